This design comes from an exercise in tuning for a short achievable clock period and few clock cycles per item on the open sky130 flow, not from production work.
In this exercise RTL edits were held to simulation tests only and were not proved equivalent to the original.
Runs are listed by start time; runs that overlapped did not see each other's results, and the first one shown may already differ from the original design.
Not every run is shown, and edits may drop behaviour that the tests do not exercise.
In runs 6 to 9 the design's own scripts or RTL, not TritonCTS, make the clock network.
The clock port is modelled as an ideal driver, which makes a skipped or thinned clock tree look cheaper than it is; a real chip needs a root buffer or a tree.

`flow/design.v`:
```
`timescale 1ns/10ps
module  SOBEL(clk,reset,busy,ready,iaddr,idata,cdata_rd,cdata_wr,caddr_rd,caddr_wr,cwr,crd,csel	);
	input clk,reset;
	input ready;
	input [7:0] idata;
	input [7:0] cdata_rd;
	output reg busy;
	output reg [16:0] iaddr;
	output reg [7:0] cdata_wr;
	output [15:0] caddr_rd;
	output reg [15:0] caddr_wr;
	output reg cwr;
	output crd;
	output reg [1:0] csel;
	assign caddr_rd = 16'd0;
	assign crd = 1'b0;
	localparam IDLE = 2'd0, READ = 2'd1, WRITE = 2'd2, DONE = 2'd3;
	reg [1:0] state;
	reg [3:0] count;
	reg [16:0] count_iaddr;    
	reg [16:0] w_count;        
	reg [71:0] pixel_value;    
	reg [7:0] sobel_x;
	wire [71:0] win = {idata, pixel_value[63:0]};
	wire [7:0] p0 = win[7:0],   p1 = win[15:8],  p2 = win[23:16];
	wire [7:0] p3 = win[31:24], p5 = win[47:40];
	wire [7:0] p6 = win[55:48], p7 = win[63:56], p8 = win[71:64];
	wire signed [11:0] gx = $signed({4'b0, p0}) + $signed({3'b0, p3, 1'b0}) + $signed({4'b0, p6})
	                      - $signed({3'b0, p5, 1'b0}) - $signed({4'b0, p2}) - $signed({4'b0, p8});
	wire signed [11:0] gy_r = $signed({4'b0, pixel_value[7:0]}) + $signed({3'b0, pixel_value[15:8], 1'b0}) + $signed({4'b0, pixel_value[23:16]})
	                        - $signed({3'b0, pixel_value[63:56], 1'b0}) - $signed({4'b0, pixel_value[55:48]}) - $signed({4'b0, pixel_value[71:64]});
	function [7:0] clamp(input signed [11:0] v);
		if (v > 255) clamp = 8'd255;
		else if (v < 0) clamp = 8'd0;
		else clamp = v[7:0];
	endfunction
	wire [8:0] temp_combine = sobel_x + cdata_wr + 9'd1;
	always @(posedge clk)
	begin
		if (reset) begin
			state <= IDLE;
			busy <= 1'b0;
			cwr <= 1'b0;
			csel <= 2'b00;
			count <= 4'd0;
			iaddr <= 17'd0;
			count_iaddr <= 17'd0;
			w_count <= 17'd0;
			caddr_wr <= 16'd0;
			cdata_wr <= 8'd0;
		end
		else begin
			case (state)
			IDLE: begin
				if (ready) begin
					busy <= 1'b1;
					state <= READ;
					count <= 4'd0;
					count_iaddr <= 17'd0;
					iaddr <= 17'd0;
					w_count <= 17'd0;
				end
			end
			READ: begin
				pixel_value[count*8 +: 8] <= idata;
				if (count == 4'd8) begin
					cwr <= 1'b1;
					csel <= 2'b01;
					cdata_wr <= clamp(gx);
					sobel_x <= clamp(gx);
					caddr_wr <= w_count[15:0];
					state <= WRITE;
				end
				else begin
					if (count == 4'd2 || count == 4'd5)
						iaddr <= iaddr + 17'd256;
					else
						iaddr <= iaddr + 17'd1;
					count <= count + 4'd1;
				end
			end
			WRITE: begin
				if (csel == 2'b01) begin
					csel <= 2'b10;
					cdata_wr <= clamp(gy_r);
				end
				else if (csel == 2'b10) begin
					csel <= 2'b11;
					cdata_wr <= temp_combine[8:1];
				end
				else begin
					cwr <= 1'b0;
					csel <= 2'b00;
					count <= 4'd0;
					w_count <= w_count + 17'd1;
					if (w_count == 17'd65535) begin
						busy <= 1'b0;
						state <= DONE;
					end
					else begin
						state <= READ;
						if (count_iaddr % 258 == 255) begin
							count_iaddr <= count_iaddr + 17'd3;
							iaddr <= count_iaddr + 17'd3;
						end
						else begin
							count_iaddr <= count_iaddr + 17'd1;
							iaddr <= count_iaddr + 17'd1;
						end
					end
				end
			end
			default: ;
			endcase
		end
	end
endmodule
```
`flow/config.mk`:
```
export PLATFORM = sky130hd
export DESIGN_NAME = SOBEL
export DESIGN_NICKNAME = SOBEL
export VERILOG_FILES = /design/flow/design.v
export SDC_FILE = /design/flow/constraint.sdc
export NUM_CORES = 4
export LEC_CHECK = 0
export CAP_MARGIN = 20
export CORE_MARGIN = 2
export CORE_UTILIZATION = 40
export SLEW_MARGIN = 20
```
`flow/constraint.sdc`:
```
create_clock -name core_clock -period 9.6 [get_ports {clk}]
set_input_delay 1.9200 -clock core_clock [delete_from_list [all_inputs] [get_ports {clk}]]
set_output_delay 1.9200 -clock core_clock [all_outputs]
set_load 0.01 [all_outputs]
```
`flow/run.sh`:
```
#!/bin/bash
# synth_recipe.tcl (not shown) runs the flow's synth.tcl, then flattens the netlist and writes it again
# the make line also repeats each setting of config.mk as NAME=value (left out here)
make -C /OpenROAD-flow-scripts/flow DESIGN_CONFIG=/design/flow/config.mk WORK_HOME=/design/flow/orfs CLKGATE_MAP_FILE= SYNTH_SCRIPT=/design/flow/synth_recipe.tcl finish
```
==> results.cfg, run 1 <==
[run_status]
status = finished clean

[setup_path]
crit_type = reg -> reg
start_kind = flop
end_kind = flop
crit_top_cell = buf_4
path_buf_inv = 5
slowest_delay_ns = 0.58
cp_slowest_cell = or4_1
required_ns = 9.89
cp.arrival_ns = 9.19
critPathTopFamily = simple AND/OR/NAND/NOR gates
cp_max_fo = 19

[logic_synthesis]
synth_edf_count = 72
yosysTopAreaCell = edfxtp_1
yosysMostFrequentCell = nand2_1
synth.distinct_cells = 101
syn-cell-area_um2 = 12400
yosys_warnings = 1
synthArstFlopShare_pct = 0
synth_cells = 1411
ys_top_cells_by_area = edfxtp_1 (17%), dfxtp_1 (14%), fa_1 (10%)
syn_avg_cell_area_um2 = 8.81
synth_top_area_share_pct = 17.4
ys_ff_latch = 157
yosys-top-cells-count = nand2_1 (163), nor2_1 (144), inv_1 (109)
ys.flop_type = dfxtp_1
synth-seq-area-share_pct = 31.1

[layout]
drive_gt1_share_pct = 9.71
n_antenna_cell = 0
design_area_um2 = 14100
syn2layout_area_growth_pct = 13.6
fin_nets = 1593
multi_input_area_um2 = 7950
fin_cells = 1869
fin_util_pct = 46.2
fillers = 2990
regArea_um2 = 3870

[clock_tree]
cts_tree = yes
cts_max_level = 4
cts-root-buf = clkbuf_16
cts-buffers-inserted = 17
cts_hold_buf = 0
insertion_delay_ns = 0.43
clk_pin_slew_worst_paths_ns = 0.07
cts.sinks = 157
cts_buffer_depth = 2

[placed_design]
hpwl_mm = 23.3
io_buffer_count = 55
place_area_um2 = 13300
dp_cells = 1823
finalWeightedCongestion = 0.878

[drt]
drc = 0
drtIter0Drc = 774
wl_per_cell_um = 16.8
via_count = 10263
wl_mm = 31.4
drt_first_pass_iters = 5
drtAntennaViolNets = 0
viasPerCell = 5.49

[die]
num_rows = 64
initial_core_util_pct = 40.6
ios = 81
die_x_um = 180
dieHeight_um = 180
die_area_um2 = 32500
core_area_um2 = 30600

[timing]
final_max_slew_viol_count = 0
finalCritPeriodShare_pct = 92.7
max_slew_margin_pct = 27.3
setup_viol = 0
finClkSkew_ns = 0.00819
fin_crit_ns = 8.90
tightest_slew_ns = 1.08
hold_viol_final = 0
rsz0062_at_grt = false
setup-tns-final_ns = 0
clock.fmax_mhz = 112

[hold_path]
hp-class = reg -> reg

[global_routing]
grt_overflow = 0
antenna_found_initial = 0
grt_start_max_net_pins = 75
grt_pass1_vias = 9783
grt_pass1_wl_mm = 51.4
grt_use_total_pct = 19.3

[job]
cap_violations = 0
-- layout make-up --
class | count | share of cell area (%)
Multi-Input combinational cell | 1083 | 56.3
Sequential cell | 157 | 27.4
Timing Repair Buffer | 91 | 5.78
Tap cell | 396 | 3.51
Clock buffer | 21 | 3.48
Inverter | 110 | 2.92
Clock inverter | 11 | 0.558
-- kinds of logic (layout without fill, tap and decap cells) --
family,Yosys count,in the layout,synth area share [%]
AOI/OAI and AO/OA,374,374,21.3
xor gates and xnor gates,69,69,4.98
adders and majority gates,114,114,15.3
buffers and inverters,187,233,6.68
DFF,157,157,31.1
muxes,15,15,1.26
other,1,17,0.0302
and+or+nand+nor,494,494,19.3
-- per-stage QoR --
step / worst slack [ns] / hold slack (ns)
floorplan: 1.19 / 0.446
global placement: 0.477 / 0.444
detailed placement: 0.323 / 0.452
CTS: 0.238 / 0.468
global route: 0.0122 / 0.483
finish: 0.697 / 0.464
-- layer usage --
layer	routed length [um]	share of wire, %	GRT usage (%)
met5	0	0	0
met4	372	1.2	5.29
met3	1340	4.3	3.44
met2	14200	45	29.9
met1	15500	49	27.7
-- flip-flops by register name, indices dropped and copies added, names as in the netlist --
signal and cells:
iaddr 17, state 2, csel 2, count 4
caddr_wr 16, w_count 17, busy 1, sobel_x 8
cwr 1, count_iaddr 17, cdata_wr 8, pixel_value 64
-- worst min-delay path: cells and delay by family (launching register included) --
family	cells	cell delay, ns
compound gates	1	0.05
flops	1	0.31
simple gates	1	0.05
-- cell usage in the layout, fill, tap and decap left out, drive strengths merged, types with 9 or more instances in the layout --
cell type      instances
mux2i                 10
o21ai                 68
nor2                 144
o221ai                10
nor3                  32
inv                  113
o21bai                13
o211ai                16
clkbuf                21
nand3                 38
and3                  19
ha                    50
edfxtp                72
nand4                 14
a211oi                 9
xnor2                 48
buf                   37
and2                  10
nand2b                12
o31ai                 13
nor2b                  9
nor4                  10
a22o                  29
or3                   10
conb                  17
nand2                164
fa                    64
a21o                  15
a21oi                108
xor2                  21
a21boi                11
clkdlybuf4s50         54
dfxtp                 85
or4                    9
-- final timing paths --
check	startpoint	to	slack (ns)	cells after the start
worst max register to register	count_iaddr[12]$_SDFFE_PP0P_	iaddr[16]$_SDFFE_PP0P_	0.70	38
worst min-delay path	caddr_wr[0]$_SDFFE_PP0P_	caddr_wr[0]$_SDFFE_PP0P_	0.46	2
worst max-delay path	count_iaddr[12]$_SDFFE_PP0P_	iaddr[16]$_SDFFE_PP0P_	0.70	38
worst min register to register	caddr_wr[0]$_SDFFE_PP0P_	caddr_wr[0]$_SDFFE_PP0P_	0.46	2
-- timing repair --
action,in CTS,in global routing
buffers inserted,0,13
endpoints found under the setup margin,0,21
gates resized for setup,0,32
Testbench counts, summed over its fixed seeds: cycles 3,145,736, pixels 262,144.
Power of run 1 is not shown: the default activity estimate is doubtful for this run.
==> run 2, diff against run 1 <==
==> flow/design.v (replaced) <==
`timescale 1ns/10ps
module  SOBEL(clk,reset,busy,ready,iaddr,idata,cdata_rd,cdata_wr,caddr_rd,caddr_wr,cwr,crd,csel	);
	input clk,reset;
	input ready;
	input [7:0] idata;
	input [7:0] cdata_rd;
	output reg busy;
	output reg [16:0] iaddr;
	output reg [7:0] cdata_wr;
	output [15:0] caddr_rd;
	output reg [15:0] caddr_wr;
	output reg cwr;
	output crd;
	output reg [1:0] csel;
	assign caddr_rd = 16'd0;
	assign crd = 1'b0;
	reg st_idle, st_pre, st_run;
	reg wact;                  
	reg [2:0] pk;              
	reg [5:0] ph;              
	reg [7:0] ry;              
	reg [7:0] rs;              
	reg [16:0] cb, cb2, nb;    
	reg [7:0] pb;              
	reg [9:0] pa;              
	reg d_pre;                 
	reg [2:0] d_pk;
	reg pl_d;                  
	reg [1:0] plk_d;
	reg [7:0] wr_r;
	reg [6:0] wr_s;
	reg [7:0] ireg;
	reg [7:0] r0, r1, r2;
	reg [7:0] p0, p1, p2, p3, p4, p5, p6, p7;
	reg [7:0] w00, w01, w02, w03, w10, w11, w12, w13, w20, w21, w22, w23;
	wire pl_now = (ry[7:2] == 6'b111111);    
	always @(posedge clk) begin
		if (reset) begin
			st_idle <= 1'b1;
			st_pre <= 1'b0;
			st_run <= 1'b0;
			busy <= 1'b0;
			wact <= 1'b0;
			cwr <= 1'b0;
			csel <= 2'b00;
		end
		else begin
			if (st_idle && ready) begin
				st_idle <= 1'b0;
				st_pre <= 1'b1;
				busy <= 1'b1;
			end
			if (st_pre && pk == 3'd7) begin
				st_pre <= 1'b0;
				st_run <= 1'b1;
			end
			if (st_run && ph[0] && ry == 8'd1 && rs == 8'd0)
				wact <= 1'b1;
			if (wact && ph[0] && wr_r == 8'd255 && wr_s == 7'd127)
				wact <= 1'b0;
			cwr <= wact;
			if (cwr && !wact) begin
				busy <= 1'b0;
				st_run <= 1'b0;
			end
			if (wact)
				csel <= (ph[1] | ph[4]) ? 2'd1 : (ph[2] | ph[5]) ? 2'd2 : 2'd3;
			else
				csel <= 2'd0;
		end
	end
	always @(posedge clk) begin
		d_pre <= st_pre;
		d_pk <= pk;
		if (!st_run) begin
			ph <= 6'b000001;
			ry <= 8'd0;
			rs <= 8'd0;
			pl_d <= 1'b0;
			pb <= 8'd0;
			cb <= 17'd516;
			if (!st_pre) begin
				pk <= 3'd0;
				iaddr <= 17'd0;
			end
			else begin
				pk <= pk + 3'd1;
				case (pk)
					3'd0: iaddr <= 17'd1;
					3'd1: iaddr <= 17'd2;
					3'd2: iaddr <= 17'd3;
					3'd3: iaddr <= 17'd258;
					3'd4: iaddr <= 17'd259;
					3'd5: iaddr <= 17'd260;
					3'd6: iaddr <= 17'd261;
					default: iaddr <= 17'd516;
				endcase
			end
		end
		else begin
			ph <= {ph[4:0], ph[5]};
			if (ph[5]) begin
				cb <= nb;
				if (ry == 8'd255) begin
					rs <= rs + 8'd1;
					pb <= pb + 8'd2;
				end
				ry <= ry + 8'd1;
			end
			case (1'b1)
				ph[0]: iaddr <= cb | 17'd1;
				ph[1]: iaddr <= cb2;
				ph[2]: iaddr <= cb2 | 17'd1;
				ph[3]: iaddr <= {7'd0, pa};
				ph[4]: iaddr <= {7'd0, pa} | 17'd1;
				default: iaddr <= nb;
			endcase
			pl_d <= ph[5] & pl_now;
			plk_d <= ry[1:0];
		end
		cb2 <= cb + 17'd2;
		nb <= (ry == 8'd255) ? {9'd0, pb} + 17'd518 : cb + 17'd258;
		pa <= {1'b0, ry[1], 8'd0} + {8'd0, ry[1], 1'b0} + {2'd0, pb} + {8'd0, ry[0], 1'b0} + 10'd2;
	end
	always @(posedge clk) begin
		ireg <= idata;
		if (ph[1] && st_run) r0 <= ireg;
		if (ph[2]) r1 <= ireg;
		if (ph[3]) r2 <= ireg;
		if (ph[4] && st_run) begin
			w20 <= r0; w21 <= r1; w22 <= r2; w23 <= ireg;
			if (ry == 8'd0) begin
				w00 <= p0; w01 <= p1; w02 <= p2; w03 <= p3;
				w10 <= p4; w11 <= p5; w12 <= p6; w13 <= p7;
			end
			else begin
				w00 <= w10; w01 <= w11; w02 <= w12; w03 <= w13;
				w10 <= w20; w11 <= w21; w12 <= w22; w13 <= w23;
			end
		end
		if (d_pre) begin
			case (d_pk)
				3'd0: p0 <= ireg;
				3'd1: p1 <= ireg;
				3'd2: p2 <= ireg;
				3'd3: p3 <= ireg;
				3'd4: p4 <= ireg;
				3'd5: p5 <= ireg;
				3'd6: p6 <= ireg;
				default: p7 <= ireg;
			endcase
		end
		if (ph[5] && st_run && pl_now) begin
			case (ry[1:0])
				2'd0: p0 <= ireg;
				2'd1: p2 <= ireg;
				2'd2: p4 <= ireg;
				default: p6 <= ireg;
			endcase
		end
		if (pl_d) begin
			case (plk_d)
				2'd0: p1 <= ireg;
				2'd1: p3 <= ireg;
				2'd2: p5 <= ireg;
				default: p7 <= ireg;
			endcase
		end
	end
	reg [9:0] sa0, sa1, sa2, sa3, t00, t01, t20, t21;
	reg [7:0] x0, y0, x1, y1;
	reg [7:0] c0, c1;
	function [7:0] clamp(input [10:0] v);    
		if (v[10]) clamp = 8'd0;
		else if (v[9] | v[8]) clamp = 8'd255;
		else clamp = v[7:0];
	endfunction
	wire [10:0] gx0 = {1'b0, sa0} - {1'b0, sa2};
	wire [10:0] gx1 = {1'b0, sa1} - {1'b0, sa3};
	wire [10:0] gy0 = {1'b0, t00} - {1'b0, t20};
	wire [10:0] gy1 = {1'b0, t01} - {1'b0, t21};
	wire [8:0] cs0 = {1'b0, x0} + {1'b0, y0} + 9'd1;
	wire [8:0] cs1 = {1'b0, x1} + {1'b0, y1} + 9'd1;
	always @(posedge clk) begin
		sa0 <= {2'd0, w00} + {1'b0, w10, 1'b0} + {2'd0, w20};
		sa1 <= {2'd0, w01} + {1'b0, w11, 1'b0} + {2'd0, w21};
		sa2 <= {2'd0, w02} + {1'b0, w12, 1'b0} + {2'd0, w22};
		sa3 <= {2'd0, w03} + {1'b0, w13, 1'b0} + {2'd0, w23};
		t00 <= {2'd0, w00} + {1'b0, w01, 1'b0} + {2'd0, w02};
		t01 <= {2'd0, w01} + {1'b0, w02, 1'b0} + {2'd0, w03};
		t20 <= {2'd0, w20} + {1'b0, w21, 1'b0} + {2'd0, w22};
		t21 <= {2'd0, w21} + {1'b0, w22, 1'b0} + {2'd0, w23};
		x0 <= clamp(gx0);
		x1 <= clamp(gx1);
		y0 <= clamp(gy0);
		y1 <= clamp(gy1);
		c0 <= cs0[8:1];
		c1 <= cs1[8:1];
	end
	always @(posedge clk) begin
		if (!wact) begin
			wr_r <= 8'd0;
			wr_s <= 7'd0;
		end
		else begin
			case (1'b1)
				ph[1]: cdata_wr <= x0;
				ph[2]: cdata_wr <= y0;
				ph[3]: cdata_wr <= c0;
				ph[4]: cdata_wr <= x1;
				ph[5]: cdata_wr <= y1;
				default: cdata_wr <= c1;
			endcase
			if (ph[1]) caddr_wr <= {wr_r, wr_s, 1'b0};
			if (ph[4]) caddr_wr[0] <= 1'b1;
			if (ph[0]) {wr_s, wr_r} <= {wr_s, wr_r} + 15'd1;
		end
	end
endmodule
==> run 2 against run 1 <==
Core utilization down 0.33 points. Highest routed layer unchanged. Clock skew up 0.021 ns. Clock-buffer cell count up 46. Via count up 36%. Cell count up 49%. Register-to-register slack better by 6.1 ns. Non-clock buffer count down 25. Synthesized cell count up 37%. Sequential cell count up 326. Critical path depth down 37. First-iteration DRC count up 0.39%. Largest cell class is now flip-flops and latches. Worst setup slack better by 5.5 ns.
==> results.cfg, run 2 <==
[logic_synthesis]
yosysTopAreaCell = dfxtp_1
yosys_warnings = 1
yosys.area_share.adder_pct = 14.3
synth_top_area_share_pct = 30.0
yosys-top-cells-count = dfxtp_1 (334), nor2_1 (153), edfxtp_1 (149)
synth.distinct_cells = 71
syn_avg_cell_area_um2 = 11.5
ys.flop_type = dfxtp_1
synth-compound-area-share_pct = 9.68
synthXorXnorAreaFrac_pct = 5.23
yosysMostFrequentCell = dfxtp_1
synth_cells = 1937
ys_ff_latch = 483
syn-cell-area_um2 = 22300
synth_top_family_by_area = adder cells
synthSimpleGateAreaFrac_pct = 8.68
synth_edf_count = 149
synthMuxAreaShare_pct = 8.40
synthArstFlopShare_pct = 0
ys_top_cells_by_area = dfxtp_1 (30%), edfxtp_1 (20%), ha_1 (8.0%)
synth-seq-area-share_pct = 50.1

[hold_path]
hold_start = cb[0]$_SDFFE_PN0P_
hp-class = reg -> reg

[timing]
fin_crit_ns = 3.39
setup-tns-final_ns = 0
finalCritPeriodShare_pct = 35.3
clock.fmax_mhz = 295
finClkSkew_ns = 0.0296
max_slew_margin_pct = 29.9
setup_viol = 0
final_max_slew_viol_count = 0
rsz0062_at_grt = false
hold_viol_final = 0
tightest_slew_ns = 1.05
hold_slack_ns = 0.362

[clock_tree]
cts_setup_buffers = 0
cts_max_level = 2
cts_hold_buf = 0
insertion_delay_ns = 0.60
cts-buffers-inserted = 50
cts.sinks = 483
cts_resized = 0
clk_pin_slew_worst_paths_ns = 0.06
cts-root-buf = clkbuf_16
cts_buffer_depth = 3
cts_tree = yes

[die]
dieHeight_um = 240
die_x_um = 240
ios = 81
core_area_um2 = 55100
initial_core_util_pct = 40.4
die_area_um2 = 57600
num_rows = 86

[drt]
drtIter0Drc = 777
via_count = 13973
wl_mm = 47.3
wl_per_cell_um = 16.9
drt_first_pass_iters = 4
viasPerCell = 5.00
drc = 0
drtAntennaViolNets = 0

[layout]
n_antenna_cell = 0
drive_gt1_share_pct = 11.7
final_common_cell = dfxtp_1
design_area_um2 = 25200
syn2layout_area_growth_pct = 13.4
fin_nets = 2237
final_cell_mix = dfxtp_1 (333), nor2_1 (153), edfxtp_1 (149)

[setup_path]
cp.arrival_ns = 1.47
r2r-start = sa0[0]$_DFF_P_
end_kind = output port
path_buf_inv = 1
cp_slowest_cell = clkdlybuf4s50_1
start_kind = flop
crit_type = reg -> out
required_ns = 7.68
path_cells = clkdlybuf4s50_1
cp_max_fo = 2
critical_path.startpoint = cwr$_SDFF_PP0_
slowest_delay_ns = 0.54
r2r_setup_slack_ns = 6.75
critPathTopFamily = buffers and inverters

[global_routing]
grt_use_total_pct = 16.6
grt_pass1_vias = 13898
antenna_found_initial = 0
grt_start_max_net_pins = 66
grt_overflow = 0
grt_pass1_wl_mm = 75.4

[job]
cap_violations = 0

[placed_design]
finalWeightedCongestion = 0.878
io_buffer_count = 55
place_area_um2 = 23500
hpwl_mm = 34.2

[run_status]
status = finished clean
==> run 2: path summary, 6_finish.rpt <==
path	depth (start not counted)	end
max reg2reg	10	x0[6]$_SDFF_PN0_
min reg2reg	0	cb2[0]$_DFF_P_
max	1	cwr
min	0	cb2[0]$_DFF_P_
==> run 2: kinds of logic (layout without fill, tap and decap cells) <==
logic type	count (synthesis)	in the layout
AOI/OAI and AO/OA	355	355
muxes	168	168
other	1	17
adders and majority gates	213	213
and+or+nand+nor	406	406
xor gates and xnor gates	133	133
buffers and inverters	178	271
DFF	483	483
==> run 2: area by class of cell <==
class / count / area [um2]
clock buffers: 67 / 1370
clock inverters: 26 / 350
fillers: 5032 / 29800
inverters: 112 / 420
multi-input cells: 1292 / 10400
flip-flops and latches: 483 / 11200
well taps: 748 / 936
repair buffers: 66 / 633
==> run 2: metal layers <==
metal | vias up | GRT usage, % | wire, um
li1 | 6903 | - | -
met1 | 6749 | 22.6 | 22500
met2 | 246 | 27.4 | 22000
met3 | 75 | 2.57 | 1640
met4 | 0 | 4.86 | 1190
met5 | - | 0 | 0
==> run 2: per-stage QoR <==
stage	setup WS (ns)	cells	utilization [%]
2_1_floorplan	6.04	1953	-
6_report	6.21	2794	45.8
5_1_grt	6.15	2794	45.8
4_1_cts	6.16	2794	45.8
3_3_place_gp	6.10	2701	42.7
3_5_place_dp	6.13	2701	42.7
Testbench counts for the RTL of run 2, summed over its fixed seeds: cycles 786,504, pixels 262,144.
Power of run 2 is not shown: the default activity estimate is doubtful for this run.
==> run 3, diff against run 2 <==
--- a/flow/config.mk
+++ b/flow/config.mk
@@ -10,2 +10,4 @@
 export CORE_UTILIZATION = 40
+export SETUP_SLACK_MARGIN = 5
 export SLEW_MARGIN = 20
+export TNS_END_PERCENT = 100
==> run 3 against run 2 <==
Clock skew unchanged. Clock-buffer cell count unchanged. Synthesized cell count unchanged. Worst setup slack unchanged. Fmax unchanged. Register-to-register slack about the same. First-iteration DRC count unchanged. Sequential share of layout area unchanged. Via count unchanged. Critical path type unchanged. Critical endpoint unchanged.
==> results.cfg, run 3 <==
[run_status]
status = finished clean

[drt]
via_count = 13973
wl_mm = 47.3
drtIter0Drc = 777
drc = 0
drtAntennaViolNets = 0
viasPerCell = 5.00
drt_first_pass_iters = 4
wl_per_cell_um = 16.9

[logic_synthesis]
ys_top_cells_by_area = dfxtp_1 (30%), edfxtp_1 (20%), ha_1 (8.0%)
syn-cell-area_um2 = 22300
synth_cells = 1937
yosys_warnings = 1
ys_ff_latch = 483
syn_avg_cell_area_um2 = 11.5
ys.flop_type = dfxtp_1
yosysMostFrequentCell = dfxtp_1
synth-seq-area-share_pct = 50.1
yosys-top-cells-count = dfxtp_1 (334), nor2_1 (153), edfxtp_1 (149)
synth_top_area_share_pct = 30.0
yosysTopAreaCell = dfxtp_1
synth.distinct_cells = 71
synth_edf_count = 149
synthArstFlopShare_pct = 0

[global_routing]
grt_overflow = 0
grt_pass1_vias = 13898
grt_start_max_net_pins = 66
grt_pass1_wl_mm = 75.4
antenna_found_initial = 0
grt_use_total_pct = 16.6

[layout]
syn2layout_area_growth_pct = 13.4
design_area_um2 = 25200
final_common_cell = dfxtp_1
fin_nets = 2237
fillers = 5032
final_cell_mix = dfxtp_1 (333), nor2_1 (153), edfxtp_1 (149)
drive_gt1_share_pct = 11.7
n_antenna_cell = 0

[timing]
hold_viol_final = 0
fin_crit_ns = 3.39
setup_viol = 0
final_max_slew_viol_count = 0
finClkSkew_ns = 0.0296
max_slew_margin_pct = 29.9
timing.final.ws_setup_ns = 6.21
clock.fmax_mhz = 295
rsz0062_at_grt = false
finalCritPeriodShare_pct = 35.3
tightest_slew_ns = 1.05
setup-tns-final_ns = 0

[hold_path]
hp-class = reg -> reg

[clock_tree]
cts-buffers-inserted = 50
cts_tree = yes
cts-root-buf = clkbuf_16
cts_max_level = 2
cts.sinks = 483
cts_resized = 0
cts_hold_buf = 0
clk_pin_slew_worst_paths_ns = 0.06
cts_setup_buffers = 0
cts_buffer_depth = 3
insertion_delay_ns = 0.60

[setup_path]
cp_slowest_cell = clkdlybuf4s50_1
crit_type = reg -> out
start_kind = flop
r2r_setup_slack_ns = 6.75
required_ns = 7.68
slowest_delay_ns = 0.54
cp.arrival_ns = 1.47
cp_max_fo = 2
critPathTopFamily = buffers and inverters
path_cells = clkdlybuf4s50_1
path_buf_inv = 1
end_kind = output port

[die]
ios = 81
num_rows = 86
die_area_um2 = 57600
core_area_um2 = 55100
dieHeight_um = 240
initial_core_util_pct = 40.4
die_x_um = 240

[placed_design]
io_buffer_count = 55
place_area_um2 = 23500
finalWeightedCongestion = 0.878
hpwl_mm = 34.2
dp_slack_ns = 6.13

[job]
cap_violations = 0
==> run 3: cell counts in the layout (fill, tap and decap cells not counted) <==
No cell type changed its count.
==> run 3: metrics by stage <==
step | hold slack [ns] | util [%] | std cells
final | 0.362 | 45.8 | 2794
after CTS | 0.360 | 45.8 | 2794
after floorplan | 0.343 | - | 1953
after global placement | 0.353 | 42.7 | 2701
after global routing | 0.374 | 45.8 | 2794
after detailed placement | 0.354 | 42.7 | 2701
==> run 3: per-layer routing <==
metal / wire length [um] / global-route usage, %
met1: 22500 / 22.6
met2: 22000 / 27.4
met3: 1640 / 2.57
met4: 1190 / 4.86
met5: 0 / 0
==> run 3: cell type report <==
class                   count  area [um2]  share of cell area [%]
clock buffers              67        1370                    5.41
repair buffers             66         633                    2.51
inverters                 112         420                    1.67
flip-flops and latches    483       11200                    44.2
clock inverters            26         350                    1.39
multi-input cells        1292       10400                    41.1
well taps                 748         936                    3.71
==> run 3: worst paths after layout <==
kind / end / cells past startpoint / start
hold / removal: cb2[0]$_DFF_P_ / 0 / cb[0]$_SDFFE_PN0P_
setup / recovery: cwr / 1 / cwr$_SDFF_PP0_
setup reg to reg: x0[6]$_SDFF_PN0_ / 10 / sa0[0]$_DFF_P_
hold reg to reg: cb2[0]$_DFF_P_ / 0 / cb[0]$_SDFFE_PN0P_
==> run 3: cells by family after synthesis <==
logic type | count (synthesis) | share of synthesized area, %
AOI/OAI and AO/OA | 355 | 9.68
xor gates and xnor gates | 133 | 5.23
adders and majority gates | 213 | 14.3
buffers and inverters | 178 | 3.53
DFF | 483 | 50.1
muxes | 168 | 8.40
other | 1 | 0.0168
and+or+nand+nor | 406 | 8.68
==> run 3: worst register-to-register path, cell delays in order (launching register included) <==
cell and delay, ns:
dfxtp_1 0.29, inv_1 0.05, ha_1 0.17, inv_1 0.06, fa_1 0.42, a211oi_1 0.40
o211ai_1 0.23, nand3_1 0.17, nand2b_1 0.07, a21oi_1 0.61, a21oi_1 0.22
Power of run 3 is not shown: the default activity estimate is doubtful for this run.
==> run 4, diff against run 3 <==
--- a/flow/design.v
+++ b/flow/design.v
@@ -47,2 +47,3 @@
 		else begin
+			busy <= (st_idle & ready) | st_pre | (st_run & ~(cwr & ~wact));
 			if (st_idle && ready) begin
@@ -50,3 +51,2 @@
 				st_pre <= 1'b1;
-				busy <= 1'b1;
 			end
@@ -61,6 +61,4 @@
 			cwr <= wact;
-			if (cwr && !wact) begin
-				busy <= 1'b0;
+			if (cwr && !wact)
 				st_run <= 1'b0;
-			end
 			if (wact)
@@ -204,15 +202,13 @@
 		end
-		else begin
-			case (1'b1)
-				ph[1]: cdata_wr <= x0;
-				ph[2]: cdata_wr <= y0;
-				ph[3]: cdata_wr <= c0;
-				ph[4]: cdata_wr <= x1;
-				ph[5]: cdata_wr <= y1;
-				default: cdata_wr <= c1;
-			endcase
-			if (ph[1]) caddr_wr <= {wr_r, wr_s, 1'b0};
-			if (ph[4]) caddr_wr[0] <= 1'b1;
-			if (ph[0]) {wr_s, wr_r} <= {wr_s, wr_r} + 15'd1;
-		end
+		else if (ph[0])
+			{wr_s, wr_r} <= {wr_s, wr_r} + 15'd1;
+		case (1'b1)
+			ph[1]: cdata_wr <= x0;
+			ph[2]: cdata_wr <= y0;
+			ph[3]: cdata_wr <= c0;
+			ph[4]: cdata_wr <= x1;
+			ph[5]: cdata_wr <= y1;
+			default: cdata_wr <= c1;
+		endcase
+		caddr_wr <= {wr_r, wr_s, ph[4] | ph[5] | ph[0]};
 	end
==> flow/flow/run.sh (new file) <==
#!/bin/bash
# Standard synthesis and layout steps, with three changes to how the layout is
# made: repair_timing aims for a larger setup margin, ports get fast buffers,
# and the clock tree is a hand-built two-level tree (flow/manual_cts.tcl).
set -euo pipefail
W=$PWD
bash standard.sh synth > synth.log 2>&1
bash standard.sh SETUP_SLACK_MARGIN=${MARGIN:-7.2} \
  "BUFFER_PORTS_ARGS=-buffer_cell sky130_fd_sc_hd__buf_4" \
  PRE_CTS_TCL=$W/flow/cts_hook.tcl finish > layout.log 2>&1
==> flow/flow/cts_hook.tcl (new file) <==
# PRE_CTS hook: build the clock tree by hand (manual_cts.tcl) and make the
# standard CTS command that follows a no-op.
source [file join [file dirname [info script]] manual_cts.tcl]
manual_clock_tree
rename clock_tree_synthesis orig_clock_tree_synthesis
proc clock_tree_synthesis {args} {
  puts "clock tree already built by manual_cts.tcl; skipping clock_tree_synthesis $args"
}
==> flow/flow/manual_cts.tcl (new file) <==
# Two-level clock tree built by hand: the clock port drives a few root
# buffers, each root buffer drives leaf buffers, and each leaf buffer drives a
# compact cluster of flip-flops. Clusters come from recursive median bisection
# of the flip-flop locations, so every flip-flop sees the same two buffers.
set mct_leaf_max [expr {[info exists ::env(MCT_LEAF_MAX)] ? $::env(MCT_LEAF_MAX) : 24}]
set mct_roots [expr {[info exists ::env(MCT_ROOTS)] ? $::env(MCT_ROOTS) : 4}]
set mct_leaf_cell [expr {[info exists ::env(MCT_LEAF_CELL)] ? $::env(MCT_LEAF_CELL) : "sky130_fd_sc_hd__clkbuf_16"}]
set mct_root_cell [expr {[info exists ::env(MCT_ROOT_CELL)] ? $::env(MCT_ROOT_CELL) : "sky130_fd_sc_hd__clkbuf_16"}]

proc mct_xy {it} {
  set inst [$it getInst]
  set b [$inst getBBox]
  return [list [expr {([$b xMin] + [$b xMax]) / 2}] [expr {([$b yMin] + [$b yMax]) / 2}]]
}

# split items (each {x y obj}) into groups of at most max items
proc mct_split {items max} {
  if {[llength $items] <= $max} { return [list $items] }
  set xs [lmap i $items {lindex $i 0}]
  set ys [lmap i $items {lindex $i 1}]
  set dx [expr {[tcl::mathfunc::max {*}$xs] - [tcl::mathfunc::min {*}$xs]}]
  set dy [expr {[tcl::mathfunc::max {*}$ys] - [tcl::mathfunc::min {*}$ys]}]
  set k [expr {$dx >= $dy ? 0 : 1}]
  set sorted [lsort -integer -index $k $items]
  # number of groups this set needs, split so both halves fill evenly
  set n [llength $sorted]
  set g [expr {($n + $max - 1) / $max}]
  set left [expr {($g / 2) * $n / $g}]
  return [concat [mct_split [lrange $sorted 0 [expr {$left - 1}]] $max] \
                 [mct_split [lrange $sorted $left end] $max]]
}

proc mct_centroid {items} {
  set sx 0; set sy 0
  foreach i $items { set sx [expr {$sx + [lindex $i 0]}]; set sy [expr {$sy + [lindex $i 1]}] }
  set n [llength $items]
  return [list [expr {$sx / $n}] [expr {$sy / $n}]]
}

proc mct_buffer {block master name x y innet outnet} {
  set inst [odb::dbInst_create $block $master $name]
  set w [[$inst getMaster] getWidth]
  set h [[$inst getMaster] getHeight]
  $inst setLocation [expr {$x - $w / 2}] [expr {$y - $h / 2}]
  $inst setPlacementStatus PLACED
  [$inst findITerm A] connect $innet
  [$inst findITerm X] connect $outnet
  return $inst
}

proc manual_clock_tree {} {
  global mct_leaf_max mct_roots mct_leaf_cell mct_root_cell
  set db [ord::get_db]
  set block [ord::get_db_block]
  set clknet [$block findNet clk]
  set leafm [$db findMaster $mct_leaf_cell]
  set rootm [$db findMaster $mct_root_cell]
  set sinks {}
  foreach it [$clknet getITerms] {
    lappend sinks [concat [mct_xy $it] [list $it]]
  }
  puts "manual clock tree: [llength $sinks] sinks"
  set groups [mct_split $sinks $mct_leaf_max]
  # leaf nets and buffer positions
  set leaves {}
  set i 0
  foreach g $groups {
    set net [odb::dbNet_create $block "clknet_leaf_$i"]
    $net setSigType CLOCK
    foreach s $g {
      set it [lindex $s 2]
      $it disconnect
      $it connect $net
    }
    lappend leaves [concat [mct_centroid $g] [list $net $i]]
    incr i
  }
  set per [expr {([llength $leaves] + $mct_roots - 1) / $mct_roots}]
  set rgroups [mct_split $leaves $per]
  set r 0
  foreach rg $rgroups {
    set rnet [odb::dbNet_create $block "clknet_root_$r"]
    $rnet setSigType CLOCK
    lassign [mct_centroid $rg] rx ry
    mct_buffer $block $rootm "clkbuf_root_$r" $rx $ry $clknet $rnet
    foreach l $rg {
      lassign $l lx ly lnet li
      mct_buffer $block $leafm "clkbuf_leaf_$li" $lx $ly $rnet $lnet
    }
    puts "manual clock tree: root $r drives [llength $rg] leaf buffers"
    incr r
  }
  $clknet setSigType CLOCK
  global_connect
  puts "manual clock tree: [llength $leaves] leaf buffers, $r root buffers"
}
==> flow/standard.sh (new file) <==
#!/bin/bash
# synth_recipe.tcl (not shown) runs the flow's synth.tcl, then flattens the netlist and writes it again
# the make line also repeats each setting of config.mk as NAME=value (left out here)
make -C /OpenROAD-flow-scripts/flow DESIGN_CONFIG=/design/flow/config.mk WORK_HOME=/design/flow/orfs CLKGATE_MAP_FILE= SYNTH_SCRIPT=/design/flow/synth_recipe.tcl "${@:-finish}"
--- a/flow/config.mk
+++ b/flow/config.mk
@@ -10,4 +10,2 @@
 export CORE_UTILIZATION = 40
-export SETUP_SLACK_MARGIN = 5
 export SLEW_MARGIN = 20
-export TNS_END_PERCENT = 100
removed: flow/run.sh
==> run 4 against run 3 <==
The run now fails in clock tree synthesis. Synthesized cell count shrank 0.72%. Area after synthesis shrank 0.16%.
==> results.cfg, run 4 <==
[die]
ios = 81
die_x_um = 240
num_rows = 86
initial_core_util_pct = 40.4
dieHeight_um = 240

[logic_synthesis]
yosys_warnings = 1
synth-seq-area-share_pct = 49.1
synth.distinct_cells = 71
synth_top_area_share_pct = 32.2
syn_avg_cell_area_um2 = 11.6
yosysMostFrequentCell = dfxtp_1
ys_ff_latch = 483
yosys-top-cells-count = dfxtp_1 (358), ha_1 (143), nor2_1 (140)
syn-cell-area_um2 = 22200
ys.flop_type = dfxtp_1
synth_cells = 1923
synth_edf_count = 125
yosysTopAreaCell = dfxtp_1
synthArstFlopShare_pct = 0
ys_top_cells_by_area = dfxtp_1 (32%), edfxtp_1 (17%), ha_1 (8.0%)

[run_status]
first-error = Error: cts.tcl, 6 can't read "mct_leaf_cell": no such variable
haltStage = clock tree synthesis
status = did not finish

[placed_design]
hpwl_mm = 33.8
finalWeightedCongestion = 0.884
io_buffer_count = 55
[run 4: cell count changes after synthesis, sizes merged, moves of 5 or more]
cell and change:
dfxtp +24, edfxtp -24, a21oi -21, nor2 -13
and2 +10, o21ai +9, inv -7, nor2b +6
and3 -5, o22ai +5, xnor2 +5, xor2 -5
[run 4: logic make-up after synthesis]
group	count (synthesis)	share of synthesized area, %
compound gates	355	9.85
xor+xnor	133	5.24
fa+ha+maj	213	14.4
buf+inv	170	3.42
flops	483	49.1
mux	167	9.25
other cells	1	0.0169
simple gates	401	8.73
[run 4: worst min path at each step]
stage | cells past startpoint | endpoint | startpoint | slack (ns)
after floorplan | 0 | cb2[0]$_DFF_P_ | cb[0]$_SDFFE_PN0P_ | 0.34
after global placement | 0 | cb2[0]$_DFF_P_ | cb[0]$_SDFFE_PN0P_ | 0.35
after detailed placement | 0 | cb2[0]$_DFF_P_ | cb[0]$_SDFFE_PN0P_ | 0.36
[run 4: through the flow]
step / instances / cell area, um2 / util, % / worst slack, ns / hold slack (ns)
detailed placement: 2686 / 23400 / 42.5 / 6.41 / 0.362
global placement: 2686 / 23400 / 42.5 / 6.39 / 0.350
floorplan: 1939 / 22300 / - / 6.91 / 0.343
Testbench counts for the RTL of run 4, summed over its fixed seeds: cycles 786,504, pixels 262,144.
==> run 5, diff against run 4 <==
==> flow/run.sh (new file) <==
#!/bin/bash
# synth_recipe.tcl (not shown) runs the flow's synth.tcl, then flattens the netlist and writes it again
# the make line also repeats each setting of config.mk as NAME=value (left out here)
make -C /OpenROAD-flow-scripts/flow DESIGN_CONFIG=/design/flow/config.mk WORK_HOME=/design/flow/orfs CLKGATE_MAP_FILE= SYNTH_SCRIPT=/design/flow/synth_recipe.tcl finish
removed: flow/flow/run.sh
removed: flow/flow/cts_hook.tcl
removed: flow/flow/manual_cts.tcl
removed: flow/standard.sh
==> run 5 against run 4 <==
Synthesized cell count did not move. Area after synthesis did not move. Now clean on timing, DRC and antenna.
==> results.cfg, run 5 <==
[setup_path]
start_kind = flop
path_cells = clkdlybuf4s50_1
r2r-start = sa1[0]$_DFF_P_
cp_slowest_cell = clkdlybuf4s50_1
worstRegToRegCells = 10
slowest_delay_ns = 0.54
endpoint = cwr
r2r_setup_slack_ns = 6.74
r2r_end = x1[6]$_SDFF_PN0_
path_buf_inv = 1
cp.arrival_ns = 1.45
cp_max_fo = 2
crit_cells = 1
crit_type = reg -> out
end_kind = output port
critPathTopFamily = buffers and inverters
required_ns = 7.68
critical_path.startpoint = cwr$_SDFF_PP0_

[global_routing]
grt_start_max_net_pins = 55
grt_pass1_vias = 13558
grt_overflow = 0
grt_use_total_pct = 16.5
antenna_found_initial = 0
grt_pass1_wl_mm = 74.2

[layout]
regArea_um2 = 10900
fin_nets = 2223
final_cell_mix = dfxtp_1 (357), ha_1 (143), nor2_1 (139)
fillers = 4981
final_common_cell = dfxtp_1
syn2layout_area_growth_pct = 13.4
multi_input_area_um2 = 10600
drive_gt1_share_pct = 11.9

[die]
dieHeight_um = 240
die_area_um2 = 57500
initial_core_util_pct = 40.4
num_rows = 86
core_area_um2 = 55000
ios = 81
die_x_um = 240

[logic_synthesis]
yosys-top-cells-count = dfxtp_1 (358), ha_1 (143), nor2_1 (140)
yosysMostFrequentCell = dfxtp_1
syn-cell-area_um2 = 22200
synth_cells = 1923
ys_ff_latch = 483
synth.distinct_cells = 71
ys_top_cells_by_area = dfxtp_1 (32%), edfxtp_1 (17%), ha_1 (8.0%)
yosys_warnings = 1
ys.flop_type = dfxtp_1
synth-seq-area-share_pct = 49.1
synth_top_area_share_pct = 32.2
syn_avg_cell_area_um2 = 11.6
synth_edf_count = 125
yosysTopAreaCell = dfxtp_1
synthArstFlopShare_pct = 0

[timing]
clock.fmax_mhz = 297
finClkSkew_ns = 0.0141
final_max_slew_viol_count = 0
hold_viol_final = 0
setup-tns-final_ns = 0
setup_viol = 0
max_slew_margin_pct = 26.8
tightest_slew_ns = 1.09
finalCritPeriodShare_pct = 35.1
rsz0062_at_grt = false
fin_crit_ns = 3.37

[run_status]
status = finished clean

[drt]
drtAntennaViolNets = 0
via_count = 13802
wl_per_cell_um = 16.7
wl_mm = 46.6
drtIter0Drc = 893
drc = 0
drt_first_pass_iters = 5
viasPerCell = 4.96

[clock_tree]
cts-root-buf = clkbuf_16
cts_tree = yes
insertion_delay_ns = 0.59
cts_hold_buf = 0
cts_max_level = 2
cts_setup_buffers = 0
cts_resized = 0
clk_pin_slew_worst_paths_ns = 0.06
cts_buffer_depth = 3
cts-buffers-inserted = 51
cts.sinks = 483

[job]
cap_violations = 0

[placed_design]
io_buffer_count = 55
hpwl_mm = 33.5
finalWeightedCongestion = 0.865

[hold_path]
hold_start = cb[0]$_SDFFE_PN0P_
hp-class = reg -> reg
run 5: cell counts after synthesis:
No cell type changed its count.
run 5: final cells by class:
cell class	count	share of cell area [%]
inverters	104	1.55
diodes	1	0.00993
multi-input cells	1286	42.1
clock inverters	16	0.491
well taps	748	3.71
clock buffers	80	6.34
repair buffers	65	2.48
flip-flops and latches	483	43.3
run 5: logic make-up after synthesis:
logic type	count (synthesis)	share of synthesized area (%)
compound gates	355	9.85
simple gates	401	8.73
buf+inv	170	3.42
mux	167	9.25
fa+ha+maj	213	14.4
other cells	1	0.0169
flops	483	49.1
xor+xnor	133	5.24
run 5: how the worst min path moves through the flow:
stage | to | slack (ns) | cells after the start
5_1_grt | cb2[0]$_DFF_P_ | 0.38 | 0
3_5_place_dp | cb2[0]$_DFF_P_ | 0.37 | 0
2_1_floorplan | cb2[0]$_DFF_P_ | 0.34 | 0
4_1_cts | cb2[0]$_DFF_P_ | 0.38 | 0
3_3_place_gp | cb2[0]$_DFF_P_ | 0.36 | 0
6_report | cb2[0]$_DFF_P_ | 0.38 | 0
run 5: per-stage QoR:
step | instances | hold WS (ns) | worst slack (ns) | utilization, % | instance area, um2
floorplan | 1939 | 0.343 | 6.18 | - | 22300
global placement | 2686 | 0.355 | 5.86 | 42.7 | 23500
detailed placement | 2686 | 0.369 | 5.85 | 42.7 | 23500
CTS | 2782 | 0.377 | 6.18 | 45.8 | 25200
global route | 2782 | 0.384 | 6.17 | 45.8 | 25200
finish | 2783 | 0.377 | 6.23 | 45.8 | 25200
run 5: metal layers:
layer / share of wire (%) / up-vias / track usage (%)
met4: 2.7 / 0 / 5.30
met1: 47 / 6615 / 22.4
met3: 3.6 / 76 / 2.67
li1: - / 6862 / -
met2: 47 / 249 / 26.9
met5: 0 / - / 0
Power of run 5 is not shown: the default activity estimate is doubtful for this run.
==> run 6, diff against run 5 <==
==> flow/flow/run.sh (new file) <==
#!/bin/bash
# Standard synthesis and layout steps, with three changes to how the layout is
# made: repair_timing aims for a larger setup margin, ports get fast buffers,
# and the clock tree is a hand-built two-level tree (flow/manual_cts.tcl).
set -euo pipefail
W=$PWD
bash standard.sh synth > synth.log 2>&1
bash standard.sh SETUP_SLACK_MARGIN=${MARGIN:-7.2} \
  "BUFFER_PORTS_ARGS=-buffer_cell sky130_fd_sc_hd__buf_4" \
  PRE_CTS_TCL=$W/flow/cts_hook.tcl finish > layout.log 2>&1
==> flow/flow/cts_hook.tcl (new file) <==
# PRE_CTS hook: build the clock tree by hand (manual_cts.tcl) and make the
# standard CTS command that follows a no-op.
source [file join [file dirname [info script]] manual_cts.tcl]
manual_clock_tree
rename clock_tree_synthesis orig_clock_tree_synthesis
proc clock_tree_synthesis {args} {
  puts "clock tree already built by manual_cts.tcl; skipping clock_tree_synthesis $args"
}
==> flow/flow/manual_cts.tcl (new file) <==
# Two-level clock tree built by hand: the clock port drives a few root
# buffers, each root buffer drives leaf buffers, and each leaf buffer drives a
# compact cluster of flip-flops. Clusters come from recursive median bisection
# of the flip-flop locations, so every flip-flop sees the same two buffers.
set ::mct_leaf_max [expr {[info exists ::env(MCT_LEAF_MAX)] ? $::env(MCT_LEAF_MAX) : 24}]
set ::mct_roots [expr {[info exists ::env(MCT_ROOTS)] ? $::env(MCT_ROOTS) : 4}]
set ::mct_leaf_cell [expr {[info exists ::env(MCT_LEAF_CELL)] ? $::env(MCT_LEAF_CELL) : "sky130_fd_sc_hd__clkbuf_16"}]
set ::mct_root_cell [expr {[info exists ::env(MCT_ROOT_CELL)] ? $::env(MCT_ROOT_CELL) : "sky130_fd_sc_hd__clkbuf_16"}]

proc mct_xy {it} {
  set inst [$it getInst]
  set b [$inst getBBox]
  return [list [expr {([$b xMin] + [$b xMax]) / 2}] [expr {([$b yMin] + [$b yMax]) / 2}]]
}

# split items (each {x y obj}) into groups of at most max items
proc mct_split {items max} {
  if {[llength $items] <= $max} { return [list $items] }
  set xs [lmap i $items {lindex $i 0}]
  set ys [lmap i $items {lindex $i 1}]
  set dx [expr {[tcl::mathfunc::max {*}$xs] - [tcl::mathfunc::min {*}$xs]}]
  set dy [expr {[tcl::mathfunc::max {*}$ys] - [tcl::mathfunc::min {*}$ys]}]
  set k [expr {$dx >= $dy ? 0 : 1}]
  set sorted [lsort -integer -index $k $items]
  # number of groups this set needs, split so both halves fill evenly
  set n [llength $sorted]
  set g [expr {($n + $max - 1) / $max}]
  set left [expr {($g / 2) * $n / $g}]
  return [concat [mct_split [lrange $sorted 0 [expr {$left - 1}]] $max] \
                 [mct_split [lrange $sorted $left end] $max]]
}

proc mct_centroid {items} {
  set sx 0; set sy 0
  foreach i $items { set sx [expr {$sx + [lindex $i 0]}]; set sy [expr {$sy + [lindex $i 1]}] }
  set n [llength $items]
  return [list [expr {$sx / $n}] [expr {$sy / $n}]]
}

proc mct_buffer {block master name x y innet outnet} {
  set inst [odb::dbInst_create $block $master $name]
  set w [[$inst getMaster] getWidth]
  set h [[$inst getMaster] getHeight]
  $inst setLocation [expr {$x - $w / 2}] [expr {$y - $h / 2}]
  $inst setPlacementStatus PLACED
  [$inst findITerm A] connect $innet
  [$inst findITerm X] connect $outnet
  return $inst
}

proc manual_clock_tree {} {
  global mct_leaf_max mct_roots mct_leaf_cell mct_root_cell
  set db [ord::get_db]
  set block [ord::get_db_block]
  set clknet [$block findNet clk]
  set leafm [$db findMaster $mct_leaf_cell]
  set rootm [$db findMaster $mct_root_cell]
  set sinks {}
  foreach it [$clknet getITerms] {
    lappend sinks [concat [mct_xy $it] [list $it]]
  }
  puts "manual clock tree: [llength $sinks] sinks"
  set groups [mct_split $sinks $mct_leaf_max]
  # leaf nets and buffer positions
  set leaves {}
  set i 0
  foreach g $groups {
    set net [odb::dbNet_create $block "clknet_leaf_$i"]
    $net setSigType CLOCK
    foreach s $g {
      set it [lindex $s 2]
      $it disconnect
      $it connect $net
    }
    lappend leaves [concat [mct_centroid $g] [list $net $i]]
    incr i
  }
  set per [expr {([llength $leaves] + $mct_roots - 1) / $mct_roots}]
  set rgroups [mct_split $leaves $per]
  set r 0
  foreach rg $rgroups {
    set rnet [odb::dbNet_create $block "clknet_root_$r"]
    $rnet setSigType CLOCK
    lassign [mct_centroid $rg] rx ry
    mct_buffer $block $rootm "clkbuf_root_$r" $rx $ry $clknet $rnet
    foreach l $rg {
      lassign $l lx ly lnet li
      mct_buffer $block $leafm "clkbuf_leaf_$li" $lx $ly $rnet $lnet
    }
    puts "manual clock tree: root $r drives [llength $rg] leaf buffers"
    incr r
  }
  $clknet setSigType CLOCK
  global_connect
  puts "manual clock tree: [llength $leaves] leaf buffers, $r root buffers"
}
==> flow/standard.sh (new file) <==
#!/bin/bash
# synth_recipe.tcl (not shown) runs the flow's synth.tcl, then flattens the netlist and writes it again
# the make line also repeats each setting of config.mk as NAME=value (left out here)
make -C /OpenROAD-flow-scripts/flow DESIGN_CONFIG=/design/flow/config.mk WORK_HOME=/design/flow/orfs CLKGATE_MAP_FILE= SYNTH_SCRIPT=/design/flow/synth_recipe.tcl "${@:-finish}"
removed: flow/run.sh
==> run 6 against run 5 <==
Fmax up 24%. Worst setup slack gained 0.66 ns. Critical path type unchanged. Hold slack worse by 0.0054 ns. Design area grew 1.6%. Critical path depth is the same. Highest routed layer is now met5. Core utilization is 0.72 points higher. Critical endpoint is now cdata_wr[1]. Synthesized cell count unchanged. Still clean on timing, DRC and antenna.
==> results.cfg, run 6 <==
[layout]
regArea_um2 = 11000
fillers = 4923
drive_gt1_share_pct = 24.1
syn2layout_area_growth_pct = 15.2
final_cell_mix = dfxtp_1 (308), nor2_1 (134), ha_1 (128)
final_common_cell = dfxtp_1
fin_nets = 2275
multi_input_area_um2 = 11300

[job]
cap_violations = 0

[setup_path]
required_ns = 7.68
critical_path.startpoint = cdata_wr[1]$_DFF_P_
start_kind = flop
end_kind = output port
path_buf_inv = 1
r2r-start = w22[2]$_DFFE_PP_
crit_type = reg -> out
slowest_delay_ns = 0.34
path_cells = buf_6
cp_slowest_cell = dfxtp_2
cp.arrival_ns = 0.79
critPathTopFamily = flip-flops
cp_max_fo = 1

[placed_design]
hpwl_mm = 33.8
io_buffer_count = 55
finalWeightedCongestion = 0.884

[die]
num_rows = 86
ios = 81
initial_core_util_pct = 40.4
die_x_um = 240
die_area_um2 = 57500
dieHeight_um = 240
core_area_um2 = 55000

[timing]
setup-tns-final_ns = 0
max_slew_margin_pct = 28.0
final_max_slew_viol_count = 0
fin_crit_ns = 2.71
hold_viol_final = 0
rsz0062_at_grt = true
setup_viol = 0
finClkSkew_ns = 0.0189
tightest_slew_ns = 1.07
finalCritPeriodShare_pct = 28.2
clock.fmax_mhz = 369

[drt]
drt_first_pass_iters = 5
drc = 0
wl_mm = 47.7
drtAntennaViolNets = 0
via_count = 13941
wl_per_cell_um = 17.1
viasPerCell = 5.00
drtIter0Drc = 749

[global_routing]
antenna_found_initial = 3
grt_overflow = 0
grt_use_total_pct = 16.3
grt_start_max_net_pins = 55
grt_pass1_wl_mm = 75.0
grt_pass1_vias = 13748

[logic_synthesis]
synth_top_area_share_pct = 32.2
syn-cell-area_um2 = 22200
yosys_warnings = 1
ys_ff_latch = 483
ys.flop_type = dfxtp_1
synth.distinct_cells = 71
yosysTopAreaCell = dfxtp_1
syn_avg_cell_area_um2 = 11.6
yosysMostFrequentCell = dfxtp_1
synth_cells = 1923
synthArstFlopShare_pct = 0
synth-seq-area-share_pct = 49.1
synth_edf_count = 125
ys_top_cells_by_area = dfxtp_1 (32%), edfxtp_1 (17%), ha_1 (8.0%)
yosys-top-cells-count = dfxtp_1 (358), ha_1 (143), nor2_1 (140)

[hold_path]
hold_start = cb[0]$_SDFFE_PN0P_
hp-class = reg -> reg

[clock_tree]
insertion_delay_ns = 0.35
clk_pin_slew_worst_paths_ns = 0.09
cts_hold_buf = 0

[run_status]
status = finished clean
==> run 6: cell counts after synthesis <==
No cell type changed its count.
==> run 6: area by class of cell <==
cell class / count / area share, %
tap: 748 / 3.66
inverter: 104 / 1.52
antenna: 1 / 0.00977
buffer: 25 / 2.44
timing repair buffer: 142 / 5.26
sequential: 483 / 42.9
multi-input combinational: 1287 / 44.2
==> run 6: layer usage <==
metal	part of all wire (%)	track usage [%]	routed length [um]
met1	47	22.3	22400
met2	48	27.9	22800
met3	2.9	1.38	1370
met4	2.4	3.56	1150
met5	0.025	0	12
==> run 6: path summary, 6_finish.rpt <==
path | depth (start not counted) | to | slack [ns]
setup reg to reg | 9 | t20[8]$_DFF_P_ | 6.97
hold / removal | 0 | cb2[0]$_DFF_P_ | 0.37
hold reg to reg | 0 | cb2[0]$_DFF_P_ | 0.37
setup / recovery | 1 | cdata_wr[1] | 6.89
==> run 6: kinds of logic (layout without fill, tap and decap cells) <==
kind of cell | after synthesis | in the layout | synth area share (%)
flip-flops | 483 | 483 | 49.1
AND/OR/NAND/NOR | 401 | 402 | 8.73
AO/OA/AOI/OAI | 355 | 355 | 9.85
adder cells (fa/ha/maj) | 213 | 213 | 14.4
buffers and inverters | 170 | 271 | 3.42
multiplexers | 167 | 167 | 9.25
XOR/XNOR | 133 | 133 | 5.24
other | 1 | 18 | 0.0169
==> run 6: what timing repair did <==
item / CTS / global route
setup endpoints to repair: 126 / 214
gates resized for setup: 107 / 182
buffers inserted: 34 / 42
pin swaps: 52 / 98
gates cloned: 1 / 0
==> run 6: through the flow <==
stage / instance area, um2 / hold WS [ns] / std cells / setup WS [ns] / utilization, %
floorplan: 22300 / 0.343 / 1939 / 6.91 / -
global placement: 23400 / 0.350 / 2686 / 6.39 / 42.5
detailed placement: 23400 / 0.362 / 2686 / 6.41 / 42.5
CTS: 24700 / 0.364 / 2746 / 6.59 / 44.8
global route: 25600 / 0.378 / 2790 / 6.86 / 46.6
finish: 25600 / 0.371 / 2790 / 6.89 / 46.6
Power of run 6 is not shown: the default activity estimate is doubtful for this run.
==> run 7, diff against run 6 <==
--- a/flow/design.v
+++ b/flow/design.v
@@ -18,2 +18,3 @@
 	reg wact;                  
+	reg wstart, wstop;         
 	reg [2:0] pk;              
@@ -56,6 +57,3 @@
 			end
-			if (st_run && ph[0] && ry == 8'd1 && rs == 8'd0)
-				wact <= 1'b1;
-			if (wact && ph[0] && wr_r == 8'd255 && wr_s == 7'd127)
-				wact <= 1'b0;
+			wact <= (wstart & st_run) | (wact & ~wstop);
 			cwr <= wact;
@@ -64,3 +62,3 @@
 			if (wact)
-				csel <= (ph[1] | ph[4]) ? 2'd1 : (ph[2] | ph[5]) ? 2'd2 : 2'd3;
+				csel <= (ph[2] | ph[5]) ? 2'd1 : (ph[3] | ph[0]) ? 2'd2 : 2'd3;
 			else
@@ -68,2 +66,6 @@
 		end
+	end
+	always @(posedge clk) begin
+		wstart <= st_run & ph[0] & (ry == 8'd1) & (rs == 8'd0);
+		wstop <= ph[0] & (wr_r == 8'd255) & (wr_s == 7'd127);
 	end
@@ -167,2 +169,3 @@
 	end
+	reg [8:0] ua0, ua1, ua2, ua3, u00, u01, u20, u21;
 	reg [9:0] sa0, sa1, sa2, sa3, t00, t01, t20, t21;
@@ -182,10 +185,18 @@
 	always @(posedge clk) begin
-		sa0 <= {2'd0, w00} + {1'b0, w10, 1'b0} + {2'd0, w20};
-		sa1 <= {2'd0, w01} + {1'b0, w11, 1'b0} + {2'd0, w21};
-		sa2 <= {2'd0, w02} + {1'b0, w12, 1'b0} + {2'd0, w22};
-		sa3 <= {2'd0, w03} + {1'b0, w13, 1'b0} + {2'd0, w23};
-		t00 <= {2'd0, w00} + {1'b0, w01, 1'b0} + {2'd0, w02};
-		t01 <= {2'd0, w01} + {1'b0, w02, 1'b0} + {2'd0, w03};
-		t20 <= {2'd0, w20} + {1'b0, w21, 1'b0} + {2'd0, w22};
-		t21 <= {2'd0, w21} + {1'b0, w22, 1'b0} + {2'd0, w23};
+		ua0 <= {1'b0, w00} + {1'b0, w20};
+		ua1 <= {1'b0, w01} + {1'b0, w21};
+		ua2 <= {1'b0, w02} + {1'b0, w22};
+		ua3 <= {1'b0, w03} + {1'b0, w23};
+		u00 <= {1'b0, w00} + {1'b0, w02};
+		u01 <= {1'b0, w01} + {1'b0, w03};
+		u20 <= {1'b0, w20} + {1'b0, w22};
+		u21 <= {1'b0, w21} + {1'b0, w23};
+		sa0 <= {1'b0, ua0} + {1'b0, w10, 1'b0};
+		sa1 <= {1'b0, ua1} + {1'b0, w11, 1'b0};
+		sa2 <= {1'b0, ua2} + {1'b0, w12, 1'b0};
+		sa3 <= {1'b0, ua3} + {1'b0, w13, 1'b0};
+		t00 <= {1'b0, u00} + {1'b0, w01, 1'b0};
+		t01 <= {1'b0, u01} + {1'b0, w02, 1'b0};
+		t20 <= {1'b0, u20} + {1'b0, w21, 1'b0};
+		t21 <= {1'b0, u21} + {1'b0, w22, 1'b0};
 		x0 <= clamp(gx0);
@@ -202,13 +213,13 @@
 		end
-		else if (ph[0])
+		else if (ph[1])
 			{wr_s, wr_r} <= {wr_s, wr_r} + 15'd1;
 		case (1'b1)
-			ph[1]: cdata_wr <= x0;
-			ph[2]: cdata_wr <= y0;
-			ph[3]: cdata_wr <= c0;
-			ph[4]: cdata_wr <= x1;
-			ph[5]: cdata_wr <= y1;
+			ph[2]: cdata_wr <= x0;
+			ph[3]: cdata_wr <= y0;
+			ph[4]: cdata_wr <= c0;
+			ph[5]: cdata_wr <= x1;
+			ph[0]: cdata_wr <= y1;
 			default: cdata_wr <= c1;
 		endcase
-		caddr_wr <= {wr_r, wr_s, ph[4] | ph[5] | ph[0]};
+		caddr_wr <= {wr_r, wr_s, ph[5] | ph[0] | ph[1]};
 	end
--- a/flow/flow/run.sh
+++ b/flow/flow/run.sh
@@ -6,2 +6,4 @@
 W=$PWD
+# hand-built clock tree: leaf buffers of up to 12 flip-flops
+export MCT_LEAF_MAX=12 MCT_LEAF_CELL=sky130_fd_sc_hd__buf_6 MCT_ROOT_CELL=sky130_fd_sc_hd__buf_16
 bash standard.sh synth > synth.log 2>&1
==> run 7 against run 6 <==
Design area grew 5.3%. Global-route usage shrank 0.36 points. Synthesized cell count grew 13%. Critical endpoint is now cwr. Highest routed layer is now met4.
==> results.cfg, run 7 <==
[run_status]
status = finished clean

[drt]
dr_wl_met2_mm = 24.7
drc = 0
top_layer_used = met4
drtAntennaViolNets = 0
viasPerCell = 5.08
drt_first_pass_iters = 5
wl_per_cell_um = 17.2
via_count = 15428
drtIter0Drc = 833
m1WireLength_mm = 24.8
wl_met3_mm = 1.69
wl_mm = 52.1

[timing]
final_max_slew_viol_count = 0
finClkSkew_ns = 0.0223
finalCritPeriodShare_pct = 27.9
setup_viol = 0
fin_crit_ns = 2.68
hold_viol_final = 0
max_slew_margin_pct = 28.7
tightest_slew_ns = 1.06
setup-tns-final_ns = 0
clock.fmax_mhz = 373
rsz0062_at_grt = true

[setup_path]
crit_cells = 1
cp_slowest_cell = dfxtp_2
crit_type = reg -> out
required_ns = 7.68
end_kind = output port
cp.arrival_ns = 0.76
slowest_delay_ns = 0.33
cp_max_fo = 2
path_buf_inv = 1
r2r_end = x1[5]$_SDFF_PN0_
endpoint = cwr
critical_path.startpoint = cwr$_SDFF_PP0_
worstRegToRegCells = 10
critPathTopFamily = flip-flops
r2r-start = sa1[0]$_DFF_P_
path_cells = buf_6
r2r_setup_slack_ns = 7.19
start_kind = flop

[placed_design]
io_buffer_count = 55
place_area_um2 = 25600
finalWeightedCongestion = 0.825
hpwl_mm = 38.4

[die]
num_rows = 90
dieHeight_um = 251
die_x_um = 251
initial_core_util_pct = 40.5
core_area_um2 = 60400
die_area_um2 = 63100
ios = 81

[layout]
fillers = 5558
design_area_um2 = 27000
syn2layout_area_growth_pct = 10.4
fin_util_pct = 44.7
final_common_cell = dfxtp_1
drive_gt1_share_pct = 17.4
n_antenna_cell = 0
final_cell_mix = dfxtp_1 (387), ha_1 (196), nor2_1 (165)
fin_nets = 2495

[clock_tree]
insertion_delay_ns = 0.32
cts_hold_buf = 0
clk_pin_slew_worst_paths_ns = 0.09

[global_routing]
grt_pass1_vias = 15129
antenna_found_initial = 0
grt_use_total_pct = 15.9
grt_start_max_net_pins = 66
grt_pass1_wl_mm = 81.7
grt_overflow = 0

[logic_synthesis]
syn-cell-area_um2 = 24400
synth-seq-area-share_pct = 50.8
syn_avg_cell_area_um2 = 11.3
synth_edf_count = 125
synth_top_area_share_pct = 35.4
yosysTopAreaCell = dfxtp_1
yosys_warnings = 1
synth_cells = 2170
synthArstFlopShare_pct = 0
ys_ff_latch = 557
yosys-top-cells-count = dfxtp_1 (432), ha_1 (199), nor2_1 (165)
ys.flop_type = dfxtp_1
synth.distinct_cells = 73
yosysMostFrequentCell = dfxtp_1
ys_top_cells_by_area = dfxtp_1 (35%), edfxtp_1 (15%), ha_1 (10%)

[job]
cap_violations = 0

[hold_path]
hp-class = reg -> reg
run 7: changes by cell type after synthesis, moves of 11 or more:
| cell | previous run | this run |
|---|---|---|
| xnor2_1 | 88 | 128 |
| dfxtp_1 | 358 | 432 |
| nor2_1 | 140 | 165 |
| fa_1 | 70 | 22 |
| ha_1 | 143 | 199 |
| a21o_1 | 26 | 41 |
| a21oi_1 | 127 | 149 |
| nand2_1 | 84 | 102 |
| o21bai_1 | 7 | 18 |
| mux2_2 | 68 | 129 |
| mux2_4 | 60 | 0 |
run 7: how the worst min path moves through the flow:
| stage | depth (start not counted) | slack [ns] | endpoint | startpoint |
|---|---|---|---|---|
| floorplan | 0 | 0.31 | sa0[0]$_DFF_P_ | ua0[0]$_DFF_P_ |
| global placement | 0 | 0.31 | sa0[0]$_DFF_P_ | ua0[0]$_DFF_P_ |
| detailed placement | 0 | 0.31 | t01[0]$_DFF_P_ | u01[0]$_DFF_P_ |
| CTS | 0 | 0.31 | t01[0]$_DFF_P_ | u01[0]$_DFF_P_ |
| global route | 0 | 0.34 | t20[0]$_DFF_P_ | u20[0]$_DFF_P_ |
| finish | 0 | 0.33 | t01[0]$_DFF_P_ | u01[0]$_DFF_P_ |
run 7: kinds of logic (layout without fill, tap and decap cells):
logic type | Yosys count | in the layout | share of synthesized area (%)
AOI/OAI and AO/OA | 432 | 432 | 11.6
xor gates and xnor gates | 182 | 182 | 6.53
adders and majority gates | 221 | 221 | 12.0
buffers and inverters | 162 | 229 | 2.90
DFF | 557 | 557 | 50.8
muxes | 169 | 169 | 7.59
other | 1 | 17 | 0.0154
and+or+nand+nor | 446 | 446 | 8.64
run 7: cell type report:
cell class	instances	area, um2	area share [%]
Sequential cell	557	12500	46.2
Multi-Input combinational cell	1467	11700	43.3
Tap cell	782	978	3.63
Timing Repair Buffer	82	841	3.12
Buffer	51	639	2.37
Inverter	96	360	1.34
run 7: routing by layer:
metal  global-route usage (%)  up-vias
met5                        0        -
met4                     2.43        0
met3                     1.43       64
met2                     28.0      233
met1                     21.6     7354
li1                         -     7777
run 7: metrics by stage:
step / std cells / hold slack [ns] / setup slack, ns
global placement: 2967 / 0.311 / 7.08
floorplan: 2186 / 0.310 / 7.27
finish: 3035 / 0.329 / 6.92
detailed placement: 2967 / 0.313 / 7.08
global route: 3035 / 0.336 / 6.88
CTS: 3022 / 0.313 / 7.16
run 7: what timing repair did:
action                     CTS  global route
setup buffers                4            13
pin swaps                    7            43
resized for setup           21           133
setup endpoints to repair   40           153
Testbench counts for the RTL of run 7, summed over its fixed seeds: cycles 786,508, pixels 262,144.
Power of run 7 is not shown: the default activity estimate is doubtful for this run.
==> run 8, diff against run 7 <==
--- a/flow/flow/run.sh
+++ b/flow/flow/run.sh
@@ -6,4 +6,4 @@
 W=$PWD
-# hand-built clock tree: leaf buffers of up to 12 flip-flops
-export MCT_LEAF_MAX=12 MCT_LEAF_CELL=sky130_fd_sc_hd__buf_6 MCT_ROOT_CELL=sky130_fd_sc_hd__buf_16
+# hand-built clock tree: leaf buffers of up to 16 flip-flops
+export MCT_LEAF_MAX=16 MCT_LEAF_CELL=sky130_fd_sc_hd__buf_8 MCT_ROOT_CELL=sky130_fd_sc_hd__buf_16
 bash standard.sh synth > synth.log 2>&1
--- a/flow/config.mk
+++ b/flow/config.mk
@@ -9,3 +9,4 @@
 export CORE_MARGIN = 2
-export CORE_UTILIZATION = 40
+export CORE_UTILIZATION = 65
+export PLACE_DENSITY = 0.75
 export SLEW_MARGIN = 20
==> run 8 against run 7 <==
Still clean on timing, DRC and antenna. Sequential share of layout area increased by 0.75 points. Global-route usage increased by 8.8 points. Synthesized cell count unchanged. Wire length decreased by 5.6%. Via count increased by 0.38%. First-iteration DRC count decreased by 7.8%. Die area decreased by 38%. Register-to-register slack improved by 0.05 ns. Area after synthesis unchanged. Fmax decreased by 0.38%. Largest cell class unchanged.
==> results.cfg, run 8 <==
[run_status]
status = finished clean

[logic_synthesis]
synth_top_area_share_pct = 35.4
synth_edf_count = 125
ys_top_cells_by_area = dfxtp_1 (35%), edfxtp_1 (15%), ha_1 (10%)
yosysTopAreaCell = dfxtp_1
synthArstFlopShare_pct = 0
synth-seq-area-share_pct = 50.8
yosys_warnings = 1
synth_cells = 2170
yosys-top-cells-count = dfxtp_1 (432), ha_1 (199), nor2_1 (165)
syn-cell-area_um2 = 24400
ys.flop_type = dfxtp_1
syn_avg_cell_area_um2 = 11.3
yosysMostFrequentCell = dfxtp_1
ys_ff_latch = 557
synth.distinct_cells = 73

[timing]
setup-tns-final_ns = 0
clock.fmax_mhz = 371
finClkSkew_ns = 0.0339
final_max_slew_viol_count = 0
fin_crit_ns = 2.69
tightest_slew_ns = 0.932
max_slew_margin_pct = 37.4
finalCritPeriodShare_pct = 28.1
hold_viol_final = 0
rsz0062_at_grt = true
timing.final.ws_setup_ns = 6.91
setup_viol = 0

[placed_design]
io_buffer_count = 55
dp_slack_ns = 7.04
finalWeightedCongestion = 0.878
place_area_um2 = 25200
hpwl_mm = 35.5

[layout]
final_cell_mix = dfxtp_1 (387), ha_1 (196), nor2_1 (165)
drive_gt1_share_pct = 16.7
final_common_cell = dfxtp_1
syn2layout_area_growth_pct = 8.66
n_antenna_cell = 0
fin_nets = 2487
design_area_um2 = 26500
fin_util_pct = 71.1

[clock_tree]
insertion_delay_ns = 0.32
clk_pin_slew_worst_paths_ns = 0.09

[drt]
wl_per_cell_um = 18.1
drtIter0Drc = 768
wl_mm = 49.2
drtAntennaViolNets = 0
via_count = 15487
viasPerCell = 5.70
drc = 0
drt_first_pass_iters = 5

[setup_path]
cp_max_fo = 1
cp_slowest_cell = dfxtp_2
path_buf_inv = 1
cp.arrival_ns = 0.77
crit_type = reg -> out
end_kind = output port
path_cells = buf_6
critPathTopFamily = flip-flops
slowest_delay_ns = 0.35
start_kind = flop
required_ns = 7.68

[global_routing]
grt_overflow = 0
grt_pass1_vias = 15037
grt_pass1_wl_mm = 78.0
antenna_found_initial = 0
grt_start_max_net_pins = 80
grt_use_total_pct = 24.7

[die]
die_x_um = 198
core_area_um2 = 37300
initial_core_util_pct = 65.5
dieHeight_um = 198
num_rows = 71
ios = 81
die_area_um2 = 39100

[job]
cap_violations = 0

[hold_path]
hp-class = reg -> reg
## run 8: cell counts after synthesis
No cell type changed its count.
## run 8: timing repair
action                     CTS  global route
buffers inserted             3            17
setup endpoints to repair   32            81
hold buffers                 0             0
resized for setup           21           119
pin swaps                   11            34
## run 8: worst paths after layout
check             slack [ns]                  from  depth (start not counted)                to
setup / recovery        6.91  iaddr[16]$_SDFF_PN0_                          1         iaddr[16]
hold / removal          0.33        u21[0]$_DFF_P_                          0    t21[0]$_DFF_P_
setup reg to reg        7.24        sa1[0]$_DFF_P_                         11  x1[5]$_SDFF_PN0_
hold reg to reg         0.33        u21[0]$_DFF_P_                          0    t21[0]$_DFF_P_
## run 8: per-stage QoR
stage	instances	hold slack, ns
final	2719	0.325
after floorplan	2186	0.310
after global placement	2659	0.311
after detailed placement	2659	0.312
after global routing	2719	0.335
after CTS	2701	0.312
## run 8: per-layer routing
metal  vias to the layer above  share of wire (%)  GRT usage (%)
met5                         -                  0              0
li1                       7769                  -              -
met4                         0                2.1           5.18
met2                       272                 48           43.4
met3                        64                3.3           2.04
met1                      7382                 46           33.6
## run 8: kinds of logic after synthesis
group,after synthesis,synth area share (%)
AOI/OAI and AO/OA,432,11.6
xor gates and xnor gates,182,6.53
adders and majority gates,221,12.0
buffers and inverters,162,2.90
DFF,557,50.8
muxes,169,7.59
other,1,0.0154
and+or+nand+nor,446,8.64
## run 8: cell type report
class	instances	area (um2)
buffer	39	636
fill	2722	10800
inverter	96	360
multi-input combinational	1467	11600
sequential	557	12500
tap	474	593
timing repair buffer	86	871
## run 8: worst reg2reg max path: cells and delay by family (launching register included)
kind	cells	cell delay (ns)
compound gates	5	0.75
fa+ha+maj	2	0.46
buf+inv	3	0.25
flops	1	0.34
simple gates	1	0.41
Power of run 8 is not shown: the default activity estimate is doubtful for this run.
==> run 9, diff against run 8 <==
--- a/flow/flow/run.sh
+++ b/flow/flow/run.sh
@@ -6,4 +6,4 @@
 W=$PWD
-# hand-built clock tree: leaf buffers of up to 16 flip-flops
-export MCT_LEAF_MAX=16 MCT_LEAF_CELL=sky130_fd_sc_hd__buf_8 MCT_ROOT_CELL=sky130_fd_sc_hd__buf_16
+# hand-built clock tree: leaf buffers of up to 12 flip-flops
+export MCT_LEAF_MAX=12 MCT_LEAF_CELL=sky130_fd_sc_hd__buf_6 MCT_ROOT_CELL=sky130_fd_sc_hd__buf_16
 bash standard.sh synth > synth.log 2>&1
==> run 9 against run 8 <==
Global-route usage hardly changed. Core utilization decreased by 0.20 points. Clock skew decreased by 0.0055 ns. Largest cell class unchanged.
==> results.cfg, run 9 <==
[run_status]
status = finished clean

[die]
num_rows = 71
ios = 81
die_area_um2 = 39100
initial_core_util_pct = 65.5
dieHeight_um = 198
core_area_um2 = 37300
die_x_um = 198

[placed_design]
place_area_um2 = 25200
hpwl_mm = 35.5
finalWeightedCongestion = 0.878
io_buffer_count = 55

[global_routing]
grt_pass1_wl_mm = 77.8
grt_pass1_vias = 15197
grt_start_max_net_pins = 80
grt_use_total_pct = 24.7
antenna_found_initial = 0
grt_overflow = 0

[timing]
finClkSkew_ns = 0.0285
tightest_slew_ns = 0.946
clock.fmax_mhz = 374
setup_viol = 0
rsz0062_at_grt = true
setup-tns-final_ns = 0
finalCritPeriodShare_pct = 27.9
hold_viol_final = 0
max_slew_margin_pct = 36.5
final_max_slew_viol_count = 0
fin_crit_ns = 2.67

[logic_synthesis]
syn-cell-area_um2 = 24400
synth_edf_count = 125
yosysMostFrequentCell = dfxtp_1
ys_ff_latch = 557
synth.distinct_cells = 73
yosysTopAreaCell = dfxtp_1
synthArstFlopShare_pct = 0
synth_top_area_share_pct = 35.4
synth-seq-area-share_pct = 50.8
yosys-top-cells-count = dfxtp_1 (432), ha_1 (199), nor2_1 (165)
ys.flop_type = dfxtp_1
syn_avg_cell_area_um2 = 11.3
ys_top_cells_by_area = dfxtp_1 (35%), edfxtp_1 (15%), ha_1 (10%)
synth_cells = 2170
yosys_warnings = 1

[clock_tree]
clk_pin_slew_worst_paths_ns = 0.09
insertion_delay_ns = 0.32

[setup_path]
crit_cells = 1
r2r_setup_slack_ns = 7.24
path_cells = buf_6
start_kind = flop
required_ns = 7.68
cp_max_fo = 1
end_kind = output port
critPathTopFamily = flip-flops
cp_slowest_cell = dfxtp_2
crit_type = reg -> out
endpoint = iaddr[11]
worstRegToRegCells = 11
cp.arrival_ns = 0.75
slowest_delay_ns = 0.32
r2r_end = y1[4]$_SDFF_PN0_
critical_path.startpoint = iaddr[11]$_SDFF_PN0_
path_buf_inv = 1
r2r-start = t01[0]$_DFF_P_

[layout]
n_antenna_cell = 0
final_cell_mix = dfxtp_1 (388), ha_1 (196), nor2_1 (165)
final_common_cell = dfxtp_1
fin_nets = 2494
drive_gt1_share_pct = 16.8
design_area_um2 = 26500
syn2layout_area_growth_pct = 8.35

[job]
cap_violations = 0

[drt]
drtIter0Drc = 722
via_count = 15566
drc = 0
wl_per_cell_um = 18.0
wl_mm = 49.0
viasPerCell = 5.71
drtAntennaViolNets = 0
drt_first_pass_iters = 6

[hold_path]
hp-class = reg -> reg
hold_start = u21[0]$_DFF_P_
==> run 9: cell count changes in the layout (fill, tap and decap cells not counted), moves of 2 or more <==
cell,previous run,this run
buf_4,35,31
buf_6,48,96
o22ai_2,14,12
o22ai_1,11,13
buf_8,35,0
==> run 9: what timing repair did <==
item,4_1_cts,5_1_grt
pin swaps,11,34
hold buffers,0,0
setup endpoints to repair,30,145
gates resized for setup,20,117
setup buffers,3,13
==> run 9: worst reg2reg max path, cell delays in order (launching register included) <==
cell,delay [ns]
dfxtp_2,0.32
inv_2,0.05
ha_4,0.13
inv_2,0.04
fa_2,0.36
a21o_1,0.18
a21oi_2,0.19
o221ai_2,0.16
o31a_1,0.33
o211ai_4,0.21
buf_12,0.15
o22ai_1,0.09
==> run 9: area by class of cell <==
cell class	count	area [um2]
sequential	557	12500
buffer	51	639
multi-input combinational	1467	11600
inverter	96	360
fill	2738	10800
tap	474	593
timing repair buffer	81	805
==> run 9: kinds of logic (layout without fill, tap and decap cells) <==
| logic type | after synthesis | in the layout | share of synthesized area, % |
|---|---|---|---|
| other cells | 1 | 17 | 0.0154 |
| compound gates | 432 | 432 | 11.6 |
| buf+inv | 162 | 228 | 2.90 |
| xor+xnor | 182 | 182 | 6.53 |
| fa+ha+maj | 221 | 221 | 12.0 |
| simple gates | 446 | 446 | 8.64 |
| mux | 169 | 169 | 7.59 |
| flops | 557 | 557 | 50.8 |
==> run 9: worst min path at each step <==
stage	slack [ns]	to	cells after the start
global route	0.33	t21[0]$_DFF_P_	0
finish	0.32	t21[0]$_DFF_P_	0
floorplan	0.31	sa0[0]$_DFF_P_	0
detailed placement	0.31	t21[0]$_DFF_P_	0
global placement	0.31	sa0[0]$_DFF_P_	0
CTS	0.31	t21[0]$_DFF_P_	0
==> run 9: stage by stage <==
step | std cells | utilization, % | setup slack, ns | hold slack [ns]
6_report | 2726 | 70.9 | 6.93 | 0.316
2_1_floorplan | 2186 | - | 7.27 | 0.310
4_1_cts | 2713 | 69.6 | 7.15 | 0.312
3_3_place_gp | 2659 | 67.6 | 7.08 | 0.311
5_1_grt | 2726 | 70.9 | 6.89 | 0.328
3_5_place_dp | 2659 | 67.6 | 7.04 | 0.312
==> run 9: metal layers <==
layer	track usage [%]	part of all wire (%)	wire, um
met1	33.3	46	22500
met4	7.07	3.0	1470
met2	42.8	48	23600
met5	0	0	0
met3	2.08	3.0	1470
Power of run 9 is not shown: the default activity estimate is doubtful for this run.

## separate check: timing with driven ports
In the flow no input, the clock included, has a driving cell. The finished layouts below were timed again as built, in two steps. Step 1 assumes that a clkbuf_16 drives the clock port and a buf_2 every other input. Step 2 adds t to the input delays and takes it off the output delays; t is the mean of the earliest and latest rising clock arrival at the registers after step 1. Input paths then give back, and output paths get back, about the clock's delay inside the block. Three values: ideal, step 1, step 2; two values: the first two.
run	t (ns)	setup slack, ns	worst setup path after step 2	worst slew at a driven data input, ns
run 1	0.478	0.697 / 0.697 / 0.697	register to register	0.04
run 2	0.643	6.209 / 6.151 / 6.088	input to register	0.07
run 3	0.643	6.209 / 6.151 / 6.088	input to register	0.07
run 5	0.643	6.231 / 6.175 / 5.807	input to register	0.03
run 6	0.463	6.890 / 6.765 / 6.623	input to register	0.06
run 7	0.457	6.917 / 6.773 / 7.129	input to register	0.05
run 8	0.437	6.907 / 6.774 / 7.106	input to register	0.06
run 9	0.443	6.925 / 6.791 / 7.100	input to register	0.06
After both steps every run listed still meets setup and hold. The setup slack of run 5, which loses most, moves by -0.056 ns with the drivers and by -0.424 ns with both steps.
